Context: an optimization exercise on an open-source flow, tuned for small area. The choices shown serve that exercise and are no tape-out recipe.
Only simulation tests tie the RTL to the original design; equivalence was not proved.
Order is by start time. A run may have started before the one above it ended, and the first run may already hold edits.
Not every run is shown, and edits may drop behaviour that the tests do not exercise.
Power figures rest on the tool's default switching activity, not on a simulated workload.

File: flow/run.sh
#!/bin/bash
# synth_recipe.tcl (not shown) runs the flow's synth.tcl, then flattens the netlist and writes it again
# the make line also repeats each setting of config.mk as NAME=value (left out here)
make -C /OpenROAD-flow-scripts/flow DESIGN_CONFIG=/design/flow/config.mk WORK_HOME=/design/flow/orfs CLKGATE_MAP_FILE= SYNTH_SCRIPT=/design/flow/synth_recipe.tcl finish
File: flow/constraint.sdc
create_clock -name core_clock -period 20.0 [get_ports {clk}]
set_input_delay 4.0000 -clock core_clock [delete_from_list [all_inputs] [get_ports {clk}]]
set_output_delay 4.0000 -clock core_clock [all_outputs]
set_load 0.01 [all_outputs]
File: flow/config.mk
export PLATFORM = sky130hd
export DESIGN_NAME = uc_cpu
export DESIGN_NICKNAME = uc_cpu
export VERILOG_FILES = /design/flow/design.v
export SDC_FILE = /design/flow/constraint.sdc
export NUM_CORES = 4
export LEC_CHECK = 0
export CAP_MARGIN = 20
export CORE_MARGIN = 2
export CORE_UTILIZATION = 30
export PLACE_DENSITY = 0.45
export SLEW_MARGIN = 20
File: flow/design.v
module Registrador (
	input wire Clk,
	input wire Reset,
	input wire Load,
	input wire [31:0] Entrada,
	output reg [31:0] Saida
);
always @(posedge Clk or posedge Reset) begin
	if (Reset == 1'b1)
		Saida <= 32'b0;
	else if (Load == 1'b1)
		Saida <= Entrada;
end
endmodule
module Instr_Reg (
	input wire Clk,
	input wire Reset,
	input wire Load_ir,
	input wire [31:0] Entrada,
	output reg [5:0] Instr31_26,
	output reg [4:0] Instr25_21,
	output reg [4:0] Instr20_16,
	output reg [15:0] Instr15_0
);
always @(posedge Clk or posedge Reset) begin
	if (Reset == 1'b1) begin
		Instr31_26 <= 6'b0;
		Instr25_21 <= 5'b0;
		Instr20_16 <= 5'b0;
		Instr15_0  <= 16'b0;
	end
	else if (Load_ir == 1'b1) begin
		Instr31_26 <= Entrada[31:26];
		Instr25_21 <= Entrada[25:21];
		Instr20_16 <= Entrada[20:16];
		Instr15_0  <= Entrada[15:0];
	end
end
endmodule
module Banco_reg (
	input wire Clk,
	input wire Reset,
	input wire RegWrite,
	input wire [4:0] ReadReg1,
	input wire [4:0] ReadReg2,
	input wire [4:0] WriteReg,
	input wire [31:0] WriteData,
	output wire [31:0] ReadData1,
	output wire [31:0] ReadData2
);
reg [31:0] Reg [0:31];
integer i;
assign ReadData1 = Reg[ReadReg1];
assign ReadData2 = Reg[ReadReg2];
always @(posedge Clk or posedge Reset) begin
	if (Reset == 1'b1) begin
		for (i = 0; i < 32; i = i + 1)
			Reg[i] <= 32'b0;
	end
	else if (RegWrite == 1'b1) begin
		Reg[WriteReg] <= WriteData;
	end
end
endmodule
module RegDesloc (
	input wire Clk,
	input wire Reset,
	input wire [2:0] Shift,
	input wire [4:0] N,
	input wire [31:0] Entrada,
	output wire [31:0] Saida
);
reg [31:0] temp;
assign Saida = temp;
always @(posedge Clk or posedge Reset) begin
	if (Reset == 1'b1)
		temp <= 32'b0;
	else begin
		case (Shift)
			3'b001: temp <= Entrada;
			3'b010: temp <= temp << N;
			3'b011: temp <= temp >> N;
			3'b100: temp <= $signed(temp) >>> N;
			3'b101: temp <= (temp >> N) | (temp << (6'd32 - {1'b0, N}));
			3'b110: temp <= (temp << N) | (temp >> (6'd32 - {1'b0, N}));
			default: temp <= temp;
		endcase
	end
end
endmodule
module ula32 (
	input wire [31:0] A,
	input wire [31:0] B,
	input wire [2:0] Seletor,
	output wire [31:0] S,
	output wire Overflow,
	output wire Negativo,
	output wire z,
	output wire Igual,
	output wire Maior,
	output wire Menor
);
reg [31:0] s_temp;
reg [31:0] novo_B;
wire [31:0] soma_temp;
wire [31:0] carry_temp;
wire igual_temp;
wire overflow_temp;
always @(*) begin
	case (Seletor)
		3'b001: novo_B = B;
		3'b100: novo_B = 32'd1;
		default: novo_B = ~B;
	endcase
end
assign soma_temp[0] = A[0] ^ novo_B[0] ^ Seletor[1];
assign carry_temp[0] = (Seletor[1] & (A[0] | novo_B[0])) | (A[0] & novo_B[0]);
genvar k;
generate
	for (k = 1; k < 32; k = k + 1) begin : g_add
		assign soma_temp[k] = A[k] ^ novo_B[k] ^ carry_temp[k-1];
		assign carry_temp[k] = (carry_temp[k-1] & (A[k] | novo_B[k])) | (A[k] & novo_B[k]);
	end
endgenerate
always @(*) begin
	case (Seletor)
		3'b000: s_temp = A;
		3'b001: s_temp = soma_temp;
		3'b010: s_temp = soma_temp;
		3'b011: s_temp = A & B;
		3'b110: s_temp = A ^ B;
		3'b101: s_temp = ~A;
		3'b100: s_temp = soma_temp;
		default: s_temp = 32'b0;
	endcase
end
assign S = s_temp;
assign Negativo = s_temp[31];
assign z = (s_temp == 32'b0);
assign overflow_temp = carry_temp[31] ^ carry_temp[30];
assign Overflow = overflow_temp;
assign igual_temp = (soma_temp == 32'b0) ? ~overflow_temp : 1'b0;
assign Igual = igual_temp;
assign Maior = ((~soma_temp[31] & ~overflow_temp) | (overflow_temp & ~A[31])) & ~igual_temp;
assign Menor = (soma_temp[31] & ~overflow_temp) | (overflow_temp & A[31]);
endmodule
module Mux2to1 (
	input wire [31:0] in1,
	input wire [31:0] in2,
	input wire control,
	output reg [31:0] out
	);
always @* begin
	case (control)
		1'b0: out <= in1;
		1'b1: out <= in2;
	endcase
end
endmodule
module Mux3to1 (
	input wire [31:0] in1,
	input wire [31:0] in2,
	input wire [31:0] in3,
	input wire [1:0] control,
	output reg [31:0] out
	);
always @* begin
	case (control)
		2'b00: out <= in1;
		2'b01: out <= in2;
		2'b10: out <= in3;
		default: out <= 32'b0;
	endcase
end
endmodule
module Mux5to1 (
	input wire [31:0] in1,
	input wire [31:0] in2,
	input wire [31:0] in3,
	input wire [31:0] in4,
	input wire [31:0] in5,
	input wire [2:0] control,
	output reg [31:0] out
	);
always @* begin
	case (control)
		3'b000: out <= in1;
		3'b001: out <= in2;
		3'b010: out <= in3;
		3'b011: out <= in4;
		3'b100: out <= in5;
		default: out <= 32'b0;
	endcase
end
endmodule
module Mux9to1 (
	input wire [31:0] in1,
	input wire [31:0] in2,
	input wire [31:0] in3,
	input wire [31:0] in4,
	input wire [31:0] in5,
	input wire [31:0] in6,
	input wire [31:0] in7,
	input wire [31:0] in8,
	input wire [31:0] in9,
	input wire [3:0] control,
	output reg [31:0] out
	);
always @(*) begin
	case (control)
		4'b0000: out <= in1;
		4'b0001: out <= in2;
		4'b0010: out <= in3;
		4'b0011: out <= in4;
		4'b0100: out <= in5;
		4'b0101: out <= in6;
		4'b0110: out <= in7;
		4'b0111: out <= in8;
		4'b1000: out <= in9;
		default: out <= 32'b0;
	endcase
end
endmodule
module mux4to1 (
	input wire [31:0] in1,
	input wire [31:0] in2,
	input wire [31:0] in3,
	input wire [31:0] in4,
	input wire [1:0] control,
	output reg [31:0] out
	);
always @(*) begin
	case (control)
		2'b00: out <= in1;
		2'b01: out <= in2;
		2'b10: out <= in3;
		2'b11: out <= in4;
	endcase
end
endmodule
module LoadSize(
	input [1:0] LSCtrl,
	input [31:0] Data,
	output reg [31:0] out
);
always @(*)
begin
	case (LSCtrl)
		2'b00: out <= {24'b0, Data[7:0]};
		2'b01: out <= {16'b0, Data[15:0]};
		2'b10: out <= Data[31:0];
		default: out <= 32'b0;
	endcase
end
endmodule
module StoreSize(
	input [1:0] SSControl,
	input [31:0] B,
	input [31:0] Data,
	output reg [31:0] out
);
always @(*)
begin
	case (SSControl)
		2'b00: out <= {Data[31:8], B[7:0]};
		2'b01: out <= {Data[31:16], B[15:0]};
		2'b10: out <= B[31:0];
		default: out <= 32'b0;
	endcase
end
endmodule
module SignExtend16to32 (
	input [15:0] in,
	input SECtrl,
	output reg [31:0] out );
always @* begin
	case (SECtrl)
		1'b0: out = {16'b0, in};
		1'b1: begin
			if (in[15] == 0) out = {16'b0, in};
			else out = {16'b1111111111111111, in};
		end
	endcase
end
endmodule
module SignExtend1to32 (
	input in,
	output [31:0] out
	);
assign out = {31'b0, in};
endmodule
module ShiftLeft16 (
	input [15:0] in, 
	output [31:0] out
	);
assign out = {in, 16'b0};
endmodule
module ShiftLeft2 (
	input [31:0] in,
	output [31:0] out 
	);
assign out = in << 2;
endmodule
module ShiftLeft26to28 (
	input [25:0] in,
	output [27:0] out );
assign out = {in, 2'b0};
endmodule
module mult (
	input [31:0] A,
	input [31:0] B,
	input clk,
	input start,
	input reset,
	output reg [31:0] HI,
	output reg [31:0] LO
	);
parameter INITIAL = 2'b00;
parameter LOAD = 2'b01;
parameter MULT = 2'b10;
parameter DONE = 2'b11;
reg [1:0] state;
reg [63:0] PROD;
reg [31:0] MPLIER;
reg [63:0] MCAND;
reg [6:0] contador;
reg negative;
always @ (posedge clk or posedge reset) begin
	if (reset == 1'b1) begin
		state <= INITIAL;
		PROD <= 0;
		MPLIER <= 0;
		MCAND  <= 0;
		HI <= 0;
		LO <= 0;
		contador <= 0;
		negative <= 0;
	end
	else begin
		case (state)
			INITIAL: begin
				if (start == 1) begin
					state <= LOAD;
				end
				PROD <= 0;
				MPLIER <= 0;
				MCAND  <= 0;
			end
			LOAD: begin
				contador <= 0;
				if (A[31] == 1) begin
					MPLIER <= ~A + 1;
					if (B[31] == 1) begin
						MCAND <= {32'b0, ~B + 1};
						negative <= 0;
					end
					else begin
						MCAND <= B;
						negative <= 1;
					end
				end
				else begin
					MPLIER <= A;
					if (B[31] == 1) begin
						MCAND <= {32'b0, ~B + 1};
						negative <= 1;
					end
					else begin
						MCAND <= B;
						negative <= 0;
					end
				end
				state <= MULT;
			end
			MULT: begin
				if (contador < 6'b100000) begin
					if (MPLIER[0] == 1)
						PROD <= PROD + MCAND;
					MPLIER <= MPLIER >> 1;
					MCAND <= MCAND << 1;
				end
				else begin
					if (negative == 1)
						PROD <= ~PROD + 1;
					else begin
						if (MPLIER[0] == 1)
							PROD <= PROD + MCAND;
						MPLIER <= MPLIER >> 1;
						MCAND <= MCAND << 1;
					end
					state <= DONE;
				end
				contador <= contador + 1;
			end
			DONE: begin
				HI <= PROD[63:32];
				LO <= PROD[31:0];
				state <= INITIAL;
			end
		endcase
	end
end
endmodule
module Div (
	input [31:0] A,
	input [31:0] B,
	input clk,
	input start,
	input reset,
	output reg [31:0] HI,
	output reg [31:0] LO,
	output reg div0
);
parameter INITIAL = 2'b00;
parameter LOAD = 2'b01;
parameter DIV = 2'b10;
parameter DONE = 2'b11;
reg [1:0] state;
reg [31:0] Quotient;
reg [63:0] Divisor;
reg [63:0] Remainder;
reg [7:0] contador;
reg negativeA;
reg negativeB;
reg [31:0] q_n;
reg [63:0] r_n;
always @(*) begin
	q_n = Quotient;
	r_n = Remainder;
	if (contador < 33) begin
		r_n = Remainder - Divisor;
		if (r_n[63] == 1) begin
			r_n = r_n + Divisor;
			q_n = {Quotient[30:0], 1'b0};
		end
		else begin
			q_n = {Quotient[30:0], 1'b1};
		end
	end
	else begin
		if (negativeA == 0) begin
			if (negativeB == 1)
				q_n = ~Quotient + 1;
		end
		else begin
			r_n = ~Remainder + 1;
			if (negativeB == 0)
				q_n = ~Quotient + 1;
		end
	end
end
always @(posedge clk or posedge reset) begin
	if (reset == 1) begin
		state <= INITIAL;
		Quotient <= 0;
		Divisor <= 0;
		Remainder <= 0;
		contador <= 0;
		negativeA <= 0;
		negativeB <= 0;
		HI <= 0;
		LO <= 0;
		div0 <= 0;
	end
	else begin
		case (state)
			INITIAL: begin
				if (start == 1) begin
					state <= LOAD;
				end
				Quotient <= 0;
				Divisor <= 0;
				Remainder <= 0;
				div0 <= 0;
			end
			LOAD: begin
				contador <= 0;
				if (B == 32'b0) begin
					div0 <= 1;
					state <= INITIAL;
				end
				else begin
					if (A[31] == 1) begin
						Remainder <= {32'b0, ~A + 32'd1};
						negativeA <= 1;
					end
					else begin
						Remainder <= {32'b0, A};
						negativeA <= 0;
					end
					if (B[31] == 1) begin
						Divisor <= {~B + 32'd1, 32'b0};
						negativeB <= 1;
					end
					else begin
						Divisor <= {B, 32'b0};
						negativeB <= 0;
					end
					state <= DIV;
				end	
			end
			DIV: begin
				Quotient <= q_n;
				Remainder <= r_n;
				if (contador < 33)
					Divisor <= Divisor >> 1;
				else
					state <= DONE;
				contador <= contador + 1;
			end
			DONE: begin
				HI <= Remainder[31:0];
				LO <= Quotient;
				state <= INITIAL;
			end
		endcase
	end
end
endmodule
module DIVMULT (
	input wire [31:0] A,
	input wire [31:0] B,
	input wire MDControl,
	input wire clk,
	input wire start,
	input wire reset,
	output wire div0,
	output wire [31:0] HI,
	output wire [31:0] LO
	);
wire [31:0] wMtoHI;
wire [31:0] wMtoLO;
wire [31:0] wDtoHI;
wire [31:0] wDtoLO;
mult m(A, B, clk, start, reset, wMtoHI, wMtoLO);
wire wDdiv0;
Div d(A, B, clk, start, reset, wDtoHI, wDtoLO, wDdiv0);
assign div0 = MDControl & wDdiv0;
assign HI = (!MDControl) ? wMtoHI : wDtoHI;
assign LO = (!MDControl) ? wMtoLO : wDtoLO;
endmodule
module CPU(
		input wire clk,
		input wire reset,
		input wire MemCtrl,
		input wire PCCtrl,
		input wire MDCtrl,
		input wire SECtrl,
		input wire ShiftSrc,
		input wire ShiftAmt,
		input wire IRWrite,
		input wire RegWrite,
		input wire ALUOutCtrl,
		input wire EPCCtrl,
		input wire HILOWrite,
		input wire [1:0] IorD,
		input wire [1:0] ALUSrcA,
		input wire [1:0] ALUSrcB,
		input wire [1:0] RegDst,
		input wire [1:0] LSCtrl,
		input wire [1:0] SSCtrl,
		input wire [1:0] ExcptCtrl,
		input wire [2:0] ShiftCtrl,
		input wire [2:0] PCSrc,
		input wire [2:0] ALUCtrl,
		input wire [3:0] DataSrc,
		output wire eqf,
		output wire gtf,
		output wire ov,
		output wire div0,
		output wire [5:0] funct,
		output wire [5:0] opCode,
		output wire [31:0] wPCOut,
		output wire [31:0] wALUResult,
		output wire [31:0] wShiftRegOut,
		input wire [31:0] wMemOut,
		input wire start,
		output wire [31:0] wMemAddr,
		output wire [31:0] wMemWData
);
wire [31:0] wPCData;
Registrador PC(clk, reset, PCCtrl, wPCData, wPCOut);
wire [31:0] wIorD;
wire [31:0] wALUOut;
wire [31:0] wExcep;
mux4to1 IorDMux(wPCOut, wALUResult, wALUOut, wExcep, IorD, wIorD);
wire [31:0] wSSOut;
assign wMemAddr = wIorD;
assign wMemWData = wSSOut;
wire exc1;
wire exc2;
wire exc3;
assign exc1 = 1'b1;
assign exc2 = 1'b0;
assign exc3 = 1'b1;
Mux3to1 ExcptCtrlMux(exc1, exc2, exc3, ExcptCtrl, wExcep);
wire [4:0] rs;
wire [4:0] rt;
wire [15:0] immediate;
assign funct = immediate[5:0];
Instr_Reg IR(clk, reset, IRWrite, wMemOut, opCode, rs, rt, immediate);
wire [4:0] rdst3;
wire [4:0] rdst4;
assign rdst3 = 30;
assign rdst4 = 31;
wire [4:0] wRegDstOut;
mux4to1 RegDstMux(rt, immediate[15:11], rdst3, rdst4, RegDst, wRegDstOut);
wire [31:0] wLSOut;
wire [31:0] wHIOut;
wire [31:0] wLOOut;
wire [31:0] wSE1Out;
wire [31:0] wSE16Out;
wire [31:0] wSL16Out;
wire [31:0] wDataSrcOut;
Mux9to1 DataSrcMux(wALUOut, wLSOut, wHIOut, wLOOut, wSE1Out, wSE16Out, wSL16Out, wExcep, wShiftRegOut, DataSrc, wDataSrcOut);
wire [31:0] wA;
wire [31:0] wB;
Banco_reg BR(clk, reset, RegWrite, rs, rt, wRegDstOut, wDataSrcOut, wA, wB);
wire loadA;
assign loadA = 1;
wire [31:0] wAOut;
Registrador A(clk, reset, loadA, wA, wAOut);
wire loadB;
assign loadB = 1;
wire [31:0] wBOut;
Registrador B(clk, reset, loadB, wB, wBOut);
wire [31:0] wAluSrcAOut;
Mux3to1 ALUSrcAMux(wPCOut, wAOut, wLSOut, ALUSrcA, wAluSrcAOut);
wire [31:0] wAluSrcBOut;
wire [31:0] wSL2Out;
wire [31:0] w4;
assign w4 = 32'b00000000000000000000000000000100;
mux4to1 ALUSrcBMux(wBOut, w4, wSE16Out, wSL2Out, ALUSrcB, wAluSrcBOut);
wire neg;
wire z;
wire ltf;
ula32 ULA(wAluSrcAOut, wAluSrcBOut, ALUCtrl, wALUResult, ov, neg, z, eqf, gtf, ltf);
Registrador ALUOut(clk, reset, ALUOutCtrl, wALUResult, wALUOut);
wire [31:0] wEPCOut;
Registrador EPC(clk, reset, EPCCtrl, wALUResult, wEPCOut);
wire [27:0] wSL26Out;
wire [31:0] wPCSrc2;
assign wPCSrc2 = {wPCOut[31:28], wSL26Out[27:0]};
Mux5to1 PCSrcMux(wALUResult, wALUOut, wPCSrc2, wLSOut, wEPCOut, PCSrc, wPCData);
wire [25:0] wSL26In;
assign wSL26In = {rs, rt, immediate};
ShiftLeft26to28 SL26(wSL26In, wSL26Out);
ShiftLeft2 SL2(wSE16Out, wSL2Out);
wire MDRLoad;
assign MDRLoad = 1;
wire [31:0] wMDROut;
Registrador MDR(clk, reset, MDRLoad, wMemOut, wMDROut);
StoreSize SS(SSCtrl, wBOut, wMDROut, wSSOut);
LoadSize LS(LSCtrl, wMDROut, wLSOut);
wire [31:0] wHIIn;
wire [31:0] wLOIn;
DIVMULT DM(wAOut, wBOut, MDCtrl, clk, start, reset, div0, wHIIn, wLOIn);
Registrador HI(clk, reset, HILOWrite, wHIIn, wHIOut);
Registrador LO(clk, reset, HILOWrite, wLOIn, wLOOut);
SignExtend1to32 SE1(ltf, wSE1Out);
SignExtend16to32 SE16(immediate, SECtrl, wSE16Out);
ShiftLeft16 SL16(immediate, wSL16Out);
wire [31:0] wShiftSrcOut;
Mux2to1 ShiftSrcMux(wAOut, wBOut, ShiftSrc, wShiftSrcOut);
wire [31:0] wShiftAmtOut;
Mux2to1 ShiftAmtMux(wBOut[4:0], immediate[10:6], ShiftAmt, wShiftAmtOut);
RegDesloc SR(clk, reset, ShiftCtrl, wShiftAmtOut, wShiftSrcOut, wShiftRegOut);
endmodule
module uControl(
		input clk,
		input reset,
		input eqf,
		input gtf,
		input ov,
		input div0,
		input [5:0] funct,
		input [5:0] opCode,
		output reg MemCtrl,
		output reg PCCtrl,
		output reg MDCtrl,
		output reg SECtrl,
		output reg ShiftSrc,
		output reg ShiftAmt,
		output reg IRWrite,
		output reg RegWrite,
		output reg ALUOutCtrl,
		output reg EPCCtrl,
		output reg HILOWrite,
		output reg [1:0] IorD,
		output reg [1:0] ALUSrcA,
		output reg [1:0] ALUSrcB,
		output reg [1:0] RegDst,
		output reg [1:0] LSCtrl,
		output reg [1:0] SSCtrl,
		output reg [1:0] ExcptCtrl,
		output reg [2:0] ShiftCtrl,
		output reg [2:0] PCSrc,
		output reg [2:0] ALUCtrl,
		output reg [3:0] DataSrc,
		output reg start
);
	parameter stateSTART				= 5'b00000;
	parameter stateSHIFT				= 5'b00001;
	parameter stateSSAVE				= 5'b00010;
	parameter stateRESULT			= 5'b00011;
	parameter stateRSAVE				= 5'b00100;
	parameter stateISAVE				= 5'b00101;
	parameter stateJR					= 5'b00110;
	parameter stateBREAK				= 5'b00111;
	parameter stateSLT				= 5'b01000;
	parameter stateJAL				= 5'b01001;
	parameter stateWAIT				= 5'b01010;
	parameter stateLS					= 5'b01011;
	parameter stateMEMWAIT			= 5'b01100;
	parameter stateHILO				= 5'b01101;
	parameter stateMEM				= 5'b01110;
	parameter stateBEQM				= 5'b01111;
	parameter stateBEQM2				= 5'b10000;
	parameter stateBRANCH			= 5'b10001;
	parameter stateEXCP				= 5'b10010;
	parameter stateOF					= 5'b10011;
	parameter stateDIV0				= 5'b10100;			
	parameter stateOPCODE			= 5'b10101;
	parameter stateEXCP2				= 5'b10110;
	parameter stateEXCP3				= 5'b10111;
	parameter stateEXCP4				= 5'b11000;
	parameter stateOP					= 5'b11001;
	parameter stateSTART2			= 5'b11010;
	parameter stateSTART3			= 5'b11011;
	parameter stateSTART4			= 5'b11100;
	parameter stateSTART5			= 5'b11101;
	parameter stateBRANCH2				= 5'b11110;
	parameter stateMEMWAIT2				= 5'b11111;
	parameter ulaSA 					= 3'b000;
	parameter ulaADD 					= 3'b001;
	parameter ulaSUB 					= 3'b010;
	parameter ulaAND 					= 3'b011;
	parameter ADD 						= 	{ 1'b0, 6'b100000 };
	parameter AND 						= 	{ 1'b0, 6'b100100 };
	parameter DIV 						= 	{ 1'b0, 6'b011010 };
	parameter MULT						= 	{ 1'b0, 6'b011000 };
	parameter JR 						= 	{ 1'b0, 6'b001000 };
	parameter MFHI 					= 	{ 1'b0, 6'b010000 };
	parameter MFLO 					= 	{ 1'b0, 6'b010010 };
	parameter SLL						=	{ 1'b0, 6'b000000 };
	parameter SLLV						=	{ 1'b0, 6'b000100 };
	parameter SLT						=	{ 1'b0, 6'b101010 };
	parameter SRA						=	{ 1'b0, 6'b000011 };
	parameter SRAV						=	{ 1'b0, 6'b000111 };
	parameter SRL 						=	{ 1'b0, 6'b000010 };
	parameter SUB 						= 	{ 1'b0, 6'b100010 };
	parameter BREAK 					=	{ 1'b0, 6'b001101 };
	parameter RTE						=	{ 1'b0, 6'b010011 };
	parameter ADDI 					= 	{ 1'b1, 6'b001000 };
	parameter ADDIU 					= 	{ 1'b1, 6'b001001 };
	parameter BEQ 						= 	{ 1'b1, 6'b000100 };
	parameter BNE						= 	{ 1'b1, 6'b000101 };
	parameter BLE 						= 	{ 1'b1, 6'b000110 };
	parameter BGT	 					= 	{ 1'b1, 6'b000111	};
	parameter BEQM 					= 	{ 1'b1, 6'b000001 };
	parameter LB						=	{ 1'b1, 6'b100000 };
	parameter LH						=	{ 1'b1, 6'b100001 };
	parameter LUI						=	{ 1'b1, 6'b001111 };
	parameter LW						=	{ 1'b1, 6'b100011	};
	parameter SB						=	{ 1'b1, 6'b101000 };
	parameter SH 						=	{ 1'b1, 6'b101001 };
	parameter SLTI						= 	{ 1'b1, 6'b001010	};
	parameter SW	 					=	{ 1'b1, 6'b101011 };
	parameter J							=	{ 1'b1, 6'b000010	};
	parameter JAL						=	{ 1'b1, 6'b000011	};
	reg [6:0] op;
	reg [4:0] currentState;
	reg mwait;
	reg BEQMCtrl;
	reg BEQMCtrl2;
	reg [7:0] counter;
	reg mdrFlag;
	reg  n_MemCtrl;
	reg  n_PCCtrl;
	reg  n_MDCtrl;
	reg  n_SECtrl;
	reg  n_ShiftSrc;
	reg  n_ShiftAmt;
	reg  n_IRWrite;
	reg  n_RegWrite;
	reg  n_ALUOutCtrl;
	reg  n_EPCCtrl;
	reg  n_HILOWrite;
	reg [1:0] n_IorD;
	reg [1:0] n_ALUSrcA;
	reg [1:0] n_ALUSrcB;
	reg [1:0] n_RegDst;
	reg [1:0] n_LSCtrl;
	reg [1:0] n_SSCtrl;
	reg [1:0] n_ExcptCtrl;
	reg [2:0] n_ShiftCtrl;
	reg [2:0] n_PCSrc;
	reg [2:0] n_ALUCtrl;
	reg [3:0] n_DataSrc;
	reg  n_start;
	reg [4:0] n_currentState;
	reg  n_mwait;
	reg  n_BEQMCtrl;
	reg  n_BEQMCtrl2;
	reg [7:0] n_counter;
	reg  n_mdrFlag;
	always @(*) begin
		n_MemCtrl = MemCtrl;
		n_PCCtrl = PCCtrl;
		n_MDCtrl = MDCtrl;
		n_SECtrl = SECtrl;
		n_ShiftSrc = ShiftSrc;
		n_ShiftAmt = ShiftAmt;
		n_IRWrite = IRWrite;
		n_RegWrite = RegWrite;
		n_ALUOutCtrl = ALUOutCtrl;
		n_EPCCtrl = EPCCtrl;
		n_HILOWrite = HILOWrite;
		n_IorD = IorD;
		n_ALUSrcA = ALUSrcA;
		n_ALUSrcB = ALUSrcB;
		n_RegDst = RegDst;
		n_LSCtrl = LSCtrl;
		n_SSCtrl = SSCtrl;
		n_ExcptCtrl = ExcptCtrl;
		n_ShiftCtrl = ShiftCtrl;
		n_PCSrc = PCSrc;
		n_ALUCtrl = ALUCtrl;
		n_DataSrc = DataSrc;
		n_start = start;
		n_currentState = currentState;
		n_mwait = mwait;
		n_BEQMCtrl = BEQMCtrl;
		n_BEQMCtrl2 = BEQMCtrl2;
		n_counter = counter;
		n_mdrFlag = mdrFlag;
		op = 7'b0;
		begin
			op = !opCode ? {1'b0, funct} : {1'b1, opCode};
			case (n_currentState)
				stateSTART:
				begin
					n_PCCtrl = 0;
					n_MDCtrl = 0;
					n_SECtrl = 0;
					n_ShiftSrc = 0;
					n_ShiftAmt = 0;
					n_IRWrite = 0;
					n_RegWrite = 0;
					n_ALUOutCtrl = 0;
					n_EPCCtrl = 0;
					n_HILOWrite = 0;
					n_RegDst = 2'b00;
					n_LSCtrl = 2'b00;
					n_SSCtrl = 2'b00;
					n_ExcptCtrl = 2'b00;
					n_ShiftCtrl = 3'b000;
					n_PCSrc = 3'b000;
					n_DataSrc = 4'b0000;
					n_IorD = 2'b00;
					n_MemCtrl = 1'b0;
					n_ALUSrcA = 2'b00;
					n_ALUSrcB = 2'b01;
					n_ALUCtrl = 3'b001;
					n_currentState = stateSTART2;
				end
				stateSTART2:
				begin
					n_currentState = stateSTART3;
				end
				stateSTART3:
				begin
					n_PCSrc = 3'b000;
					n_PCCtrl = 1'b1;
					n_IRWrite = 1'b1;
					n_SECtrl = 1'b0;
					n_currentState = stateSTART4;
				end
				stateSTART4:
				begin
					n_PCCtrl = 1'b0;
					n_IRWrite = 0;
					n_ALUSrcA = 2'b00;
					n_ALUSrcB = 2'b11;
					n_ALUCtrl = 3'b001;
					n_currentState = stateSTART5;
				end
				stateSTART5:
				begin
					n_ALUOutCtrl = 1'b1;
					n_currentState = stateOP;
				end
				stateSHIFT:
				begin
					case (op)
						SLL, SLLV:
						begin
							n_ShiftCtrl = 3'b010;
						end
						SRA, SRAV:
						begin
							n_ShiftCtrl = 3'b100;
						end
						SRL:
						begin
							n_ShiftCtrl = 3'b011;
						end
					endcase
					n_currentState = stateSSAVE;
				end
				stateSSAVE:
				begin
					n_ShiftCtrl = 3'b000;
					n_DataSrc = 4'b1000;
					n_RegDst = 2'b01;
					n_RegWrite = 1'b1;
					n_currentState = stateWAIT;
				end
				stateRESULT:
				begin
					n_ALUOutCtrl = 1'b1;
					case (op)
						ADD, SUB, AND:
						begin
							if(ov) n_currentState = stateEXCP;
							else n_currentState = stateRSAVE;
						end
						ADDI, ADDIU:
						begin
							if(ov) n_currentState = stateEXCP;
							n_currentState = stateISAVE;
						end
						JAL:
						begin
							n_currentState = stateJAL;
						end
						LB, LH, LW, SB, SH, SW:
						begin 
							n_currentState = stateMEM;
						end
					endcase
				end
				stateRSAVE:
				begin
					n_DataSrc = 4'b0000;
					n_RegDst = 2'b01;
					n_RegWrite = 1'b1;
					n_currentState = stateWAIT;
				end
				stateISAVE:
				begin
					n_DataSrc = 4'b0000;
					n_RegDst = 2'b00;
					n_RegWrite = 1'b1;
					n_currentState = stateWAIT;
				end
				stateJR, stateBREAK:
				begin
					n_PCSrc = 3'b000;
					n_PCCtrl = 1'b1;
					n_currentState = stateWAIT;
				end
				stateSLT:
				begin
					n_DataSrc = 4'b0100;
					n_RegDst = 2'b01;
					n_RegWrite = 1'b1;
					n_currentState = stateWAIT;
				end
				stateJAL:
				begin
					n_DataSrc = 4'b0000;
					n_RegWrite = 1'b1;
					n_RegDst = 2'b11;
					n_PCSrc = 3'b010;
					n_PCCtrl = 1'b1;
					n_currentState = stateWAIT;
				end
				stateWAIT:
				begin
					n_PCCtrl = 0;
					n_currentState = stateSTART;
				end
				stateLS:
				begin
					case (op)
						LB:
						begin
							n_LSCtrl = 2'b00;
							n_RegDst = 2'b00;
							n_DataSrc = 4'b0001;
							n_RegWrite = 1'b1;
						end
						LH:
						begin
							n_LSCtrl = 2'b01;
							n_RegDst = 2'b00;
							n_DataSrc = 4'b0001;
							n_RegWrite = 1'b1;
						end
						LW:	
						begin
							n_LSCtrl = 2'b10;
							n_RegDst = 2'b00;
							n_DataSrc = 4'b0001;
							n_RegWrite = 1'b1;
						end
						SB:
						begin
							n_SSCtrl = 2'b00;
							n_MemCtrl =  1'b1;
							n_IorD = 2'b10;
						end
						SH:
						begin
							n_SSCtrl = 2'b01;
							n_MemCtrl =  1'b1;
							n_IorD = 2'b10;
						end
						SW:
						begin
							n_SSCtrl = 2'b10;
							n_MemCtrl =  1'b1;
							n_IorD = 2'b10;
						end
					endcase
					if(n_mwait) begin
						n_currentState = stateLS;
						n_mwait = 0;
					end
					else begin 
						n_currentState = stateWAIT;
					end
				end
				stateMEMWAIT2:
				begin
					n_currentState = stateLS;
					n_mwait = 1;
				end
				stateMEMWAIT:
				begin
					case (op)
						LB, LH, LW, SB, SH, SW:
						begin
							if(!n_mwait)
								n_currentState = stateMEMWAIT2;
							else begin
								n_currentState = stateMEMWAIT;
								n_mwait = 0;
							end		
						end
						BEQM:
						begin
							n_currentState = stateBEQM2;
						end
						DIV, MULT:
						begin
							if(!div0) begin
								n_start = 0;
								if(n_counter < 40)
									n_counter = n_counter + 1;
								else 
									n_currentState = stateHILO;
							end
							else n_currentState = stateEXCP;
						end
					endcase
				end
				stateHILO:
				begin
					n_HILOWrite = 1'b1;
					n_currentState = stateWAIT;
				end
				stateMEM:
				begin
					n_mwait = 1;
					n_IorD = 2'b10;
					n_MemCtrl = 1'b0;
					n_currentState = stateMEMWAIT;
				end
				stateBEQM:
				begin
					n_ALUOutCtrl = 1'b0;
					n_IorD = 2'b01;
					n_MemCtrl = 1'b0;
					n_currentState = stateMEMWAIT;
				end
				stateBEQM2:
				begin
					if(!n_BEQMCtrl) begin
						n_BEQMCtrl = 1;
						n_LSCtrl = 2'b10;
						n_ALUSrcA = 2'b10;
						n_ALUSrcB = 2'b00;
						n_ALUCtrl = 3'b111;
					end
					else 
					if(n_BEQMCtrl && !n_BEQMCtrl2) begin
				n_BEQMCtrl2 = 1;
				end
					else begin
						if (eqf)
								n_currentState = stateBRANCH;
						else
								n_currentState = stateWAIT;
					end
				end
				stateBRANCH:
				begin
					n_PCSrc = 2'b001;
					n_PCCtrl = 1'b1;
					n_currentState = stateWAIT;
				end
				stateEXCP:
				begin
					n_ALUSrcA = 2'b00;
					n_ALUSrcB = 2'b01;
					n_ALUCtrl = 3'b010;
					case (op)
						ADD, SUB, ADDI:
						begin
							n_currentState = stateOF;
						end
						DIV:
						begin
							n_currentState = stateDIV0;
						end
						default:
						begin
							n_currentState = stateOPCODE;
						end
					endcase
				end
				stateOF:
				begin
					n_EPCCtrl = 1'b1;
					n_ExcptCtrl = 2'b01;
					n_MemCtrl = 1'b0; 
					n_IorD = 2'b11;
					n_currentState = stateEXCP2;
				end
				stateDIV0:
				begin
					n_EPCCtrl = 1'b1;
					n_ExcptCtrl = 2'b10;
					n_MemCtrl = 1'b0;
					n_IorD = 2'b11;
					n_currentState = stateEXCP2;
				end
				stateOPCODE:
				begin
					n_EPCCtrl = 1'b1;
					n_ExcptCtrl = 2'b00;
					n_MemCtrl = 1'b0;
					n_IorD = 2'b11;
					n_currentState = stateEXCP2;
				end
				stateEXCP2:
				begin
					if(!n_mdrFlag) begin
						n_mdrFlag = 1'b1;
						n_currentState = stateEXCP2;
					end	
					else begin
						n_currentState = stateEXCP3;
						n_mdrFlag = 1'b0;
					end
				end
				stateEXCP3:
				begin
					n_LSCtrl = 2'b00;
					n_ALUSrcA = 2'b10;
					n_ALUCtrl = 3'b000;
					n_currentState = stateEXCP4;
				end
				stateEXCP4:
				begin
					n_PCSrc = 3'b000;
					n_PCCtrl = 1'b1;
					n_currentState = stateWAIT;
				end
				stateBRANCH2:
				begin
					if (
							(op == BEQ && eqf == 1'b1) || (op == BNE && eqf == 1'b0) ||
							(op == BGT && gtf == 1'b1) || (op == BLE && (eqf == 1'b1 || gtf == 1'b0))
						) n_currentState = stateBRANCH;
					else
						n_currentState = stateWAIT;
				end
				stateOP:
				begin
					n_ALUOutCtrl = 0;
					case (op)
						ADD:
						begin
							n_ALUSrcA = 2'b01;
							n_ALUSrcB = 2'b00;
							n_ALUCtrl = 3'b001;
							n_currentState = ov ? stateEXCP : stateRESULT;
						end
						AND:
						begin
							n_ALUSrcA = 2'b01;
							n_ALUSrcB = 2'b00;
							n_ALUCtrl = ulaAND;
							n_currentState = stateRESULT;
						end
						DIV:
						begin
							n_MDCtrl = 1'b1;
							n_start = 1'b1;
							n_counter = 0;
							n_currentState = div0 ? stateEXCP : stateMEMWAIT;
						end
						MULT:
						begin
							n_MDCtrl = 1'b0;
							n_start = 1'b1;
							n_counter = 0;
							n_currentState = stateMEMWAIT;
						end
						JR:
						begin
							n_ALUSrcA = 2'b01;
							n_ALUCtrl = ulaSA;
							n_currentState = stateJR;
						end
						MFHI:
						begin
							n_DataSrc = 4'b0010;
							n_RegDst = 2'b01;
							n_RegWrite = 1'b1;
							n_currentState = stateWAIT;
						end
						MFLO:
						begin
							n_DataSrc = 4'b0011;
							n_RegDst = 2'b01;
							n_RegWrite = 1'b1;
							n_currentState = stateWAIT;
						end
						SLL, SRA, SRL:
						begin
							n_ShiftSrc = 1'b1;
							n_ShiftAmt = 1'b1;
							n_ShiftCtrl = 3'b001;
							n_currentState = stateSHIFT;
						end
						SLLV, SRAV:
						begin
							n_ShiftSrc = 1'b0;
							n_ShiftAmt = 1'b0;
							n_ShiftCtrl = 3'b001;
							n_currentState = stateSHIFT;
						end
						SLT:
						begin
							n_ALUSrcA = 2'b01;
							n_ALUSrcB = 1'b00;
							n_ALUCtrl = 3'b111;
							n_currentState = stateSLT;
						end
						SUB:
						begin
							n_ALUSrcA = 2'b01;
							n_ALUSrcB = 2'b00;
							n_ALUCtrl = ulaSUB;
							n_currentState = ov ? stateEXCP : stateRESULT;
						end
						BREAK:
						begin
							n_ALUSrcA = 2'b00;
							n_ALUSrcB = 2'b01;
							n_ALUCtrl = 3'b010;
							n_currentState = stateBREAK;
						end
						RTE:
						begin
							n_PCSrc = 3'b100;
							n_PCCtrl = 1'b1;
							n_currentState = stateWAIT;
						end
						ADDI:
						begin
							n_ALUSrcA = 2'b01;
							n_ALUSrcB = 2'b10;
							n_SECtrl = 1'b1;
							n_ALUCtrl = 3'b001;
							n_currentState = ov ? stateEXCP : stateRESULT;
						end
						ADDIU:
						begin
							n_ALUSrcA = 2'b01;
							n_ALUSrcB = 2'b10;
							n_SECtrl = 1'b0;
							n_ALUCtrl = 3'b001;
							n_currentState = stateRESULT;
						end
						BEQ, BNE, BLE, BGT:
						begin
							n_ALUSrcA = 2'b01;
							n_ALUSrcB = 2'b00;
							n_ALUCtrl = 3'b111;
							n_currentState = stateBRANCH2;
						end
						BEQM:
						begin
							n_ALUSrcA = 2'b01;
							n_ALUOutCtrl = 1'b0;
							n_ALUCtrl = 3'b000;
							n_currentState = stateBEQM;
						end
						LB, LH, LW, SB, SH, SW:
						begin
							n_ALUSrcA = 2'b01;
							n_ALUSrcB = 2'b10;
							n_SECtrl = 1'b0;
							n_ALUCtrl = 3'b001;
							n_currentState = stateRESULT;
						end
						LUI:
						begin
							n_DataSrc = 4'b0110;
							n_RegDst = 2'b00;
							n_RegWrite = 1'b1;
							n_currentState = stateWAIT;
						end
						SLTI:
						begin
							n_SECtrl = 1'b1;
							n_ALUSrcB = 2'b10;
							n_ALUSrcA= 2'b01;
							n_ALUCtrl = 3'b111;
							n_currentState = stateSLT;
						end
						J:
						begin
							n_PCSrc = 3'b010;
							n_PCCtrl = 1'b1;
							n_currentState = stateWAIT;
						end
						JAL:
						begin
							n_ALUSrcA = 2'b00;
							n_ALUCtrl = 3'b000;
							n_currentState = stateRESULT;
						end
						default:
						begin
							n_currentState = stateEXCP;
						end
					endcase
				end
			endcase		
		end
	end
	always @ (posedge clk or posedge reset) begin
		if(reset) begin
			currentState <= stateSTART;
			mwait <= 0;
			BEQMCtrl <= 0;
			BEQMCtrl2 <= 0;
			counter <= 0;
			mdrFlag <= 0;
			start <= 0;
			MemCtrl <= 0;
			PCCtrl <= 0;
			MDCtrl <= 0;
			SECtrl <= 0;
			ShiftSrc <= 0;
			ShiftAmt <= 0;
			IRWrite <= 0;
			RegWrite <= 0;
			ALUOutCtrl <= 0;
			EPCCtrl <= 0;
			HILOWrite <= 0;
			IorD <= 2'b00;
			ALUSrcA <= 2'b00;
			ALUSrcB <= 2'b00;
			RegDst <= 2'b00;
			LSCtrl <= 2'b00;
			SSCtrl <= 2'b00;
			ExcptCtrl <= 2'b00;
			ShiftCtrl <= 3'b000;
			PCSrc <= 3'b000;
			ALUCtrl <= 3'b000;
			DataSrc <= 4'b0000;
		end
		else begin
			MemCtrl <= n_MemCtrl;
			PCCtrl <= n_PCCtrl;
			MDCtrl <= n_MDCtrl;
			SECtrl <= n_SECtrl;
			ShiftSrc <= n_ShiftSrc;
			ShiftAmt <= n_ShiftAmt;
			IRWrite <= n_IRWrite;
			RegWrite <= n_RegWrite;
			ALUOutCtrl <= n_ALUOutCtrl;
			EPCCtrl <= n_EPCCtrl;
			HILOWrite <= n_HILOWrite;
			IorD <= n_IorD;
			ALUSrcA <= n_ALUSrcA;
			ALUSrcB <= n_ALUSrcB;
			RegDst <= n_RegDst;
			LSCtrl <= n_LSCtrl;
			SSCtrl <= n_SSCtrl;
			ExcptCtrl <= n_ExcptCtrl;
			ShiftCtrl <= n_ShiftCtrl;
			PCSrc <= n_PCSrc;
			ALUCtrl <= n_ALUCtrl;
			DataSrc <= n_DataSrc;
			start <= n_start;
			currentState <= n_currentState;
			mwait <= n_mwait;
			BEQMCtrl <= n_BEQMCtrl;
			BEQMCtrl2 <= n_BEQMCtrl2;
			counter <= n_counter;
			mdrFlag <= n_mdrFlag;
		end
	end
endmodule
module uc_cpu (
	input wire clk,
	input wire reset,
	input wire [31:0] mem_rdata,
	output wire [31:0] mem_addr,
	output wire [31:0] mem_wdata,
	output wire mem_wr,
	output wire [31:0] pc
);
wire MemCtrl;
wire PCCtrl;
wire MDCtrl;
wire SECtrl;
wire ShiftSrc;
wire ShiftAmt;
wire IRWrite;
wire RegWrite;
wire ALUOutCtrl;
wire EPCCtrl;
wire HILOWrite;
wire [1:0] IorD;
wire [1:0] ALUSrcA;
wire [1:0] ALUSrcB;
wire [1:0] RegDst;
wire [1:0] LSCtrl;
wire [1:0] SSCtrl;
wire [1:0] ExcptCtrl;
wire [2:0] ShiftCtrl;
wire [2:0] PCSrc;
wire [2:0] ALUCtrl;
wire [3:0] DataSrc;
wire eqf;
wire gtf;
wire ov;
wire div0;
wire [5:0] funct;
wire [5:0] opCode;
wire start;
wire [31:0] wALUResult;
wire [31:0] wShiftRegOut;
assign mem_wr = MemCtrl;
CPU cpu(clk, reset, MemCtrl, PCCtrl, MDCtrl, SECtrl, ShiftSrc, ShiftAmt, IRWrite, RegWrite, ALUOutCtrl, EPCCtrl, HILOWrite, IorD,
			ALUSrcA, ALUSrcB, RegDst, LSCtrl, SSCtrl, ExcptCtrl, ShiftCtrl, PCSrc, ALUCtrl, DataSrc, eqf, gtf, ov, div0, funct, opCode, pc, wALUResult, wShiftRegOut, mem_rdata, start,
			mem_addr, mem_wdata);
uControl uc(clk, reset, eqf, gtf, ov, div0, funct, opCode, MemCtrl, PCCtrl, MDCtrl, SECtrl, ShiftSrc, ShiftAmt, IRWrite, RegWrite, ALUOutCtrl, EPCCtrl, HILOWrite, IorD,
			ALUSrcA, ALUSrcB, RegDst, LSCtrl, SSCtrl, ExcptCtrl, ShiftCtrl, PCSrc, ALUCtrl, DataSrc, start);
endmodule
==> results.toml, run 1 <==
[critical_path]
critical_path.endpoint_type = "output port"
cell_occurring_most_often_along_the_worst_timing_path = "sky130_fd_sc_hd__fa_1"
worstPathArrival_ns = 15.40
worst_path_dominant_cell_family = "adder cells"
crit_slowest_cell = "sky130_fd_sc_hd__dfrtp_4"
timing_worst_setup_path_type = "flop to output port"
crit_path_start_kind = "flop"
cp.required_ns = 16.00
slowest_delay_ns = 0.66
cp.buffers_inverters = 6
critical_path_peak_fanout = 26

[global_routing]
maximum_number_of_pins_on_one_net_before_global_route_repair = 165
first_global_vias = 105148
grt_antenna_before_repair = 64
grt_first_pass_wirelength_mm = 881
overflow = 0
track_usage = 0.324

[die]
floorplan.die.width_um = 617
fp.dieArea_um2 = 381000
initial_utilization = 0.301
std_cell_rows = 225
ios = 131
die_ht_um = 617
floorplan.core_area_um2 = 375000

[routing]
detailroute.via_count = 111871
route.detailed.drc = 0
detail-route-antenna-nets = 0
drt-pass1-iter-count = 9
drt_iter0_markers = 15018
wl_mm = 639
post_drt_via_cell_ratio = 6.23
routed_wire_length_per_instance_um = 35.6

[clock_network]
ctsRootBufferMaster = "sky130_fd_sc_hd__clkbuf_16"
clock_h_tree_levels = 4
worst_setup_hold_path_clk_slew_ns = 0.07
cts_buffers = 224
tritoncts_num_sinks = 1869
tritoncts_clock_tree = "done"
ctsHoldBuffers = 0
worstSkewPairLatency_ns = 0.99
clk_path_buf_depth = 4

[sta]
timing.final.setup_violations = 0
rsz_0062_raised_after_global_routing = "false"
timing_hold_violations_final = 0
final.min_clock_period_ns = 19.40
fin_worst_skew_ns = 0.114
max_freq_ghz = 0.0516
final_sum_of_negative_setup_slack_ns = 0
finalWorstSetupSlack_ns = 0.602
final-max-slew-violation-count = 0
timing_worst_slew_pin_value_ns = 1.35
final.period_utilization = 0.970
timing.max_slew.rel_slack = 0.0974
hold_ws_ns = 0.475

[synth]
yosysSeqAreaShare = 0.415
mappedNetlistArea_um2 = 113000
synth_async_reset_ratio = 1.00
synth_area_leaders = "sky130_fd_sc_hd__dfrtp_1 (41%), sky130_fd_sc_hd__o21ai_0 (5.9%), sky130_fd_sc_hd__nand2_1 (5.6%)"
synth.largest_area_cell = "sky130_fd_sc_hd__dfrtp_1"
synth.distinct_cells = 88
syn_avg_cell_area_um2 = 8.58
ys_seq_elements = 1869
synth-edff-count = 0
netlist_instances = 13154
yosysTopAreaCellShare = 0.415
synth.yosys.warnings = 28
synth-main-ff-cell = "sky130_fd_sc_hd__dfrtp_1"
synth_fp_nets = 13463

[finish]
layout.area.seq_um2 = 46800
fillerInstances = 39124
area_of_the_multi_input_gates_um2 = 62400
final_net_count = 13068
drive_above_1_share = 0.0941
area_growth_syn_to_layout_pct = 13.6

[placement]
placement.setup.worst_slack_ns = 1.54
gp_congestion = 1.01
place.port_buffers = 130
dp.final_hpwl_mm = 427

[job]
cap_violations = 0

[status]
status = "complete, no violations"

[hold_path]
worst_hold_path_type = "flop to flop"

[power]
total_leakage_power_nw = 54.5
vdd_drop_max_mv = 0.372
power.density_cell_area_nw_per_um2 = 228
[report_power, final]
| part | switching [W] | internal [W] |
|---|---|---|
| Combinational | 0.0123 | 0.00554 |
| Sequential | 0.00190 | 0.00513 |
| Clock | 0.00185 | 0.00256 |
| Total | 0.0160 | 0.0132 |
[through the flow]
| stage | cells | total power [W] | util | instance area, um^2 |
|---|---|---|---|---|
| 2_1_floorplan | 13154 | 0.0169 | - | 113000 |
| 3_3_place_gp | 17526 | 0.0244 | 0.321 | 120000 |
| 3_5_place_dp | 17526 | 0.0243 | 0.321 | 120000 |
| 4_1_cts | 17932 | 0.0288 | 0.342 | 128000 |
| 5_1_grt | 17934 | 0.0306 | 0.342 | 128000 |
| 6_report | 17959 | 0.0293 | 0.342 | 128000 |
[final cells by class]
| cell class | instances | share of cell area |
|---|---|---|
| multi-input combinational | 9935 | 0.487 |
| clock buffer | 317 | 0.0506 |
| clock inverter | 89 | 0.00917 |
| tap | 4994 | 0.0487 |
| timing repair buffer | 487 | 0.0318 |
| antenna | 26 | 0.000508 |
| inverter | 242 | 0.00712 |
| sequential | 1869 | 0.365 |
[worst paths after layout]
| path | from | endpoint | slack [ns] | cells after the start |
|---|---|---|---|---|
| max | uc.ALUCtrl[1]$_DFFE_PP0P_ | mem_addr[31] | 0.60 | 47 |
| min | cpu.DM.m.MPLIER[2]$_DFFE_PP0P_ | cpu.DM.m.MPLIER[2]$_DFFE_PP0P_ | 0.47 | 2 |
| min in group asynchronous | reset | cpu.BR.Reg[4][20]$_DFFE_PP0P_ | 3.47 | 2 |
| min reg2reg | cpu.DM.m.MPLIER[2]$_DFFE_PP0P_ | cpu.DM.m.MPLIER[2]$_DFFE_PP0P_ | 0.47 | 2 |
| max reg2reg | uc.ALUCtrl[1]$_DFFE_PP0P_ | uc.currentState[0]$_DFFE_PP0P_ | 5.34 | 48 |
| max in group asynchronous | reset | cpu.DM.d.Quotient[25]$_DFFE_PP0P_ | 12.65 | 6 |
[synth_stat cells, drive strengths merged, types with 40 or more instances]
cell	n
a211oi	87
a21o	165
a21oi	1176
a221oi	377
a22o	398
a22oi	478
a31oi	112
a32oi	40
and2	65
and3	63
buf	94
clkbuf	1014
dfrtp	1869
ha	239
inv	240
mux2	223
mux2i	344
nand2	1672
nand2b	58
nand3	237
nand4	197
nor2	1190
nor2b	46
nor3	159
nor4	45
o211ai	65
o21a	51
o21ai	1331
o22ai	164
o31ai	41
o32a	65
or3	61
xnor2	171
xor2	101
[cells by family after synthesis]
logic type / share of synthesized area
AO/OA/AOI/OAI: 0.281
XOR/XNOR: 0.0211
AND/OR/NAND/NOR: 0.152
flip-flops: 0.415
multiplexers: 0.0530
adder cells (fa/ha/maj): 0.0330
buffers and inverters: 0.0450
[per-layer routing]
metal	global-route usage	vias up	share of wire
met5	0.00114	-	0.00073
met4	0.214	54	0.080
met3	0.0779	1853	0.094
met2	0.488	6565	0.43
met1	0.414	55663	0.40
li1	-	47736	-
[worst register-to-register path: cells and delay by family, from the launching register on]
kind,cells,cell delay [ns]
AND/OR/NAND/NOR,5,1.05
buffers and inverters,5,0.55
adder cells (fa/ha/maj),32,10.83
flip-flops,1,0.66
XOR/XNOR,1,0.25
AO/OA/AOI/OAI,5,1.06
[repair_timing]
action / 4_1_cts / 5_1_grt
endpoints found under the setup margin: 0 / 1
gates resized for setup: 0 / 1
buffers inserted: 0 / 1
[state kept, by name, indices dropped and copies added (netlist names), 64 cells and up, named ones only]
register	cells
cpu.BR.Reg	1024
cpu.DM.d.Divisor	64
cpu.DM.d.Remainder	64
cpu.DM.m.MCAND	64
cpu.DM.m.PROD	64
[layout by cell type (no fill, tap or decap), types with 51 or more instances in the layout]
master,n
sky130_fd_sc_hd__dfrtp_1,1856
sky130_fd_sc_hd__nand2_1,1650
sky130_fd_sc_hd__o21ai_0,1324
sky130_fd_sc_hd__a21oi_1,1169
sky130_fd_sc_hd__nor2_1,1118
sky130_fd_sc_hd__a22oi_1,475
sky130_fd_sc_hd__a22o_1,398
sky130_fd_sc_hd__a221oi_1,365
sky130_fd_sc_hd__buf_4,349
sky130_fd_sc_hd__mux2i_1,341
sky130_fd_sc_hd__nand3_1,236
sky130_fd_sc_hd__inv_1,235
sky130_fd_sc_hd__ha_1,233
sky130_fd_sc_hd__clkbuf_16,225
sky130_fd_sc_hd__mux2_2,223
sky130_fd_sc_hd__nand4_1,197
sky130_fd_sc_hd__a21o_1,165
sky130_fd_sc_hd__o22ai_1,163
sky130_fd_sc_hd__xnor2_1,148
sky130_fd_sc_hd__nor3_1,142
sky130_fd_sc_hd__clkdlybuf4s50_1,130
sky130_fd_sc_hd__a31oi_1,112
sky130_fd_sc_hd__xor2_1,95
sky130_fd_sc_hd__a211oi_1,85
sky130_fd_sc_hd__o211ai_1,65
sky130_fd_sc_hd__o32a_1,65
sky130_fd_sc_hd__and2_1,62
sky130_fd_sc_hd__and3_1,61
sky130_fd_sc_hd__nor2_4,60
sky130_fd_sc_hd__or3_1,57
sky130_fd_sc_hd__nand2b_1,56
sky130_fd_sc_hd__clkbuf_8,51
==> run 2: changes to the inputs <==
--- a/flow/design.v
+++ b/flow/design.v
@@ -1,90 +1,38 @@
-module Registrador (
-	input wire Clk,
-	input wire Reset,
-	input wire Load,
-	input wire [31:0] Entrada,
-	output reg [31:0] Saida
-);
-always @(posedge Clk or posedge Reset) begin
-	if (Reset == 1'b1)
-		Saida <= 32'b0;
-	else if (Load == 1'b1)
-		Saida <= Entrada;
-end
-endmodule
-module Instr_Reg (
-	input wire Clk,
-	input wire Reset,
-	input wire Load_ir,
-	input wire [31:0] Entrada,
-	output reg [5:0] Instr31_26,
-	output reg [4:0] Instr25_21,
-	output reg [4:0] Instr20_16,
-	output reg [15:0] Instr15_0
-);
-always @(posedge Clk or posedge Reset) begin
-	if (Reset == 1'b1) begin
-		Instr31_26 <= 6'b0;
-		Instr25_21 <= 5'b0;
-		Instr20_16 <= 5'b0;
-		Instr15_0  <= 16'b0;
-	end
-	else if (Load_ir == 1'b1) begin
-		Instr31_26 <= Entrada[31:26];
-		Instr25_21 <= Entrada[25:21];
-		Instr20_16 <= Entrada[20:16];
-		Instr15_0  <= Entrada[15:0];
-	end
-end
-endmodule
 module Banco_reg (
 	input wire Clk,
 	input wire Reset,
 	input wire RegWrite,
-	input wire [4:0] ReadReg1,
-	input wire [4:0] ReadReg2,
+	input wire [4:0] ReadReg,
 	input wire [4:0] WriteReg,
 	input wire [31:0] WriteData,
-	output wire [31:0] ReadData1,
-	output wire [31:0] ReadData2
+	output reg [31:0] ReadData
 );
-reg [31:0] Reg [0:31];
-integer i;
-assign ReadData1 = Reg[ReadReg1];
-assign ReadData2 = Reg[ReadReg2];
-always @(posedge Clk or posedge Reset) begin
-	if (Reset == 1'b1) begin
-		for (i = 0; i < 32; i = i + 1)
-			Reg[i] <= 32'b0;
-	end
-	else if (RegWrite == 1'b1) begin
-		Reg[WriteReg] <= WriteData;
+reg [1023:0] rf;
+reg [31:0] valid;
+wire [31:0] wsel;
+wire [31:0] rsel;
+genvar r;
+generate
+	for (r = 0; r < 32; r = r + 1) begin : g_reg
+		assign wsel[r] = RegWrite & (WriteReg == r);
+		assign rsel[r] = valid[r] & (ReadReg == r);
 	end
-end
-endmodule
-module RegDesloc (
-	input wire Clk,
-	input wire Reset,
-	input wire [2:0] Shift,
-	input wire [4:0] N,
-	input wire [31:0] Entrada,
-	output wire [31:0] Saida
-);
-reg [31:0] temp;
-assign Saida = temp;
+endgenerate
 always @(posedge Clk or posedge Reset) begin
-	if (Reset == 1'b1)
-		temp <= 32'b0;
-	else begin
-		case (Shift)
-			3'b001: temp <= Entrada;
-			3'b010: temp <= temp << N;
-			3'b011: temp <= temp >> N;
-			3'b100: temp <= $signed(temp) >>> N;
-			3'b101: temp <= (temp >> N) | (temp << (6'd32 - {1'b0, N}));
-			3'b110: temp <= (temp << N) | (temp >> (6'd32 - {1'b0, N}));
-			default: temp <= temp;
-		endcase
-	end
+	if (Reset)
+		valid <= 32'b0;
+	else
+		valid <= valid | wsel;
+end
+integer i;
+always @(posedge Clk) begin
+	for (i = 0; i < 32; i = i + 1)
+		if (wsel[i])
+			rf[32*i +: 32] <= WriteData;
+end
+always @(*) begin
+	ReadData = 32'b0;
+	for (i = 0; i < 32; i = i + 1)
+		ReadData = ReadData | ({32{rsel[i]}} & rf[32*i +: 32]);
 end
 endmodule
@@ -93,465 +41,130 @@
 	input wire [31:0] B,
 	input wire [2:0] Seletor,
-	output wire [31:0] S,
+	output reg [31:0] S,
 	output wire Overflow,
-	output wire Negativo,
-	output wire z,
 	output wire Igual,
 	output wire Maior,
 	output wire Menor
 );
-reg [31:0] s_temp;
-reg [31:0] novo_B;
-wire [31:0] soma_temp;
-wire [31:0] carry_temp;
-wire igual_temp;
-wire overflow_temp;
-always @(*) begin
-	case (Seletor)
-		3'b001: novo_B = B;
-		3'b100: novo_B = 32'd1;
-		default: novo_B = ~B;
-	endcase
-end
-assign soma_temp[0] = A[0] ^ novo_B[0] ^ Seletor[1];
-assign carry_temp[0] = (Seletor[1] & (A[0] | novo_B[0])) | (A[0] & novo_B[0]);
+wire inv = Seletor[1] | ~Seletor[0];
+wire [31:0] nb = B ^ {32{inv}};
+wire [31:0] soma;
+wire [32:0] c;
+assign c[0] = Seletor[1];
 genvar k;
 generate
-	for (k = 1; k < 32; k = k + 1) begin : g_add
-		assign soma_temp[k] = A[k] ^ novo_B[k] ^ carry_temp[k-1];
-		assign carry_temp[k] = (carry_temp[k-1] & (A[k] | novo_B[k])) | (A[k] & novo_B[k]);
+	for (k = 0; k < 32; k = k + 1) begin : g_add
+		assign soma[k] = A[k] ^ nb[k] ^ c[k];
+		assign c[k+1] = (A[k] & nb[k]) | (c[k] & (A[k] ^ nb[k]));
 	end
 endgenerate
 always @(*) begin
-	case (Seletor)
-		3'b000: s_temp = A;
-		3'b001: s_temp = soma_temp;
-		3'b010: s_temp = soma_temp;
-		3'b011: s_temp = A & B;
-		3'b110: s_temp = A ^ B;
-		3'b101: s_temp = ~A;
-		3'b100: s_temp = soma_temp;
-		default: s_temp = 32'b0;
-	endcase
-end
-assign S = s_temp;
-assign Negativo = s_temp[31];
-assign z = (s_temp == 32'b0);
-assign overflow_temp = carry_temp[31] ^ carry_temp[30];
-assign Overflow = overflow_temp;
-assign igual_temp = (soma_temp == 32'b0) ? ~overflow_temp : 1'b0;
-assign Igual = igual_temp;
-assign Maior = ((~soma_temp[31] & ~overflow_temp) | (overflow_temp & ~A[31])) & ~igual_temp;
-assign Menor = (soma_temp[31] & ~overflow_temp) | (overflow_temp & A[31]);
-endmodule
-module Mux2to1 (
-	input wire [31:0] in1,
-	input wire [31:0] in2,
-	input wire control,
-	output reg [31:0] out
-	);
-always @* begin
-	case (control)
-		1'b0: out <= in1;
-		1'b1: out <= in2;
-	endcase
-end
-endmodule
-module Mux3to1 (
-	input wire [31:0] in1,
-	input wire [31:0] in2,
-	input wire [31:0] in3,
-	input wire [1:0] control,
-	output reg [31:0] out
-	);
-always @* begin
-	case (control)
-		2'b00: out <= in1;
-		2'b01: out <= in2;
-		2'b10: out <= in3;
-		default: out <= 32'b0;
-	endcase
-end
-endmodule
-module Mux5to1 (
-	input wire [31:0] in1,
-	input wire [31:0] in2,
-	input wire [31:0] in3,
-	input wire [31:0] in4,
-	input wire [31:0] in5,
-	input wire [2:0] control,
-	output reg [31:0] out
-	);
-always @* begin
-	case (control)
-		3'b000: out <= in1;
-		3'b001: out <= in2;
-		3'b010: out <= in3;
-		3'b011: out <= in4;
-		3'b100: out <= in5;
-		default: out <= 32'b0;
-	endcase
-end
-endmodule
-module Mux9to1 (
-	input wire [31:0] in1,
-	input wire [31:0] in2,
-	input wire [31:0] in3,
-	input wire [31:0] in4,
-	input wire [31:0] in5,
-	input wire [31:0] in6,
-	input wire [31:0] in7,
-	input wire [31:0] in8,
-	input wire [31:0] in9,
-	input wire [3:0] control,
-	output reg [31:0] out
-	);
-always @(*) begin
-	case (control)
-		4'b0000: out <= in1;
-		4'b0001: out <= in2;
-		4'b0010: out <= in3;
-		4'b0011: out <= in4;
-		4'b0100: out <= in5;
-		4'b0101: out <= in6;
-		4'b0110: out <= in7;
-		4'b0111: out <= in8;
-		4'b1000: out <= in9;
-		default: out <= 32'b0;
+	if (Seletor[2])
+		S = 32'b0;
+	else case (Seletor[1:0])
+		2'b00: S = A;
+		2'b11: S = A & B;
+		default: S = soma;
 	endcase
 end
+assign Overflow = c[32] ^ c[31];
+assign Igual = (soma == 32'b0) & ~Overflow;
+assign Maior = ((~soma[31] & ~Overflow) | (Overflow & ~A[31])) & ~Igual;
+assign Menor = (soma[31] & ~Overflow) | (Overflow & A[31]);
 endmodule
-module mux4to1 (
-	input wire [31:0] in1,
-	input wire [31:0] in2,
-	input wire [31:0] in3,
-	input wire [31:0] in4,
-	input wire [1:0] control,
-	output reg [31:0] out
-	);
-always @(*) begin
-	case (control)
-		2'b00: out <= in1;
-		2'b01: out <= in2;
-		2'b10: out <= in3;
-		2'b11: out <= in4;
-	endcase
-end
-endmodule
-module LoadSize(
-	input [1:0] LSCtrl,
-	input [31:0] Data,
-	output reg [31:0] out
-);
-always @(*)
-begin
-	case (LSCtrl)
-		2'b00: out <= {24'b0, Data[7:0]};
-		2'b01: out <= {16'b0, Data[15:0]};
-		2'b10: out <= Data[31:0];
-		default: out <= 32'b0;
-	endcase
-end
-endmodule
-module StoreSize(
-	input [1:0] SSControl,
-	input [31:0] B,
-	input [31:0] Data,
-	output reg [31:0] out
+module DIVMULT (
+	input wire clk,
+	input wire reset,
+	input wire [31:0] A,
+	input wire [31:0] B,
+	input wire active,
+	input wire isdiv,
+	input wire bzero,
+	input wire [5:0] cnt,
+	output wire [31:0] HI,
+	output wire [31:0] LO,
+	output reg valid
 );
-always @(*)
-begin
-	case (SSControl)
-		2'b00: out <= {Data[31:8], B[7:0]};
-		2'b01: out <= {Data[31:16], B[15:0]};
-		2'b10: out <= B[31:0];
-		default: out <= 32'b0;
-	endcase
-end
-endmodule
-module SignExtend16to32 (
-	input [15:0] in,
-	input SECtrl,
-	output reg [31:0] out );
-always @* begin
-	case (SECtrl)
-		1'b0: out = {16'b0, in};
-		1'b1: begin
-			if (in[15] == 0) out = {16'b0, in};
-			else out = {16'b1111111111111111, in};
-		end
-	endcase
-end
-endmodule
-module SignExtend1to32 (
-	input in,
-	output [31:0] out
-	);
-assign out = {31'b0, in};
-endmodule
-module ShiftLeft16 (
-	input [15:0] in, 
-	output [31:0] out
-	);
-assign out = {in, 16'b0};
-endmodule
-module ShiftLeft2 (
-	input [31:0] in,
-	output [31:0] out 
-	);
-assign out = in << 2;
-endmodule
-module ShiftLeft26to28 (
-	input [25:0] in,
-	output [27:0] out );
-assign out = {in, 2'b0};
-endmodule
-module mult (
-	input [31:0] A,
-	input [31:0] B,
-	input clk,
-	input start,
-	input reset,
-	output reg [31:0] HI,
-	output reg [31:0] LO
-	);
-parameter INITIAL = 2'b00;
-parameter LOAD = 2'b01;
-parameter MULT = 2'b10;
-parameter DONE = 2'b11;
-reg [1:0] state;
-reg [63:0] PROD;
-reg [31:0] MPLIER;
-reg [63:0] MCAND;
-reg [6:0] contador;
-reg negative;
-always @ (posedge clk or posedge reset) begin
-	if (reset == 1'b1) begin
-		state <= INITIAL;
-		PROD <= 0;
-		MPLIER <= 0;
-		MCAND  <= 0;
-		HI <= 0;
-		LO <= 0;
-		contador <= 0;
-		negative <= 0;
+reg [31:0] ph;
+reg [31:0] pl;
+wire run = active & ~(isdiv & bzero);
+wire ld = run & (cnt == 6'd0);
+wire m_step = run & ~isdiv & (cnt >= 6'd1) & (cnt <= 6'd32);
+wire m_last = (cnt == 6'd32);
+wire d_step = run & isdiv & (cnt >= 6'd2) & (cnt <= 6'd33);
+wire neg_lo = run & isdiv & (((cnt == 6'd1) & A[31]) | ((cnt == 6'd34) & (A[31] ^ B[31])));
+wire neg_hi = run & isdiv & (cnt == 6'd35) & A[31];
+reg [31:0] x;
+reg [31:0] y;
+reg cin;
+always @(*) begin
+	if (d_step) begin
+		x = {ph[30:0], pl[31]};
+		y = B ^ {32{~B[31]}};
+		cin = ~B[31];
+	end
+	else if (m_step) begin
+		x = ph;
+		y = pl[0] ? (B ^ {32{m_last}}) : 32'b0;
+		cin = pl[0] & m_last;
 	end
 	else begin
-		case (state)
-			INITIAL: begin
-				if (start == 1) begin
-					state <= LOAD;
-				end
-				PROD <= 0;
-				MPLIER <= 0;
-				MCAND  <= 0;
-			end
-			LOAD: begin
-				contador <= 0;
-				if (A[31] == 1) begin
-					MPLIER <= ~A + 1;
-					if (B[31] == 1) begin
-						MCAND <= {32'b0, ~B + 1};
-						negative <= 0;
-					end
-					else begin
-						MCAND <= B;
-						negative <= 1;
-					end
-				end
-				else begin
-					MPLIER <= A;
-					if (B[31] == 1) begin
-						MCAND <= {32'b0, ~B + 1};
-						negative <= 1;
-					end
-					else begin
-						MCAND <= B;
-						negative <= 0;
-					end
-				end
-				state <= MULT;
-			end
-			MULT: begin
-				if (contador < 6'b100000) begin
-					if (MPLIER[0] == 1)
-						PROD <= PROD + MCAND;
-					MPLIER <= MPLIER >> 1;
-					MCAND <= MCAND << 1;
-				end
-				else begin
-					if (negative == 1)
-						PROD <= ~PROD + 1;
-					else begin
-						if (MPLIER[0] == 1)
-							PROD <= PROD + MCAND;
-						MPLIER <= MPLIER >> 1;
-						MCAND <= MCAND << 1;
-					end
-					state <= DONE;
-				end
-				contador <= contador + 1;
-			end
-			DONE: begin
-				HI <= PROD[63:32];
-				LO <= PROD[31:0];
-				state <= INITIAL;
-			end
-		endcase
+		x = 32'b0;
+		y = neg_lo ? ~pl : ~ph;
+		cin = 1'b1;
 	end
 end
-endmodule
-module Div (
-	input [31:0] A,
-	input [31:0] B,
-	input clk,
-	input start,
-	input reset,
-	output reg [31:0] HI,
-	output reg [31:0] LO,
-	output reg div0
-);
-parameter INITIAL = 2'b00;
-parameter LOAD = 2'b01;
-parameter DIV = 2'b10;
-parameter DONE = 2'b11;
-reg [1:0] state;
-reg [31:0] Quotient;
-reg [63:0] Divisor;
-reg [63:0] Remainder;
-reg [7:0] contador;
-reg negativeA;
-reg negativeB;
-reg [31:0] q_n;
-reg [63:0] r_n;
-always @(*) begin
-	q_n = Quotient;
-	r_n = Remainder;
-	if (contador < 33) begin
-		r_n = Remainder - Divisor;
-		if (r_n[63] == 1) begin
-			r_n = r_n + Divisor;
-			q_n = {Quotient[30:0], 1'b0};
-		end
-		else begin
-			q_n = {Quotient[30:0], 1'b1};
-		end
+wire [31:0] sum;
+wire [32:0] c;
+assign c[0] = cin;
+genvar k;
+generate
+	for (k = 0; k < 32; k = k + 1) begin : g_add
+		assign sum[k] = x[k] ^ y[k] ^ c[k];
+		assign c[k+1] = (x[k] & y[k]) | (c[k] & (x[k] ^ y[k]));
 	end
-	else begin
-		if (negativeA == 0) begin
-			if (negativeB == 1)
-				q_n = ~Quotient + 1;
-		end
-		else begin
-			r_n = ~Remainder + 1;
-			if (negativeB == 0)
-				q_n = ~Quotient + 1;
-		end
+endgenerate
+wire co = c[32];
+wire s32 = x[31] ^ y[31] ^ co;
+always @(posedge clk) begin
+	if (ld) begin
+		ph <= 32'b0;
+		pl <= A;
 	end
-end
-always @(posedge clk or posedge reset) begin
-	if (reset == 1) begin
-		state <= INITIAL;
-		Quotient <= 0;
-		Divisor <= 0;
-		Remainder <= 0;
-		contador <= 0;
-		negativeA <= 0;
-		negativeB <= 0;
-		HI <= 0;
-		LO <= 0;
-		div0 <= 0;
+	else if (m_step) begin
+		ph <= {s32, sum[31:1]};
+		pl <= {sum[0], pl[31:1]};
 	end
-	else begin
-		case (state)
-			INITIAL: begin
-				if (start == 1) begin
-					state <= LOAD;
-				end
-				Quotient <= 0;
-				Divisor <= 0;
-				Remainder <= 0;
-				div0 <= 0;
-			end
-			LOAD: begin
-				contador <= 0;
-				if (B == 32'b0) begin
-					div0 <= 1;
-					state <= INITIAL;
-				end
-				else begin
-					if (A[31] == 1) begin
-						Remainder <= {32'b0, ~A + 32'd1};
-						negativeA <= 1;
-					end
-					else begin
-						Remainder <= {32'b0, A};
-						negativeA <= 0;
-					end
-					if (B[31] == 1) begin
-						Divisor <= {~B + 32'd1, 32'b0};
-						negativeB <= 1;
-					end
-					else begin
-						Divisor <= {B, 32'b0};
-						negativeB <= 0;
-					end
-					state <= DIV;
-				end	
-			end
-			DIV: begin
-				Quotient <= q_n;
-				Remainder <= r_n;
-				if (contador < 33)
-					Divisor <= Divisor >> 1;
-				else
-					state <= DONE;
-				contador <= contador + 1;
-			end
-			DONE: begin
-				HI <= Remainder[31:0];
-				LO <= Quotient;
-				state <= INITIAL;
-			end
-		endcase
+	else if (d_step) begin
+		ph <= co ? sum : x;
+		pl <= {pl[30:0], co};
 	end
+	else if (neg_lo)
+		pl <= sum;
+	else if (neg_hi)
+		ph <= sum;
 end
-endmodule
-module DIVMULT (
-	input wire [31:0] A,
-	input wire [31:0] B,
-	input wire MDControl,
-	input wire clk,
-	input wire start,
-	input wire reset,
-	output wire div0,
-	output wire [31:0] HI,
-	output wire [31:0] LO
-	);
-wire [31:0] wMtoHI;
-wire [31:0] wMtoLO;
-wire [31:0] wDtoHI;
-wire [31:0] wDtoLO;
-mult m(A, B, clk, start, reset, wMtoHI, wMtoLO);
-wire wDdiv0;
-Div d(A, B, clk, start, reset, wDtoHI, wDtoLO, wDdiv0);
-assign div0 = MDControl & wDdiv0;
-assign HI = (!MDControl) ? wMtoHI : wDtoHI;
-assign LO = (!MDControl) ? wMtoLO : wDtoLO;
+always @(posedge clk or posedge reset) begin
+	if (reset)
+		valid <= 1'b0;
+	else if (ld)
+		valid <= 1'b1;
+end
+assign HI = ph;
+assign LO = pl;
 endmodule
 module CPU(
 		input wire clk,
 		input wire reset,
-		input wire MemCtrl,
 		input wire PCCtrl,
-		input wire MDCtrl,
 		input wire SECtrl,
-		input wire ShiftSrc,
-		input wire ShiftAmt,
 		input wire IRWrite,
 		input wire RegWrite,
 		input wire ALUOutCtrl,
 		input wire EPCCtrl,
-		input wire HILOWrite,
+		input wire exc0,
+		input wire bload,
+		input wire md_active,
+		input wire [5:0] md_cnt,
 		input wire [1:0] IorD,
 		input wire [1:0] ALUSrcA,
@@ -560,6 +173,4 @@
 		input wire [1:0] LSCtrl,
 		input wire [1:0] SSCtrl,
-		input wire [1:0] ExcptCtrl,
-		input wire [2:0] ShiftCtrl,
 		input wire [2:0] PCSrc,
 		input wire [2:0] ALUCtrl,
@@ -568,102 +179,143 @@
 		output wire gtf,
 		output wire ov,
-		output wire div0,
+		output wire bzero,
 		output wire [5:0] funct,
 		output wire [5:0] opCode,
 		output wire [31:0] wPCOut,
-		output wire [31:0] wALUResult,
-		output wire [31:0] wShiftRegOut,
 		input wire [31:0] wMemOut,
-		input wire start,
-		output wire [31:0] wMemAddr,
-		output wire [31:0] wMemWData
+		output reg [31:0] wMemAddr,
+		output reg [31:0] wMemWData
 );
-wire [31:0] wPCData;
-Registrador PC(clk, reset, PCCtrl, wPCData, wPCOut);
-wire [31:0] wIorD;
-wire [31:0] wALUOut;
-wire [31:0] wExcep;
-mux4to1 IorDMux(wPCOut, wALUResult, wALUOut, wExcep, IorD, wIorD);
-wire [31:0] wSSOut;
-assign wMemAddr = wIorD;
-assign wMemWData = wSSOut;
-wire exc1;
-wire exc2;
-wire exc3;
-assign exc1 = 1'b1;
-assign exc2 = 1'b0;
-assign exc3 = 1'b1;
-Mux3to1 ExcptCtrlMux(exc1, exc2, exc3, ExcptCtrl, wExcep);
-wire [4:0] rs;
-wire [4:0] rt;
-wire [15:0] immediate;
-assign funct = immediate[5:0];
-Instr_Reg IR(clk, reset, IRWrite, wMemOut, opCode, rs, rt, immediate);
-wire [4:0] rdst3;
-wire [4:0] rdst4;
-assign rdst3 = 30;
-assign rdst4 = 31;
-wire [4:0] wRegDstOut;
-mux4to1 RegDstMux(rt, immediate[15:11], rdst3, rdst4, RegDst, wRegDstOut);
-wire [31:0] wLSOut;
-wire [31:0] wHIOut;
-wire [31:0] wLOOut;
-wire [31:0] wSE1Out;
-wire [31:0] wSE16Out;
-wire [31:0] wSL16Out;
-wire [31:0] wDataSrcOut;
-Mux9to1 DataSrcMux(wALUOut, wLSOut, wHIOut, wLOOut, wSE1Out, wSE16Out, wSL16Out, wExcep, wShiftRegOut, DataSrc, wDataSrcOut);
-wire [31:0] wA;
-wire [31:0] wB;
-Banco_reg BR(clk, reset, RegWrite, rs, rt, wRegDstOut, wDataSrcOut, wA, wB);
-wire loadA;
-assign loadA = 1;
-wire [31:0] wAOut;
-Registrador A(clk, reset, loadA, wA, wAOut);
-wire loadB;
-assign loadB = 1;
-wire [31:0] wBOut;
-Registrador B(clk, reset, loadB, wB, wBOut);
-wire [31:0] wAluSrcAOut;
-Mux3to1 ALUSrcAMux(wPCOut, wAOut, wLSOut, ALUSrcA, wAluSrcAOut);
-wire [31:0] wAluSrcBOut;
-wire [31:0] wSL2Out;
-wire [31:0] w4;
-assign w4 = 32'b00000000000000000000000000000100;
-mux4to1 ALUSrcBMux(wBOut, w4, wSE16Out, wSL2Out, ALUSrcB, wAluSrcBOut);
-wire neg;
-wire z;
+reg [31:0] PC;
+reg [31:0] IR;
+reg [31:0] A;
+reg [31:0] B;
+reg [31:0] MDR;
+reg [31:0] ALUOut;
+reg [31:0] EPC;
+reg epc_valid;
+wire [31:0] aluS;
+reg [31:0] pcnext;
+assign wPCOut = PC;
+assign opCode = IR[31:26];
+assign funct = IR[5:0];
+wire [4:0] rs = IR[25:21];
+wire [4:0] rt = IR[20:16];
+wire [4:0] rd = IR[15:11];
+wire [15:0] imm = IR[15:0];
+wire [31:0] rdata;
+reg [4:0] waddr;
+reg [31:0] wdata;
+Banco_reg BR(clk, reset, RegWrite, bload ? rt : rs, waddr, wdata, rdata);
+always @(posedge clk) begin
+	A <= rdata;
+	if (bload)
+		B <= rdata;
+	MDR <= wMemOut;
+	if (IRWrite)
+		IR <= wMemOut;
+	if (ALUOutCtrl)
+		ALUOut <= aluS;
+	if (EPCCtrl)
+		EPC <= aluS;
+end
+always @(posedge clk or posedge reset) begin
+	if (reset) begin
+		PC <= 32'b0;
+		epc_valid <= 1'b0;
+	end
+	else begin
+		if (PCCtrl)
+			PC <= pcnext;
+		if (EPCCtrl)
+			epc_valid <= 1'b1;
+	end
+end
+reg [31:0] LSOut;
+always @(*) begin
+	case (LSCtrl)
+		2'b00: LSOut = {24'b0, MDR[7:0]};
+		2'b01: LSOut = {16'b0, MDR[15:0]};
+		default: LSOut = MDR;
+	endcase
+end
+always @(*) begin
+	case (SSCtrl)
+		2'b00: wMemWData = {MDR[31:8], B[7:0]};
+		2'b01: wMemWData = {MDR[31:16], B[15:0]};
+		default: wMemWData = B;
+	endcase
+end
+reg [31:0] srcA;
+reg [31:0] srcB;
+wire [31:0] se16 = {{16{SECtrl & imm[15]}}, imm};
+always @(*) begin
+	case (ALUSrcA)
+		2'b00: srcA = PC;
+		2'b01: srcA = A;
+		default: srcA = LSOut;
+	endcase
+	case (ALUSrcB)
+		2'b00: srcB = B;
+		2'b01: srcB = 32'd4;
+		2'b10: srcB = se16;
+		default: srcB = {14'b0, imm, 2'b00};
+	endcase
+end
 wire ltf;
-ula32 ULA(wAluSrcAOut, wAluSrcBOut, ALUCtrl, wALUResult, ov, neg, z, eqf, gtf, ltf);
-Registrador ALUOut(clk, reset, ALUOutCtrl, wALUResult, wALUOut);
-wire [31:0] wEPCOut;
-Registrador EPC(clk, reset, EPCCtrl, wALUResult, wEPCOut);
-wire [27:0] wSL26Out;
-wire [31:0] wPCSrc2;
-assign wPCSrc2 = {wPCOut[31:28], wSL26Out[27:0]};
-Mux5to1 PCSrcMux(wALUResult, wALUOut, wPCSrc2, wLSOut, wEPCOut, PCSrc, wPCData);
-wire [25:0] wSL26In;
-assign wSL26In = {rs, rt, immediate};
-ShiftLeft26to28 SL26(wSL26In, wSL26Out);
-ShiftLeft2 SL2(wSE16Out, wSL2Out);
-wire MDRLoad;
-assign MDRLoad = 1;
-wire [31:0] wMDROut;
-Registrador MDR(clk, reset, MDRLoad, wMemOut, wMDROut);
-StoreSize SS(SSCtrl, wBOut, wMDROut, wSSOut);
-LoadSize LS(LSCtrl, wMDROut, wLSOut);
-wire [31:0] wHIIn;
-wire [31:0] wLOIn;
-DIVMULT DM(wAOut, wBOut, MDCtrl, clk, start, reset, div0, wHIIn, wLOIn);
-Registrador HI(clk, reset, HILOWrite, wHIIn, wHIOut);
-Registrador LO(clk, reset, HILOWrite, wLOIn, wLOOut);
-SignExtend1to32 SE1(ltf, wSE1Out);
-SignExtend16to32 SE16(immediate, SECtrl, wSE16Out);
-ShiftLeft16 SL16(immediate, wSL16Out);
-wire [31:0] wShiftSrcOut;
-Mux2to1 ShiftSrcMux(wAOut, wBOut, ShiftSrc, wShiftSrcOut);
-wire [31:0] wShiftAmtOut;
-Mux2to1 ShiftAmtMux(wBOut[4:0], immediate[10:6], ShiftAmt, wShiftAmtOut);
-RegDesloc SR(clk, reset, ShiftCtrl, wShiftAmtOut, wShiftSrcOut, wShiftRegOut);
+ula32 ULA(srcA, srcB, ALUCtrl, aluS, ov, eqf, gtf, ltf);
+always @(*) begin
+	case (IorD)
+		2'b00: wMemAddr = PC;
+		2'b01: wMemAddr = aluS;
+		2'b10: wMemAddr = ALUOut;
+		default: wMemAddr = {31'b0, ~exc0};
+	endcase
+end
+always @(*) begin
+	case (PCSrc[1:0])
+		2'b00: pcnext = PCSrc[2] ? (epc_valid ? EPC : 32'b0) : aluS;
+		2'b01: pcnext = ALUOut;
+		default: pcnext = {PC[31:28], IR[25:0], 2'b00};
+	endcase
+end
+wire [31:0] shsrc = funct[2] ? A : B;
+wire [4:0] shamt = funct[2] ? B[4:0] : imm[10:6];
+wire left = ~funct[1];
+wire fill = funct[0] & shsrc[31];
+reg [31:0] shx;
+reg [31:0] shout;
+integer i;
+always @(*) begin
+	for (i = 0; i < 32; i = i + 1)
+		shx[i] = left ? shsrc[31 - i] : shsrc[i];
+end
+wire [31:0] shy = $signed({fill, shx}) >>> shamt;
+always @(*) begin
+	for (i = 0; i < 32; i = i + 1)
+		shout[i] = left ? shy[31 - i] : shy[i];
+end
+wire [31:0] HI;
+wire [31:0] LO;
+wire hl_valid;
+assign bzero = (B == 32'b0);
+DIVMULT DM(clk, reset, A, B, md_active, funct[1], bzero, md_cnt, HI, LO, hl_valid);
+always @(*) begin
+	case (RegDst)
+		2'b00: waddr = rt;
+		2'b01: waddr = rd;
+		2'b10: waddr = 5'd30;
+		default: waddr = 5'd31;
+	endcase
+	case (DataSrc)
+		4'b0000: wdata = ALUOut;
+		4'b0001: wdata = LSOut;
+		4'b0010: wdata = hl_valid ? HI : 32'b0;
+		4'b0011: wdata = hl_valid ? LO : 32'b0;
+		4'b0100: wdata = {31'b0, ltf};
+		4'b0110: wdata = {imm, 16'b0};
+		default: wdata = shout;
+	endcase
+end
 endmodule
 module uControl(
@@ -673,5 +325,5 @@
 		input gtf,
 		input ov,
-		input div0,
+		input bzero,
 		input [5:0] funct,
 		input [5:0] opCode,
@@ -698,5 +350,8 @@
 		output reg [2:0] ALUCtrl,
 		output reg [3:0] DataSrc,
-		output reg start
+		output reg start,
+		output wire bload,
+		output wire md_active,
+		output wire [5:0] md_cnt
 );
 	parameter stateSTART				= 5'b00000;
@@ -769,11 +424,15 @@
 	parameter J							=	{ 1'b1, 6'b000010	};
 	parameter JAL						=	{ 1'b1, 6'b000011	};
-	reg [6:0] op;
+	wire [6:0] op = (opCode == 6'b0) ? {1'b0, funct} : {1'b1, opCode};
 	reg [4:0] currentState;
 	reg mwait;
 	reg BEQMCtrl;
 	reg BEQMCtrl2;
-	reg [7:0] counter;
+	reg [5:0] counter;
 	reg mdrFlag;
+	wire div0 = (currentState == stateMEMWAIT) && (op == DIV) && (counter == 6'd2) && bzero;
+	assign bload = (currentState == stateSTART5);
+	assign md_active = (currentState == stateMEMWAIT) && (op == DIV || op == MULT);
+	assign md_cnt = counter;
 	reg  n_MemCtrl;
 	reg  n_PCCtrl;
@@ -803,5 +462,5 @@
 	reg  n_BEQMCtrl;
 	reg  n_BEQMCtrl2;
-	reg [7:0] n_counter;
+	reg [5:0] n_counter;
 	reg  n_mdrFlag;
 	always @(*) begin
@@ -835,7 +494,5 @@
 		n_counter = counter;
 		n_mdrFlag = mdrFlag;
-		op = 7'b0;
 		begin
-			op = !opCode ? {1'b0, funct} : {1'b1, opCode};
 			case (n_currentState)
 				stateSTART:
@@ -1455,15 +1112,16 @@
 wire gtf;
 wire ov;
-wire div0;
+wire bzero;
 wire [5:0] funct;
 wire [5:0] opCode;
 wire start;
-wire [31:0] wALUResult;
-wire [31:0] wShiftRegOut;
+wire bload;
+wire md_active;
+wire [5:0] md_cnt;
 assign mem_wr = MemCtrl;
-CPU cpu(clk, reset, MemCtrl, PCCtrl, MDCtrl, SECtrl, ShiftSrc, ShiftAmt, IRWrite, RegWrite, ALUOutCtrl, EPCCtrl, HILOWrite, IorD,
-			ALUSrcA, ALUSrcB, RegDst, LSCtrl, SSCtrl, ExcptCtrl, ShiftCtrl, PCSrc, ALUCtrl, DataSrc, eqf, gtf, ov, div0, funct, opCode, pc, wALUResult, wShiftRegOut, mem_rdata, start,
-			mem_addr, mem_wdata);
-uControl uc(clk, reset, eqf, gtf, ov, div0, funct, opCode, MemCtrl, PCCtrl, MDCtrl, SECtrl, ShiftSrc, ShiftAmt, IRWrite, RegWrite, ALUOutCtrl, EPCCtrl, HILOWrite, IorD,
-			ALUSrcA, ALUSrcB, RegDst, LSCtrl, SSCtrl, ExcptCtrl, ShiftCtrl, PCSrc, ALUCtrl, DataSrc, start);
+CPU cpu(clk, reset, PCCtrl, SECtrl, IRWrite, RegWrite, ALUOutCtrl, EPCCtrl, ExcptCtrl[0], bload, md_active, md_cnt,
+		IorD, ALUSrcA, ALUSrcB, RegDst, LSCtrl, SSCtrl, PCSrc, ALUCtrl, DataSrc,
+		eqf, gtf, ov, bzero, funct, opCode, pc, mem_rdata, mem_addr, mem_wdata);
+uControl uc(clk, reset, eqf, gtf, ov, bzero, funct, opCode, MemCtrl, PCCtrl, MDCtrl, SECtrl, ShiftSrc, ShiftAmt, IRWrite, RegWrite, ALUOutCtrl, EPCCtrl, HILOWrite, IorD,
+			ALUSrcA, ALUSrcB, RegDst, LSCtrl, SSCtrl, ExcptCtrl, ShiftCtrl, PCSrc, ALUCtrl, DataSrc, start, bload, md_active, md_cnt);
 endmodule
==> run 2 against run 1 <==
Against the previous run: critical path depth decreased by 3; final cell count decreased by 55%; first-iteration DRC count decreased by 51%; synthesized cell count decreased by 62%; sequential share of layout area increased by 17 points; setup slack got worse by 0.098 ns; combinational power decreased by about 80%; synthesized area decreased by 43%; non-clock buffer count decreased by 139; utilization increased by 1.1 points; design area decreased by 42%; routed wire length decreased by 54%; critical path type unchanged; largest cell class is now flip-flops and latches.
==> results.toml, run 2 <==
[status]
status = "complete, no violations"

[routing]
wl_mm = 293
met2RoutedLength_mm = 134
detail-route-antenna-nets = 0
drt_iter0_markers = 7369
routed_wire_length_per_instance_um = 36.3
route.detailed.drc = 0
wire_length_the_detailed_router_placed_on_met1_mm = 121
met3RoutedLength_mm = 24.3
top_layer_used = "met5"
drt-pass1-iter-count = 10
post_drt_via_cell_ratio = 6.10
detailroute.via_count = 49240

[sta]
timing.final.setup_violations = 0
final_sum_of_negative_setup_slack_ns = 0
timing_hold_violations_final = 0
final.period_utilization = 0.975
rsz_0062_raised_after_global_routing = "false"
max_freq_ghz = 0.0513
final.min_clock_period_ns = 19.50
final-max-slew-violation-count = 0
timing.max_slew.rel_slack = 0.146
timing_worst_slew_pin_value_ns = 1.28
fin_worst_skew_ns = 0.0676

[placement]
dp.cells = 7779
dp.final_hpwl_mm = 175
gp_congestion = 0.994
post_dp_cell_area_um2 = 69500
place.port_buffers = 130

[finish]
mostFrequentLayoutCell = "sky130_fd_sc_hd__edfxtp_1"
layout_utilization = 0.353
layout.cell_area.non_filler_um2 = 74700
final_net_count = 5228
largest_register_ff_count = 1024
final_cell_mix = "sky130_fd_sc_hd__edfxtp_1 (1184), sky130_fd_sc_hd__a22oi_1 (541), sky130_fd_sc_hd__nand2_1 (347), sky130_fd_sc_hd__a21oi_1 (249), sky130_fd_sc_hd__nor2_1 (217)"
registers.top_by_ff_count = "cpu.BR.rf"
drive_above_1_share = 0.132
area_growth_syn_to_layout_pct = 16.9
layout.cells.non_filler = 8072

[synth]
syn_avg_cell_area_um2 = 12.7
yosysSeqAreaShare = 0.630
synth_area_leaders = "sky130_fd_sc_hd__edfxtp_1 (56%), sky130_fd_sc_hd__a22oi_1 (6.4%), sky130_fd_sc_hd__dfrtp_1 (4.3%)"
synth_fp_nets = 5136
synth_async_reset_ratio = 0.0798
synth.distinct_cells = 92
synth-edff-count = 1184
synth-main-ff-cell = "sky130_fd_sc_hd__edfxtp_1"
synth.yosys.warnings = 5
ys_seq_elements = 1391
netlist_instances = 5027
synth_most_common_cell = "sky130_fd_sc_hd__edfxtp_1"
mappedNetlistArea_um2 = 63900
yosysTopAreaCellShare = 0.556
synth.largest_area_cell = "sky130_fd_sc_hd__edfxtp_1"
yosys-top-cells-count = "sky130_fd_sc_hd__edfxtp_1 (1184), sky130_fd_sc_hd__a22oi_1 (541), sky130_fd_sc_hd__nand2_1 (347), sky130_fd_sc_hd__clkbuf_1 (338), sky130_fd_sc_hd__nor2_1 (252)"

[clock_network]
cts_buffers = 157
tritoncts_clock_tree = "done"
worst_setup_hold_path_clk_slew_ns = 0.06
worstSkewPairLatency_ns = 0.84
tritoncts_num_sinks = 1391
clock_h_tree_levels = 4
post_cts_setup_bufs = 0
ctsRootBufferMaster = "sky130_fd_sc_hd__clkbuf_16"
clk_path_buf_depth = 3

[power]
comb_power_share = 0.331
power.total_w = 0.0106
power_frac_clock = 0.271
cell_internal_pwr_w = 0.00664
seqPwrFrac = 0.398
net-switching-power_w = 0.00400
power.density_cell_area_nw_per_um2 = 142
vdd_drop_max_mv = 0.0945
netSwitchingFraction = 0.376
total_leakage_power_nw = 25.1

[job]
cap_violations = 0

[critical_path]
worst_r2r_endpoint = "cpu.DM.ph[4]$_SDFFE_PP0P_"
cell_occurring_most_often_along_the_worst_timing_path = "sky130_fd_sc_hd__fa_2"
slowest_delay_ns = 0.47
worst-r2r-setup-slack_ns = 2.28
crit_path_start_kind = "flop"
critical_path.endpoint_type = "output port"
timing_worst_setup_path_type = "flop to output port"
worstPathArrival_ns = 15.50
cp.required_ns = 16.00
reg2regPathDepth = 48
critical_path_peak_fanout = 2
worstReg2RegStart = "cpu.B[31]$_DFFE_PP_"
crit_slowest_cell = "sky130_fd_sc_hd__fa_1"

[hold_path]
worst_hold_path_type = "flop to flop"
min_delay_path_depth = 1
holdCritStartpoint = "cpu.epc_valid$_DFFE_PP0P_"
timing.hold.worst_endpoint = "cpu.epc_valid$_DFFE_PP0P_"

[die]
fp.dieArea_um2 = 217000
ios = 131
initial_utilization = 0.302
floorplan.core_area_um2 = 212000
std_cell_rows = 169
floorplan.die.width_um = 466
die_ht_um = 466

[global_routing]
grt_antenna_before_repair = 9
first_global_vias = 46522
overflow = 0
maximum_number_of_pins_on_one_net_before_global_route_repair = 73
track_usage = 0.263
grt_first_pass_wirelength_mm = 399
[run 2: changes by cell type in the layout (fill, tap and decap cells not counted), moves of 226 or more]
cell,change
sky130_fd_sc_hd__o21ai_0,-1135
sky130_fd_sc_hd__nand2_1,-1303
sky130_fd_sc_hd__edfxtp_1,+1184
sky130_fd_sc_hd__a22o_1,-359
sky130_fd_sc_hd__a21oi_1,-920
sky130_fd_sc_hd__nor2_1,-901
sky130_fd_sc_hd__a221oi_1,-315
sky130_fd_sc_hd__ha_1,-226
sky130_fd_sc_hd__dfrtp_1,-1749
[run 2: logic make-up after synthesis]
logic type,synth area share
compound gates,0.176
flops,0.630
simple gates,0.0888
buf+inv,0.0319
mux,0.0460
fa+ha+maj,0.0224
xor+xnor,0.00575
[run 2: worst max-delay path by stage]
stage / slack (ns) / to / startpoint
detailed placement: 0.08 / mem_addr[31] / uc.ALUSrcB[1]$_DFFE_PP0P_
floorplan: 0.60 / mem_addr[31] / cpu.IR[1]$_DFFE_PP_
CTS: -0.02 / mem_addr[31] / uc.ALUSrcB[1]$_DFFE_PP0P_
global route: 0.05 / mem_addr[31] / uc.ALUSrcB[1]$_DFFE_PP0P_
finish: 0.50 / mem_addr[31] / uc.ALUSrcB[1]$_DFFE_PP0P_
global placement: 0.12 / mem_addr[31] / uc.ALUSrcB[1]$_DFFE_PP0P_
[run 2: worst max-delay path: cells and delay by family (launching register included)]
kind | cells | cell delay [ns]
adders and majority gates | 32 | 12.68
buffers and inverters | 5 | 0.58
DFF | 1 | 0.36
muxes | 1 | 0.34
and+or+nand+nor | 3 | 0.31
AOI/OAI and AO/OA | 2 | 0.21
xor gates and xnor gates | 1 | 0.17
[run 2: area by class of cell]
class                           count  area, um^2
Multi-Input combinational cell   3117       22500
Fill cell                       20700      137000
Sequential cell                  1391       40300
Clock inverter                     84         890
Timing Repair Buffer              348        2950
Antenna cell                        3        7.51
Inverter                          104         393
Clock buffer                      204        4210
Tap cell                         2821        3530
[run 2: metal layers]
metal | global-route usage | vias to the layer above
li1 | - | 20182
met1 | 0.354 | 25817
met2 | 0.416 | 2702
met3 | 0.0504 | 537
met4 | 0.110 | 2
met5 | 0 | -
[run 2: repair_timing]
action,in CTS,in global routing
hold buffers,0,0
endpoints found under the setup margin,4,3
resized for setup,15,11
pin swaps,1,1
[run 2: power groups by stage]
stage | registers (W) | logic [W] | clock network, W
6_report | 0.00424 | 0.00353 | 0.00288
5_1_grt | 0.00426 | 0.00372 | 0.00304
4_1_cts | 0.00423 | 0.00344 | 0.00292
3_5_place_dp | 0.00429 | 0.00342 | 0
3_3_place_gp | 0.00428 | 0.00342 | 0
2_1_floorplan | 0.00413 | 0.00189 | 0
[run 2: stage by stage]
| stage | hold slack, ns | worst slack, ns |
|---|---|---|
| after CTS | 0.460 | -0.0227 |
| after detailed placement | 0.445 | 0.0812 |
| after floorplan | 0.424 | 0.603 |
| after global routing | 0.475 | 0.0466 |
| after global placement | 0.443 | 0.118 |
| final | 0.453 | 0.504 |
==> run 3: changes to the inputs <==
==> flow/design.v (replaced) <==
module Banco_reg (
	input wire Clk,
	input wire Reset,
	input wire RegWrite,
	input wire [4:0] ReadReg,
	input wire [4:0] WriteReg,
	input wire [31:0] WriteData,
	output reg [31:0] ReadData
);
reg [1023:0] rf;
reg [31:0] valid;
wire [31:0] wsel;
wire [31:0] rsel;
genvar r;
generate
	for (r = 0; r < 32; r = r + 1) begin : g_reg
		assign wsel[r] = RegWrite & (WriteReg == r);
		assign rsel[r] = valid[r] & (ReadReg == r);
	end
endgenerate
always @(posedge Clk or posedge Reset) begin
	if (Reset)
		valid <= 32'b0;
	else
		valid <= valid | wsel;
end
integer i;
always @(posedge Clk) begin
	for (i = 0; i < 32; i = i + 1)
		if (wsel[i])
			rf[32*i +: 32] <= WriteData;
end
always @(*) begin
	ReadData = 32'b0;
	for (i = 0; i < 32; i = i + 1)
		ReadData = ReadData | ({32{rsel[i]}} & rf[32*i +: 32]);
end
endmodule
module ula32 (
	input wire [31:0] A,
	input wire [31:0] B,
	input wire [2:0] Seletor,
	input wire ovr,
	input wire ovr_inv,
	output reg [31:0] S,
	output wire [31:0] soma,
	output wire co,
	output wire Overflow,
	output wire Igual,
	output wire Maior,
	output wire Menor
);
wire inv = ovr ? ovr_inv : (Seletor[1] | ~Seletor[0]);
wire [31:0] nb = B ^ {32{inv}};
wire [32:0] c;
assign c[0] = ovr ? ovr_inv : Seletor[1];
genvar k;
generate
	for (k = 0; k < 32; k = k + 1) begin : g_add
		assign soma[k] = A[k] ^ nb[k] ^ c[k];
		assign c[k+1] = (A[k] & nb[k]) | (c[k] & (A[k] ^ nb[k]));
	end
endgenerate
always @(*) begin
	if (Seletor[2])
		S = 32'b0;
	else case (Seletor[1:0])
		2'b00: S = A;
		2'b11: S = A & B;
		default: S = soma;
	endcase
end
assign co = c[32];
assign Overflow = c[32] ^ c[31];
assign Igual = (soma == 32'b0) & ~Overflow;
assign Maior = ((~soma[31] & ~Overflow) | (Overflow & ~A[31])) & ~Igual;
assign Menor = (soma[31] & ~Overflow) | (Overflow & A[31]);
endmodule
module DIVMULT (
	input wire clk,
	input wire reset,
	input wire [31:0] A,
	input wire [31:0] B,
	input wire active,
	input wire isdiv,
	input wire bzero,
	input wire [5:0] cnt,
	input wire [31:0] sum,
	input wire co,
	output wire xph,
	output wire xsh,
	output wire yb,
	output wire ylo,
	output wire yhi,
	output wire inv,
	output wire cin,
	output wire [31:0] xshift,
	output reg [31:0] HI,
	output reg [31:0] LO,
	output reg valid
);
wire run = active & ~(isdiv & bzero);
wire ld = run & (cnt == 6'd0);
wire m_step = run & ~isdiv & (cnt >= 6'd1) & (cnt <= 6'd32);
wire m_last = (cnt == 6'd32);
wire d_step = run & isdiv & (cnt >= 6'd2) & (cnt <= 6'd33);
wire neg_lo = run & isdiv & (((cnt == 6'd1) & A[31]) | ((cnt == 6'd34) & (A[31] ^ B[31])));
wire neg_hi = run & isdiv & (cnt == 6'd35) & A[31];
wire m_add = m_step & LO[0];
assign xshift = {HI[30:0], LO[31]};
assign xph = m_step;
assign xsh = d_step;
assign yb = m_add | d_step;
assign ylo = neg_lo;
assign yhi = neg_hi;
assign inv = (m_add & m_last) | (d_step & ~B[31]) | neg_lo | neg_hi;
assign cin = inv;
wire s32 = HI[31] ^ (m_add & (B[31] ^ m_last)) ^ co;
always @(posedge clk) begin
	if (ld) begin
		HI <= 32'b0;
		LO <= A;
	end
	else if (m_step) begin
		HI <= {s32, sum[31:1]};
		LO <= {sum[0], LO[31:1]};
	end
	else if (d_step) begin
		HI <= co ? sum : xshift;
		LO <= {LO[30:0], co};
	end
	else if (neg_lo)
		LO <= sum;
	else if (neg_hi)
		HI <= sum;
end
always @(posedge clk or posedge reset) begin
	if (reset)
		valid <= 1'b0;
	else if (ld)
		valid <= 1'b1;
end
endmodule
module CPU(
		input wire clk,
		input wire reset,
		input wire PCCtrl,
		input wire IRWrite,
		input wire RegWrite,
		input wire ALUOutCtrl,
		input wire EPCCtrl,
		input wire exc0,
		input wire bload,
		input wire md_active,
		input wire [5:0] md_cnt,
		input wire [1:0] IorD,
		input wire [1:0] ALUSrcA,
		input wire [1:0] ALUSrcB,
		input wire [1:0] RegDst,
		input wire [1:0] LSCtrl,
		input wire [1:0] SSCtrl,
		input wire [2:0] PCSrc,
		input wire [2:0] ALUCtrl,
		input wire [3:0] DataSrc,
		output wire eqf,
		output wire gtf,
		output wire ov,
		output wire bzero,
		output wire [5:0] funct,
		output wire [5:0] opCode,
		output wire [31:0] wPCOut,
		input wire [31:0] wMemOut,
		output reg [31:0] wMemAddr,
		output reg [31:0] wMemWData
);
reg [31:0] PC;
reg [31:0] IR;
reg [31:0] A;
reg [31:0] B;
reg [31:0] MDR;
reg [31:0] ALUOut;
reg [7:0] EPC;
reg epc_valid;
wire [31:0] aluS;
reg [31:0] pcnext;
assign wPCOut = PC;
assign opCode = IR[31:26];
assign funct = IR[5:0];
wire [4:0] rs = IR[25:21];
wire [4:0] rt = IR[20:16];
wire [4:0] rd = IR[15:11];
wire [15:0] imm = IR[15:0];
wire [31:0] rdata;
reg [4:0] waddr;
reg [31:0] wdata;
Banco_reg BR(clk, reset, RegWrite, bload ? rt : rs, waddr, wdata, rdata);
always @(posedge clk) begin
	A <= rdata;
	if (bload)
		B <= rdata;
	MDR <= wMemOut;
	if (IRWrite)
		IR <= wMemOut;
	if (ALUOutCtrl)
		ALUOut <= aluS;
	if (EPCCtrl)
		EPC <= aluS[7:0];
end
always @(posedge clk or posedge reset) begin
	if (reset) begin
		PC <= 32'b0;
		epc_valid <= 1'b0;
	end
	else begin
		if (PCCtrl)
			PC <= pcnext;
		if (EPCCtrl)
			epc_valid <= 1'b1;
	end
end
reg [31:0] LSOut;
always @(*) begin
	case (LSCtrl)
		2'b00: LSOut = {24'b0, MDR[7:0]};
		2'b01: LSOut = {16'b0, MDR[15:0]};
		default: LSOut = MDR;
	endcase
end
always @(*) begin
	case (SSCtrl)
		2'b00: wMemWData = {MDR[31:8], B[7:0]};
		2'b01: wMemWData = {MDR[31:16], B[15:0]};
		default: wMemWData = B;
	endcase
end
reg [31:0] srcA;
reg [31:0] srcB;
wire sext = (opCode[5:3] == 3'b001) & ~opCode[2] & ~opCode[0];
wire [31:0] se16 = {{16{sext & imm[15]}}, imm};
wire md_xph, md_xsh, md_yb, md_ylo, md_yhi, md_inv, md_cin;
wire [31:0] md_xshift;
wire [31:0] HI;
wire [31:0] LO;
always @(*) begin
	if (md_active)
		srcA = md_xph ? HI : md_xsh ? md_xshift : 32'b0;
	else case (ALUSrcA)
		2'b00: srcA = PC;
		2'b01: srcA = A;
		default: srcA = LSOut;
	endcase
	if (md_active)
		srcB = md_yb ? B : md_ylo ? LO : md_yhi ? HI : 32'b0;
	else case (ALUSrcB)
		2'b00: srcB = B;
		2'b01: srcB = 32'd4;
		2'b10: srcB = se16;
		default: srcB = {14'b0, imm, 2'b00};
	endcase
end
wire ltf;
wire [31:0] soma;
wire co;
ula32 ULA(srcA, srcB, ALUCtrl, md_active, md_inv, aluS, soma, co, ov, eqf, gtf, ltf);
always @(*) begin
	case (IorD)
		2'b00: wMemAddr = PC;
		2'b01: wMemAddr = ALUCtrl[2] ? 32'b0 : A;
		2'b10: wMemAddr = ALUOut;
		default: wMemAddr = {31'b0, ~exc0};
	endcase
end
always @(*) begin
	case (PCSrc[1:0])
		2'b00: pcnext = PCSrc[2] ? {24'b0, epc_valid ? EPC : 8'b0} : aluS;
		2'b01: pcnext = ALUOut;
		default: pcnext = {PC[31:28], IR[25:0], 2'b00};
	endcase
end
wire [31:0] shsrc = funct[2] ? A : B;
wire [4:0] shamt = funct[2] ? B[4:0] : imm[10:6];
wire left = ~funct[1];
wire fill = funct[0] & shsrc[31];
reg [31:0] shx;
reg [31:0] shout;
integer i;
always @(*) begin
	for (i = 0; i < 32; i = i + 1)
		shx[i] = left ? shsrc[31 - i] : shsrc[i];
end
wire [31:0] shy = $signed({fill, shx}) >>> shamt;
always @(*) begin
	for (i = 0; i < 32; i = i + 1)
		shout[i] = left ? shy[31 - i] : shy[i];
end
wire hl_valid;
assign bzero = (B == 32'b0);
DIVMULT DM(clk, reset, A, B, md_active, funct[1], bzero, md_cnt, soma, co,
		md_xph, md_xsh, md_yb, md_ylo, md_yhi, md_inv, md_cin, md_xshift, HI, LO, hl_valid);
always @(*) begin
	case (RegDst)
		2'b00: waddr = rt;
		2'b01: waddr = rd;
		2'b10: waddr = 5'd30;
		default: waddr = 5'd31;
	endcase
	case (DataSrc)
		4'b0000: wdata = ALUOut;
		4'b0001: wdata = LSOut;
		4'b0010: wdata = hl_valid ? HI : 32'b0;
		4'b0011: wdata = hl_valid ? LO : 32'b0;
		4'b0100: wdata = {31'b0, ltf};
		4'b0110: wdata = {imm, 16'b0};
		default: wdata = shout;
	endcase
end
endmodule
module uControl(
		input clk,
		input reset,
		input eqf,
		input gtf,
		input ov,
		input bzero,
		input [5:0] funct,
		input [5:0] opCode,
		output reg MemCtrl,
		output reg PCCtrl,
		output wire IRWrite,
		output reg RegWrite,
		output reg ALUOutCtrl,
		output reg EPCCtrl,
		output reg [1:0] IorD,
		output reg [1:0] ALUSrcA,
		output reg [1:0] ALUSrcB,
		output reg [1:0] RegDst,
		output reg [1:0] LSCtrl,
		output reg [1:0] SSCtrl,
		output reg exc0,
		output reg [2:0] PCSrc,
		output reg [2:0] ALUCtrl,
		output reg [3:0] DataSrc,
		output wire bload,
		output wire md_active,
		output wire [5:0] md_cnt
);
	localparam stateSTART    = 5'b00000;
	localparam stateSHIFT    = 5'b00001;
	localparam stateSSAVE    = 5'b00010;
	localparam stateRESULT   = 5'b00011;
	localparam stateRSAVE    = 5'b00100;
	localparam stateISAVE    = 5'b00101;
	localparam stateJR       = 5'b00110;
	localparam stateBREAK    = 5'b00111;
	localparam stateSLT      = 5'b01000;
	localparam stateJAL      = 5'b01001;
	localparam stateWAIT     = 5'b01010;
	localparam stateLS       = 5'b01011;
	localparam stateMEMWAIT  = 5'b01100;
	localparam stateHILO     = 5'b01101;
	localparam stateMEM      = 5'b01110;
	localparam stateBEQM     = 5'b01111;
	localparam stateBEQM2    = 5'b10000;
	localparam stateBRANCH   = 5'b10001;
	localparam stateEXCP     = 5'b10010;
	localparam stateOF       = 5'b10011;
	localparam stateDIV0     = 5'b10100;
	localparam stateOPCODE   = 5'b10101;
	localparam stateEXCP2    = 5'b10110;
	localparam stateEXCP3    = 5'b10111;
	localparam stateEXCP4    = 5'b11000;
	localparam stateOP       = 5'b11001;
	localparam stateSTART2   = 5'b11010;
	localparam stateSTART3   = 5'b11011;
	localparam stateSTART4   = 5'b11100;
	localparam stateSTART5   = 5'b11101;
	localparam stateBRANCH2  = 5'b11110;
	localparam stateMEMWAIT2 = 5'b11111;
	wire rtype = (opCode == 6'b000000);
	wire iADD   = rtype & (funct == 6'b100000);
	wire iAND   = rtype & (funct == 6'b100100);
	wire iDIV   = rtype & (funct == 6'b011010);
	wire iMULT  = rtype & (funct == 6'b011000);
	wire iJR    = rtype & (funct == 6'b001000);
	wire iMFHI  = rtype & (funct == 6'b010000);
	wire iMFLO  = rtype & (funct == 6'b010010);
	wire iSLL   = rtype & (funct == 6'b000000);
	wire iSLLV  = rtype & (funct == 6'b000100);
	wire iSLT   = rtype & (funct == 6'b101010);
	wire iSRA   = rtype & (funct == 6'b000011);
	wire iSRAV  = rtype & (funct == 6'b000111);
	wire iSRL   = rtype & (funct == 6'b000010);
	wire iSUB   = rtype & (funct == 6'b100010);
	wire iBREAK = rtype & (funct == 6'b001101);
	wire iRTE   = rtype & (funct == 6'b010011);
	wire iADDI  = (opCode == 6'b001000);
	wire iADDIU = (opCode == 6'b001001);
	wire iBEQ   = (opCode == 6'b000100);
	wire iBNE   = (opCode == 6'b000101);
	wire iBLE   = (opCode == 6'b000110);
	wire iBGT   = (opCode == 6'b000111);
	wire iBEQM  = (opCode == 6'b000001);
	wire iLB    = (opCode == 6'b100000);
	wire iLH    = (opCode == 6'b100001);
	wire iLUI   = (opCode == 6'b001111);
	wire iLW    = (opCode == 6'b100011);
	wire iSB    = (opCode == 6'b101000);
	wire iSH    = (opCode == 6'b101001);
	wire iSLTI  = (opCode == 6'b001010);
	wire iSW    = (opCode == 6'b101011);
	wire iJ     = (opCode == 6'b000010);
	wire iJAL   = (opCode == 6'b000011);
	wire iLoad  = iLB | iLH | iLW;
	wire iStore = iSB | iSH | iSW;
	wire iShift = iSLL | iSLLV | iSRA | iSRAV | iSRL;
	wire iBr    = iBEQ | iBNE | iBLE | iBGT;
	wire iMD    = iDIV | iMULT;
	reg [4:0] state;
	reg mwait;
	reg BEQMCtrl;
	reg BEQMCtrl2;
	reg [5:0] counter;
	reg mdrFlag;
	wire div0 = (state == stateMEMWAIT) & iDIV & (counter == 6'd2) & bzero;
	assign IRWrite = (state == stateSTART4);
	assign bload = (state == stateSTART5);
	assign md_active = (state == stateMEMWAIT) & iMD;
	assign md_cnt = counter;
	reg [4:0] n_state;
	reg n_MemCtrl, n_PCCtrl, n_RegWrite, n_ALUOutCtrl, n_EPCCtrl, n_exc0;
	reg [1:0] n_IorD, n_ALUSrcA, n_ALUSrcB, n_RegDst, n_LSCtrl, n_SSCtrl;
	reg [2:0] n_PCSrc, n_ALUCtrl;
	reg [3:0] n_DataSrc;
	reg n_mwait, n_BEQMCtrl, n_BEQMCtrl2, n_mdrFlag;
	reg [5:0] n_counter;
	always @(*) begin
		n_state = state;
		n_MemCtrl = MemCtrl;
		n_PCCtrl = PCCtrl;
		n_RegWrite = RegWrite;
		n_ALUOutCtrl = ALUOutCtrl;
		n_EPCCtrl = EPCCtrl;
		n_exc0 = exc0;
		n_IorD = IorD;
		n_ALUSrcA = ALUSrcA;
		n_ALUSrcB = ALUSrcB;
		n_RegDst = RegDst;
		n_LSCtrl = LSCtrl;
		n_SSCtrl = SSCtrl;
		n_PCSrc = PCSrc;
		n_ALUCtrl = ALUCtrl;
		n_DataSrc = DataSrc;
		n_mwait = mwait;
		n_BEQMCtrl = BEQMCtrl;
		n_BEQMCtrl2 = BEQMCtrl2;
		n_mdrFlag = mdrFlag;
		n_counter = counter;
		case (state)
			stateSTART: begin
				n_PCCtrl = 1'b0;
				n_RegWrite = 1'b0;
				n_ALUOutCtrl = 1'b0;
				n_EPCCtrl = 1'b0;
				n_RegDst = 2'b00;
				n_LSCtrl = 2'b00;
				n_SSCtrl = 2'b00;
				n_exc0 = 1'b0;
				n_PCSrc = 3'b000;
				n_DataSrc = 4'b0000;
				n_IorD = 2'b00;
				n_MemCtrl = 1'b0;
				n_ALUSrcA = 2'b00;
				n_ALUSrcB = 2'b01;
				n_ALUCtrl = 3'b001;
				n_state = stateSTART2;
			end
			stateSTART2: n_state = stateSTART3;
			stateSTART3: begin
				n_PCSrc = 3'b000;
				n_PCCtrl = 1'b1;
				n_state = stateSTART4;
			end
			stateSTART4: begin
				n_PCCtrl = 1'b0;
				n_ALUSrcA = 2'b00;
				n_ALUSrcB = 2'b11;
				n_ALUCtrl = 3'b001;
				n_state = stateSTART5;
			end
			stateSTART5: begin
				n_ALUOutCtrl = 1'b1;
				n_state = stateOP;
			end
			stateSHIFT: n_state = stateSSAVE;
			stateSSAVE: begin
				n_DataSrc = 4'b1000;
				n_RegDst = 2'b01;
				n_RegWrite = 1'b1;
				n_state = stateWAIT;
			end
			stateRESULT: begin
				n_ALUOutCtrl = 1'b1;
				if (iADD | iSUB | iAND)
					n_state = ov ? stateEXCP : stateRSAVE;
				else if (iADDI | iADDIU)
					n_state = stateISAVE;
				else if (iJAL)
					n_state = stateJAL;
				else if (iLoad | iStore)
					n_state = stateMEM;
			end
			stateRSAVE: begin
				n_DataSrc = 4'b0000;
				n_RegDst = 2'b01;
				n_RegWrite = 1'b1;
				n_state = stateWAIT;
			end
			stateISAVE: begin
				n_DataSrc = 4'b0000;
				n_RegDst = 2'b00;
				n_RegWrite = 1'b1;
				n_state = stateWAIT;
			end
			stateJR, stateBREAK: begin
				n_PCSrc = 3'b000;
				n_PCCtrl = 1'b1;
				n_state = stateWAIT;
			end
			stateSLT: begin
				n_DataSrc = 4'b0100;
				n_RegDst = 2'b01;
				n_RegWrite = 1'b1;
				n_state = stateWAIT;
			end
			stateJAL: begin
				n_DataSrc = 4'b0000;
				n_RegWrite = 1'b1;
				n_RegDst = 2'b11;
				n_PCSrc = 3'b010;
				n_PCCtrl = 1'b1;
				n_state = stateWAIT;
			end
			stateWAIT: begin
				n_PCCtrl = 1'b0;
				n_state = stateSTART;
			end
			stateLS: begin
				if (iLoad) begin
					n_LSCtrl = iLB ? 2'b00 : iLH ? 2'b01 : 2'b10;
					n_RegDst = 2'b00;
					n_DataSrc = 4'b0001;
					n_RegWrite = 1'b1;
				end
				if (iStore) begin
					n_SSCtrl = iSB ? 2'b00 : iSH ? 2'b01 : 2'b10;
					n_MemCtrl = 1'b1;
					n_IorD = 2'b10;
				end
				if (mwait) begin
					n_state = stateLS;
					n_mwait = 1'b0;
				end
				else
					n_state = stateWAIT;
			end
			stateMEMWAIT2: begin
				n_state = stateLS;
				n_mwait = 1'b1;
			end
			stateMEMWAIT: begin
				if (iLoad | iStore) begin
					if (!mwait)
						n_state = stateMEMWAIT2;
					else begin
						n_state = stateMEMWAIT;
						n_mwait = 1'b0;
					end
				end
				else if (iBEQM)
					n_state = stateBEQM2;
				else if (iMD) begin
					if (!div0) begin
						if (counter < 6'd40)
							n_counter = counter + 6'd1;
						else
							n_state = stateHILO;
					end
					else
						n_state = stateEXCP;
				end
			end
			stateHILO: n_state = stateWAIT;
			stateMEM: begin
				n_mwait = 1'b1;
				n_IorD = 2'b10;
				n_MemCtrl = 1'b0;
				n_state = stateMEMWAIT;
			end
			stateBEQM: begin
				n_ALUOutCtrl = 1'b0;
				n_IorD = 2'b01;
				n_MemCtrl = 1'b0;
				n_state = stateMEMWAIT;
			end
			stateBEQM2: begin
				if (!BEQMCtrl) begin
					n_BEQMCtrl = 1'b1;
					n_LSCtrl = 2'b10;
					n_ALUSrcA = 2'b10;
					n_ALUSrcB = 2'b00;
					n_ALUCtrl = 3'b111;
				end
				else if (!BEQMCtrl2)
					n_BEQMCtrl2 = 1'b1;
				else
					n_state = eqf ? stateBRANCH : stateWAIT;
			end
			stateBRANCH: begin
				n_PCSrc = 3'b001;
				n_PCCtrl = 1'b1;
				n_state = stateWAIT;
			end
			stateEXCP: begin
				n_ALUSrcA = 2'b00;
				n_ALUSrcB = 2'b01;
				n_ALUCtrl = 3'b010;
				if (iADD | iSUB | iADDI)
					n_state = stateOF;
				else if (iDIV)
					n_state = stateDIV0;
				else
					n_state = stateOPCODE;
			end
			stateOF, stateDIV0, stateOPCODE: begin
				n_EPCCtrl = 1'b1;
				n_exc0 = (state == stateOF);
				n_MemCtrl = 1'b0;
				n_IorD = 2'b11;
				n_state = stateEXCP2;
			end
			stateEXCP2: begin
				if (!mdrFlag) begin
					n_mdrFlag = 1'b1;
					n_state = stateEXCP2;
				end
				else begin
					n_state = stateEXCP3;
					n_mdrFlag = 1'b0;
				end
			end
			stateEXCP3: begin
				n_LSCtrl = 2'b00;
				n_ALUSrcA = 2'b10;
				n_ALUCtrl = 3'b000;
				n_state = stateEXCP4;
			end
			stateEXCP4: begin
				n_PCSrc = 3'b000;
				n_PCCtrl = 1'b1;
				n_state = stateWAIT;
			end
			stateBRANCH2: begin
				if ((iBEQ & eqf) | (iBNE & ~eqf) | (iBGT & gtf) | (iBLE & (eqf | ~gtf)))
					n_state = stateBRANCH;
				else
					n_state = stateWAIT;
			end
			stateOP: begin
				n_ALUOutCtrl = 1'b0;
				if (iADD | iAND | iSUB | iSLT | iBr) begin
					n_ALUSrcA = 2'b01;
					n_ALUSrcB = 2'b00;
				end
				if (iADDI | iADDIU | iLoad | iStore | iSLTI) begin
					n_ALUSrcA = 2'b01;
					n_ALUSrcB = 2'b10;
				end
				if (iJR | iBEQM)
					n_ALUSrcA = 2'b01;
				if (iBREAK | iJAL)
					n_ALUSrcA = 2'b00;
				if (iBREAK)
					n_ALUSrcB = 2'b01;
				if (iADD | iADDI | iADDIU | iLoad | iStore)
					n_ALUCtrl = 3'b001;
				if (iAND)
					n_ALUCtrl = 3'b011;
				if (iSUB | iBREAK)
					n_ALUCtrl = 3'b010;
				if (iSLT | iSLTI | iBr)
					n_ALUCtrl = 3'b111;
				if (iJR | iBEQM | iJAL)
					n_ALUCtrl = 3'b000;
				if (iMFHI | iMFLO | iLUI) begin
					n_DataSrc = iMFHI ? 4'b0010 : iMFLO ? 4'b0011 : 4'b0110;
					n_RegDst = iLUI ? 2'b00 : 2'b01;
					n_RegWrite = 1'b1;
				end
				if (iMD)
					n_counter = 6'd0;
				if (iRTE | iJ) begin
					n_PCSrc = iRTE ? 3'b100 : 3'b010;
					n_PCCtrl = 1'b1;
				end
				if (iADD | iSUB | iADDI)
					n_state = ov ? stateEXCP : stateRESULT;
				else if (iAND | iADDIU | iLoad | iStore | iJAL)
					n_state = stateRESULT;
				else if (iMD)
					n_state = stateMEMWAIT;
				else if (iJR)
					n_state = stateJR;
				else if (iMFHI | iMFLO | iRTE | iLUI | iJ)
					n_state = stateWAIT;
				else if (iShift)
					n_state = stateSHIFT;
				else if (iSLT | iSLTI)
					n_state = stateSLT;
				else if (iBREAK)
					n_state = stateBREAK;
				else if (iBr)
					n_state = stateBRANCH2;
				else if (iBEQM)
					n_state = stateBEQM;
				else
					n_state = stateEXCP;
			end
		endcase
	end
	always @(posedge clk or posedge reset) begin
		if (reset) begin
			state <= stateSTART;
			BEQMCtrl <= 1'b0;
			BEQMCtrl2 <= 1'b0;
			mdrFlag <= 1'b0;
			MemCtrl <= 1'b0;
			PCCtrl <= 1'b0;
			RegWrite <= 1'b0;
			ALUOutCtrl <= 1'b0;
			EPCCtrl <= 1'b0;
			exc0 <= 1'b0;
			IorD <= 2'b00;
			ALUSrcA <= 2'b00;
			ALUSrcB <= 2'b00;
			RegDst <= 2'b00;
			LSCtrl <= 2'b00;
			SSCtrl <= 2'b00;
			PCSrc <= 3'b000;
			ALUCtrl <= 3'b000;
			DataSrc <= 4'b0000;
		end
		else begin
			state <= n_state;
			BEQMCtrl <= n_BEQMCtrl;
			BEQMCtrl2 <= n_BEQMCtrl2;
			mdrFlag <= n_mdrFlag;
			MemCtrl <= n_MemCtrl;
			PCCtrl <= n_PCCtrl;
			RegWrite <= n_RegWrite;
			ALUOutCtrl <= n_ALUOutCtrl;
			EPCCtrl <= n_EPCCtrl;
			exc0 <= n_exc0;
			IorD <= n_IorD;
			ALUSrcA <= n_ALUSrcA;
			ALUSrcB <= n_ALUSrcB;
			RegDst <= n_RegDst;
			LSCtrl <= n_LSCtrl;
			SSCtrl <= n_SSCtrl;
			PCSrc <= n_PCSrc;
			ALUCtrl <= n_ALUCtrl;
			DataSrc <= n_DataSrc;
		end
	end
	always @(posedge clk) begin
		mwait <= n_mwait;
		counter <= n_counter;
	end
endmodule
module uc_cpu (
	input wire clk,
	input wire reset,
	input wire [31:0] mem_rdata,
	output wire [31:0] mem_addr,
	output wire [31:0] mem_wdata,
	output wire mem_wr,
	output wire [31:0] pc
);
wire MemCtrl;
wire PCCtrl;
wire IRWrite;
wire RegWrite;
wire ALUOutCtrl;
wire EPCCtrl;
wire exc0;
wire [1:0] IorD;
wire [1:0] ALUSrcA;
wire [1:0] ALUSrcB;
wire [1:0] RegDst;
wire [1:0] LSCtrl;
wire [1:0] SSCtrl;
wire [2:0] PCSrc;
wire [2:0] ALUCtrl;
wire [3:0] DataSrc;
wire eqf;
wire gtf;
wire ov;
wire bzero;
wire [5:0] funct;
wire [5:0] opCode;
wire bload;
wire md_active;
wire [5:0] md_cnt;
assign mem_wr = MemCtrl;
CPU cpu(clk, reset, PCCtrl, IRWrite, RegWrite, ALUOutCtrl, EPCCtrl, exc0, bload, md_active, md_cnt,
		IorD, ALUSrcA, ALUSrcB, RegDst, LSCtrl, SSCtrl, PCSrc, ALUCtrl, DataSrc,
		eqf, gtf, ov, bzero, funct, opCode, pc, mem_rdata, mem_addr, mem_wdata);
uControl uc(clk, reset, eqf, gtf, ov, bzero, funct, opCode, MemCtrl, PCCtrl, IRWrite, RegWrite, ALUOutCtrl, EPCCtrl,
			IorD, ALUSrcA, ALUSrcB, RegDst, LSCtrl, SSCtrl, exc0, PCSrc, ALUCtrl, DataSrc, bload, md_active, md_cnt);
endmodule
--- a/flow/config.mk
+++ b/flow/config.mk
@@ -9,4 +9,7 @@
 export CORE_MARGIN = 2
 export CORE_UTILIZATION = 30
+export CTS_BUF_LIST = sky130_fd_sc_hd__clkbuf_16
+export CTS_CLUSTER_DIAMETER = 90
+export CTS_CLUSTER_SIZE = 25
 export PLACE_DENSITY = 0.45
 export SLEW_MARGIN = 20
==> run 3 against run 2 <==
Against the previous run: global-route usage up 2.0 points; combinational power is 37% higher; synthesized area down 3.2%; die area fell by 3.2%; non-clock buffer count is 5 higher; final cell count is 5.6% lower; critical path depth grew 5; sequential cell count down 26; first-iteration DRC count down 10%; clock skew is 0.023 ns lower; sequential share of layout area rose by 2.8 points; maximum frequency up 1.4%; critical path type is now flop to flop.
==> results.toml, run 3 <==
[status]
status = "complete, no violations"

[power]
power.total_w = 0.0110
power.density_cell_area_nw_per_um2 = 158
vdd_drop_max_mv = 0.108
total_leakage_power_nw = 22.5

[die]
fp.dieArea_um2 = 210000
floorplan.die.width_um = 458
ios = 131
std_cell_rows = 166
floorplan.core_area_um2 = 205000
die_ht_um = 458
initial_utilization = 0.302

[clock_network]
clock_h_tree_levels = 3
worst_setup_hold_path_clk_slew_ns = 0.11
clk_path_buf_depth = 3
tritoncts_clock_tree = "done"
worstSkewPairLatency_ns = 0.77
ctsHoldBuffers = 0
ctsRootBufferMaster = "sky130_fd_sc_hd__clkbuf_16"
cts_buffers = 75
tritoncts_num_sinks = 1365

[routing]
routed_wire_length_per_instance_um = 40.1
drt_iter0_markers = 6635
wl_mm = 306
route.detailed.drc = 0
detailroute.via_count = 47289
detail-route-antenna-nets = 0
post_drt_via_cell_ratio = 6.21
drt-pass1-iter-count = 7

[synth]
yosysSeqAreaShare = 0.638
synth-edff-count = 1167
synth_fp_nets = 4919
netlist_instances = 4844
yosys-top-cells-count = "sky130_fd_sc_hd__edfxtp_1 (1167), sky130_fd_sc_hd__a22oi_1 (496), sky130_fd_sc_hd__nor2_1 (326), sky130_fd_sc_hd__clkbuf_1 (310), sky130_fd_sc_hd__nand2_1 (293)"
synth_async_reset_ratio = 0.0747
mappedNetlistArea_um2 = 61900
yosysTopAreaCellShare = 0.566
synth.largest_area_cell = "sky130_fd_sc_hd__edfxtp_1"
synth.distinct_cells = 89
synth.yosys.warnings = 5
syn_avg_cell_area_um2 = 12.8
ys_seq_elements = 1365
synth-main-ff-cell = "sky130_fd_sc_hd__edfxtp_1"
synth_most_common_cell = "sky130_fd_sc_hd__edfxtp_1"
synth_area_leaders = "sky130_fd_sc_hd__edfxtp_1 (57%), sky130_fd_sc_hd__a22oi_1 (6.0%), sky130_fd_sc_hd__dfrtp_1 (4.1%)"

[finish]
fillerInstances = 20094
final_net_count = 4961
mostFrequentLayoutCell = "sky130_fd_sc_hd__edfxtp_1"
final_cell_mix = "sky130_fd_sc_hd__edfxtp_1 (1167), sky130_fd_sc_hd__a22oi_1 (496), sky130_fd_sc_hd__nor2_1 (291), sky130_fd_sc_hd__nand2_1 (290), sky130_fd_sc_hd__o21ai_0 (233)"
drive_above_1_share = 0.121
area_of_the_multi_input_gates_um2 = 21200
largest_register_ff_count = 1024
area_growth_syn_to_layout_pct = 12.6
registers.top_by_ff_count = "cpu.BR.rf"
layout.area.seq_um2 = 39500

[critical_path]
cp.required_ns = 20.60
critical_path_peak_fanout = 7
crit_path_start_kind = "flop"
worst-r2r-setup-slack_ns = 0.78
crit_slowest_cell = "sky130_fd_sc_hd__fa_1"
cell_occurring_most_often_along_the_worst_timing_path = "sky130_fd_sc_hd__fa_1"
worstPathArrival_ns = 19.82
slowest_delay_ns = 0.63
critical_path.endpoint_type = "flop"
timing_worst_setup_path_type = "flop to flop"

[placement]
place.port_buffers = 130
placement.setup.worst_slack_ns = 0.506
dp.final_hpwl_mm = 195
gp_congestion = 0.990

[hold_path]
worst_hold_path_type = "flop to flop"

[sta]
rsz_0062_raised_after_global_routing = "false"
timing.final.setup_violations = 0
final.period_utilization = 0.961
final-max-slew-violation-count = 0
final_sum_of_negative_setup_slack_ns = 0
fin_worst_skew_ns = 0.0447
timing_worst_slew_pin_value_ns = 1.25
finalWorstSetupSlack_ns = 0.782
max_freq_ghz = 0.0520
timing.max_slew.rel_slack = 0.170
final.min_clock_period_ns = 19.22
timing_hold_violations_final = 0

[global_routing]
overflow = 0
track_usage = 0.283
grt_antenna_before_repair = 7
maximum_number_of_pins_on_one_net_before_global_route_repair = 88
first_global_vias = 44355
grt_first_pass_wirelength_mm = 409

[job]
cap_violations = 0
[run 3: logic make-up (layout without fill, tap and decap cells)]
family,Yosys count,count (layout),synth area share
AOI/OAI and AO/OA,1508,1508,0.172
DFF,1365,1365,0.638
and+or+nand+nor,1210,1210,0.0955
buffers and inverters,430,510,0.0276
muxes,242,242,0.0471
xor gates and xnor gates,48,48,0.00679
adders and majority gates,41,41,0.0123
other,0,4,0
[run 3: worst paths after layout]
path | end | from | cells past startpoint
min in group asynchronous | cpu.BR.valid[28]$_DFF_PP0_ | reset | 2
min | cpu.BR.valid[24]$_DFF_PP0_ | cpu.BR.valid[24]$_DFF_PP0_ | 1
max in group asynchronous | cpu.PC[13]$_DFFE_PP0P_ | reset | 3
min reg2reg | cpu.BR.valid[24]$_DFF_PP0_ | cpu.BR.valid[24]$_DFF_PP0_ | 1
max reg2reg | uc.state[1]$_DFFE_PP0P_ | cpu.B[16]$_DFFE_PP_ | 49
max | uc.state[1]$_DFFE_PP0P_ | cpu.B[16]$_DFFE_PP_ | 49
[run 3: area by class of cell]
cell class	count	share of cell area
timing repair buffer	353	0.0429
clock buffer	76	0.0273
inverter	42	0.00230
antenna	4	0.000144
clock inverter	39	0.00783
tap	2688	0.0482
sequential	1365	0.567
multi-input combinational	3049	0.304
[run 3: critical path, delay by kind of cell (launching register included)]
family | cells | cell delay [ns]
XOR/XNOR | 2 | 0.41
buffers and inverters | 3 | 0.25
flip-flops | 1 | 0.52
adder cells (fa/ha/maj) | 32 | 14.34
AND/OR/NAND/NOR | 5 | 1.69
AO/OA/AOI/OAI | 7 | 1.82
[run 3: per-stage QoR]
stage | instances | hold WS [ns] | area [um^2] | utilization
floorplan | 4844 | 0.430 | 61900 | -
global placement | 7491 | 0.443 | 67100 | 0.328
detailed placement | 7495 | 0.442 | 67200 | 0.328
CTS | 7610 | 0.468 | 69700 | 0.340
global route | 7612 | 0.479 | 69700 | 0.340
finish | 7616 | 0.470 | 69700 | 0.340
[run 3: routing by layer]
layer,wire length [um],GRT usage,up-vias
met5,13,0,-
met3,22400,0.0479,517
met1,124000,0.370,25112
met4,16800,0.128,2
li1,-,-,19252
met2,143000,0.461,2406
[run 3: repair_timing]
action | in CTS | in global routing
gates resized for setup | 0 | 4
endpoints found under the setup margin | 0 | 4
setup buffers | 0 | 1
[run 3: power by group]
part / switching [W] / leakage (nW) / internal, W
Combinational: 0.00324 / 8.67 / 0.00159
Clock: 0.00107 / 1.21 / 0.000753
Sequential: 0.000310 / 12.6 / 0.00402
Total: 0.00462 / 22.5 / 0.00637

==> static timing again, ports no longer ideal <==
The flow's constraints put no driver on any port. The routed layouts listed below were extracted and timed again, unchanged, in two steps. Step 1, drivers: a clkbuf_16 drives clk and a buf_2 each remaining input, both assumed. Step 2, shift: input delay + t, output delay - t, t = (earliest + latest rising clock arrival at the registers) / 2. This alone moves slack from input paths to output paths. Three values: ideal ports, drivers, drivers and shift; two values: the first two.
run | shift t [ns] | slack for setup (ns) | hold slack, ns
run 1 | 1.042 | 0.602 / 0.494 / 1.537 | 0.475 / 0.475 / 0.475
run 2 | 0.909 | 0.504 / 0.406 / 1.315 | 0.453 / 0.453 / 0.453
run 3 | 0.839 | 0.782 / 0.782 / 0.782 | 0.470 / 0.470 / 0.470
After both steps every run listed still meets setup and hold.
